Background: an optimization exercise with open tools, aiming at small area. Do not read the settings as production practice. Where RTL was checked, it was by simulation tests only, not by an equivalence proof against the original. Runs are listed by start time; runs that overlapped did not see each other's results, and the first one shown may already differ from the original design. The series may have gaps, and a smaller design here may also do less where the tests do not look. For run 2, only the layout was checked, not whether the RTL still works. In runs 4 to 9 the design's own scripts or RTL, not TritonCTS, make the clock network. The clock port is modelled as an ideal driver, which makes a skipped or thinned clock tree look cheaper than it is; a real chip needs a root buffer or a tree. Power figures rest on the tool's default switching activity, not on a simulated workload.

## config.mk

```make
export PLATFORM = sky130hd
export DESIGN_NAME = final_top
export DESIGN_NICKNAME = final_top
export VERILOG_FILES = /design/flow/design.v
export SDC_FILE = /design/flow/constraint.sdc
export NUM_CORES = 4
export LEC_CHECK = 0
export CAP_MARGIN = 20
export CORE_MARGIN = 2
export CORE_UTILIZATION = 40
export PLACE_DENSITY = 0.6
export SLEW_MARGIN = 20
```

## design.v

```verilog
module final_top(
    input freqIn,
    input clk,
    input rst,
    input ips_r, ips_L, ips_a,
    input obs_det,
    output RMF,RMB,LMF,LMB, LM_pwm,RM_pwm,  
    output select0,
    output select1,
    output reg select2,
    output reg select3,
    output EO,
    output [3:0]an, 
    output a, b, c, d, e, f, g 
    );
    reg [24:0] red;
    reg [24:0] green;
    reg [24:0] blue;
    reg prevFreq;
    reg [21:0] counter;
    reg [21:0] clkCount;
    reg [24:0] freqCount;
    reg [24:0] freq;
    reg [6:0]sseg_temp;
    reg [1:0] colState;
    reg[20:0] counter_r;
    reg[20:0] counter_L;
    reg[22:0] pulsewidth_r;
    reg[22:0] pulsewidth_L;
    reg RM_pwm_temp;
    reg LM_pwm_temp;
    reg [2:0] motor_temp;
    reg RMF_temp, RMB_temp, LMF_temp, LMB_temp;
    reg [2:0] state_temp;
    reg [2:0] state_cur;
    reg [2:0] pwm_state;
    reg green_state;
    reg red_state;
    reg blue_state;
    assign EO = 0;
    assign select0 = 1;
    assign select1 = 0;
    assign an = 4'b0111;
    always@ (posedge clk)
    begin
        if(rst)
        begin
            counter <= 0;
            prevFreq <= 0;
            freqCount <= 0;
            freq <= 0;
        end
        else
        begin
            prevFreq <= freqIn;
            if(counter == 3_125_000)
            begin
                freq <= freqCount << 5;
                freqCount <= (freqIn == 1 && prevFreq == 0) ? 25'd1 : 25'd0;
                counter <= 0;
            end
            else
            begin
                counter <= counter + 1;
                if(freqIn == 1 && prevFreq == 0)
                    freqCount <= freqCount + 1;
            end
        end
    end
    always@(posedge clk)
    begin
        if(rst)
        begin
            counter_r <= 0;
            RM_pwm_temp <= 0;
        end
        else
        begin
            if(counter_r == 1666667)
                counter_r <= 0;
            else
                counter_r <= counter_r +1;
            if(counter_r < pulsewidth_r)
                RM_pwm_temp <= 1;
            else
                RM_pwm_temp <= 0;
        end
    end
    always@(posedge clk)
    begin
        if(rst)
        begin
            counter_L <= 0;
            LM_pwm_temp <= 0;
        end
        else
        begin
            if(counter_L == 1666667)
                counter_L <= 0;
            else
                counter_L <= counter_L +1;
            if(counter_L < pulsewidth_L)
                LM_pwm_temp <= 1;
            else
                LM_pwm_temp <= 0;
        end
    end
    always@ (posedge clk)
    begin
    if(rst)
    begin
        red <= 0;
        green <= 0;
        blue <= 0;
        clkCount <= 0;
        colState <= 0;
        select2 <= 0;
        select3 <= 0;
        sseg_temp <= 7'b0111111;
        red_state <= 0;
        green_state <= 0;
        blue_state <= 0;
    end
    else
    case(colState)
    0 : begin  
            clkCount <= clkCount + 1;
            if(clkCount == 3_125_000)
            begin 
                red <= freq;
                clkCount <= 0;
                colState <= 1;
                select2 <= 0;
                select3 <= 1;
            end
        end
    1 : begin  
            clkCount <= clkCount + 1;
            if(clkCount == 3_125_000)
            begin
                blue <= freq;
                clkCount <= 0;
                colState <= 2;
                select2 <= 1;
                select3 <= 1;
            end
        end
    2 : begin
            clkCount <= clkCount + 1;
            if(clkCount == 3_125_000)
            begin
                green <= freq;
                clkCount <= 0;
                colState <= 3;
                select2 <= 0;
                select3 <= 0;
            end
        end
    3: begin
         if(blue < green && red > blue && blue > 1000)  
            begin
                sseg_temp   <= 7'b0000010;
                blue_state  <= 0;
                green_state <= 1;
                red_state   <= 0;
            end
         else if(red < green && red < blue && red > 700)  
            begin   
                sseg_temp   <= 7'b0101111;
                blue_state  <= 0;
                green_state <= 0;
                red_state   <= 1;
            end
         else if(green > blue && red > blue && green > 1700)  
            begin
                sseg_temp   <= 7'b0000011;
                blue_state  <= 1;
                green_state <= 0;
                red_state   <= 0;
            end
         else
            begin
                sseg_temp <= 7'b0111111;
            end
            colState <= 0;
            select2 <= 0;
            select3 <= 0;
        end
    endcase
    end
always@(*)
begin
    if(obs_det == 0)
        state_cur = 4'd1;
    else
        state_cur = state_temp;
end
always@(posedge clk)
begin
    if(rst)
    begin
        state_temp <= 0;
        motor_temp <= 0;
        pwm_state <= 0;
    end
    else
    begin
    if(obs_det == 0)
     begin
     end
    else if(red_state == 1)
     begin
          pwm_state <= 4'd6;
     end
    else if(blue_state == 1)
     begin
          pwm_state <= 4'd2;
     end
    else if(green_state == 1)
     begin
          pwm_state <= 4'd0;
     end
    case(state_cur)
        4'd0:  
         begin
           if(ips_L == 0 && ips_r == 0)
                begin
                    motor_temp <= 4'd0;
                    state_temp <= 4'd0;
                end 
          else if(ips_L == 0)
                begin                  
                    motor_temp <= 4'd1;
                    state_temp <= 4'd0;
                end
          else if(ips_r == 0)
                begin                   
                    motor_temp <= 4'd2;
                    state_temp <= 4'd0;
                end
          else
                begin
                    motor_temp <= 4'd0;
                    state_temp <= 4'd0;
                end
        end
        4'd1:  
         begin
            if(ips_a == 0)  
             begin           
                state_temp <= 4'd2;  
             end
            else 
             begin
                motor_temp <= 4'd4;  
                state_temp <= 4'd1;
             end
         end
       4'd2:  
        begin
            if(ips_r == 1)
             begin
                motor_temp <= 4'd2;
                state_temp <= 4'd2; 
             end
            else 
             begin
                state_temp <= 4'd6;                
             end
        end 
        4'd6:  
         begin
         if(ips_L == 0 && ips_r == 0)
                begin
                    motor_temp <= 4'd0;
                    state_temp <= 4'd6;
                end 
          else if(ips_L == 0)
                begin                  
                    motor_temp <= 4'd1;
                    state_temp <= 4'd6;
                end
          else if(ips_r == 0)
                begin                   
                    motor_temp <= 4'd2;
                    state_temp <= 4'd6;
                end
          else if(ips_a == 0)
           begin
                   state_temp <= 4'd2;
           end
          else
                begin
                    motor_temp <= 4'd0;
                    state_temp <= 4'd6;
                end
         end
        default:
                state_temp <= state_cur;
    endcase
    end
end
always@(*)
    begin
        case(pwm_state)
        4'd0:  
         begin
             pulsewidth_L = 1666667;
             pulsewidth_r = 1666667;
         end
        4'd1:  
         begin
            pulsewidth_L = 1333333;
            pulsewidth_r = 1333333;
         end
        4'd2:  
         begin
            pulsewidth_L = 833334;
            pulsewidth_r = 833334;
         end
        4'd3:  
         begin
            pulsewidth_L = 500000;
            pulsewidth_r = 500000;
         end
        4'd4: 
         begin
            pulsewidth_L = 333333;
            pulsewidth_r = 333333;            
         end
         4'd5:  
          begin 
            pulsewidth_L = 416666;
            pulsewidth_r = 416666;
          end
         4'd6:  
          begin
            pulsewidth_L = 0;
            pulsewidth_r = 0;
          end
         4'd7:  
          begin
            pulsewidth_L = 1083333;
            pulsewidth_r = 1083333;
          end
         default:
          begin
            pulsewidth_L = 0;
            pulsewidth_r = 0;
          end
        endcase
    end
    always@(*)
     begin 
        case(motor_temp)
            4'd0:  
                begin
                    RMF_temp  =  1;
                    RMB_temp  =  0;
                    LMF_temp  =  1;
                    LMB_temp  =  0;
                end
            4'd1:  
                begin
                    RMF_temp  =  1;
                    RMB_temp  =  0;
                    LMF_temp  =  0;
                    LMB_temp  =  1;
                end
           4'd2:  
                begin
                    RMF_temp  =  0;
                    RMB_temp  =  1;
                    LMF_temp  =  1;
                    LMB_temp  =  0;
                end
          4'd3:  
                begin
                    RMF_temp  =  0;
                    RMB_temp  =  0;
                    LMF_temp  =  0;
                    LMB_temp  =  0;
                end
          4'd4:  
                begin
                    RMF_temp  =  0;
                    RMB_temp  =  1;
                    LMF_temp  =  0;
                    LMB_temp  =  1;
                end
           default:  
                begin
                    RMF_temp  =  1;
                    RMB_temp  =  0;
                    LMF_temp  =  1;
                    LMB_temp  =  0;
                end
        endcase
     end
    assign {g, f, e, d, c, b, a} = sseg_temp;
    assign RM_pwm = RM_pwm_temp;  
    assign LM_pwm = LM_pwm_temp;  
    assign RMF = RMF_temp;
    assign RMB = RMB_temp;
    assign LMF = LMF_temp;
    assign LMB = LMB_temp;
endmodule
```

## run.sh

```bash
#!/bin/bash
# synth_recipe.tcl (not shown) runs the flow's synth.tcl, then flattens the netlist and writes it again
# the make line also repeats each setting of config.mk as NAME=value (left out here)
make -C /OpenROAD-flow-scripts/flow DESIGN_CONFIG=/design/flow/config.mk WORK_HOME=/design/flow/orfs CLKGATE_MAP_FILE= SYNTH_SCRIPT=/design/flow/synth_recipe.tcl finish
```

## constraint.sdc

```tcl
create_clock -name core_clock -period 10.0 [get_ports {clk}]
set_input_delay 2.0000 -clock core_clock [delete_from_list [all_inputs] [get_ports {clk}]]
set_output_delay 2.0000 -clock core_clock [all_outputs]
set_load 0.01 [all_outputs]
```

==> run_results.csv, run 1 <==
group,metric,value,unit
timing,hold_viol,0,
worst_setup_path,startpoint,"motor_temp[2]",
yosys,syn_area,10900,um^2
final_layout,mostFrequentLayoutCells,"nand2_1, dfxtp_1, nor2_1, a21oi_1, ha_1",
clock_tree,cts_tree,"built",
timing,finalCritPeriodShare,0.385,
final_layout,n_antenna_cell,0,
placed_design,io_buffers,19,
yosys,ys.flop_type,"dfxtp_1",
worst_setup_path,worstReg2RegEnd,"colState[0]",
clock_tree,cts.reportedPaths.clkPinSlew,60,ps
clock_tree,cts_buffer_depth,3,
final_layout,area_delta_synth_final,10.3,%
final_layout,fillers,2702,
grt,grt_max_degree,59,
routing,drt_first_iter_violations,461,
grt,met3_usage,0.0215,
yosys,yosysWarnings,1,
worst_setup_path,r2r-start,"clkCount[15]",
worst_setup_path,path_max_fanout,4,
routing,drt_wl_total,24100,um
outcome,outcome,"no timing/DRC/antenna violations",
clock_tree,post_cts_buffers,0,
routing,firstDrtPassIters,4,
timing,rsz0062_at_grt,"false",
timing,worst_slew_pin_slew,1040,ps
grt,grt_antenna_before_repair,0,
routing,via_count,8744,
die,pin_count,29,
pwr,irDropWorstVdd,0.101,mV
routing,detail_route.wl_per_cell,14.2,um
yosys,synth.avg_cell_area,8.21,um^2
worst_setup_path,end_kind,"primary output",
yosys,synth.distinct_cells,58,
min_path,holdCritStartpoint,"blue[8]",
worst_setup_path,r2r_slack,7060,ps
die,chipHeight,169,um
die,core,26900,um^2
timing,finalSetupTns,0,ps
die,initial_utilization,0.407,
worst_setup_path,critical_path_class,"flip-flop to primary output",
final_layout,final_cell_count_no_fill,1694,
clock_tree,cts_buffers,24,
job,maxCapViolations,0,
placed_design,globalplace.congestion,0.833,
timing,relSlewSlack,0.310,
placed_design,dpl.hpwl,16900,um
routing,postRouteAntennaNets,0,
placed_design,dpl.cell_count,1651,
timing,timing.fmax,260,MHz
timing,holdWs,453,ps
final_layout,final_common_cell,"nand2_1",
grt,grtUsageTotal,0.171,
worst_setup_path,worstPathRequired,8000,ps
final_layout,drive_above_1_share,0.0399,
pwr,p_leak,0.00472,uW
grt,met2_usage,0.278,
clock_tree,cts_resized,0,
clock_tree,insertion_delay,510,ps
clock_tree,cts_root_buf,"clkbuf_16",
clock_tree,htreeDepth,1,
placed_design,pre_cts_ws,5700,ps
clock_tree,clock_sinks,213,
die,die_w,169,um
worst_setup_path,reg2reg_depth,6,
die,rows,60,
clock_tree,ctsHoldBuffers,0,
grt,grt-busiest-layer,"met2",
die,die_area,28700,um^2
timing,setup_slack,6150,ps
yosys,synth_edf_count,0,
grt,overflow,0,
timing,setup_viol,0,
yosys,synthCells,1334,
grt,grt_pass1_wl,40800,um
timing,slew_viol_final,0,
timing,fin_crit,3850,ps
routing,remaining_drc_errors,0,
grt,first_global_vias,8115,
yosys,async_flop_share,0,
grt,met1_usage,0.237,
yosys,ys_seq_area_frac,0.390,
worst_setup_path,crit_path_end,"LMB",
worst_setup_path,crit_arrival,1850,ps
yosys,synth_seq_cells,213,
final_layout,fin_nets,1450,
routing,via_per_inst,5.16,
min_path,min_path_type,"flip-flop to flip-flop",
pwr,powerDensity,148,nW/um^2
timing,skew,9.14,ps
worst_setup_path,critical_path.startpoint_type,"flip-flop",
[cells by family (layout without fill, tap and decap cells)]
family / Yosys count / in the layout / share of synthesized area
AO/OA/AOI/OAI: 221 / 221 / 0.114
XOR/XNOR: 91 / 91 / 0.0728
adder cells (fa/ha/maj): 107 / 107 / 0.122
buffers and inverters: 124 / 136 / 0.0533
flip-flops: 213 / 213 / 0.390
multiplexers: 5 / 5 / 0.00457
other: 2 / 9 / 0.000686
AND/OR/NAND/NOR: 571 / 571 / 0.243
[per-stage QoR]
stage / cell area (um^2) / total power (uW) / utilization
2_1_floorplan: 11000 / 926 / -
3_3_place_gp: 11300 / 941 / 0.421
3_5_place_dp: 11300 / 941 / 0.421
4_1_cts: 12100 / 1810 / 0.449
5_1_grt: 12100 / 1850 / 0.449
6_report: 12100 / 1780 / 0.449
[worst min-delay path by stage]
stage | to | slack, ps | cells after the start
CTS | blue[8] | 460 | 2
detailed placement | blue[8] | 450 | 2
global route | blue[6] | 490 | 2
global placement | blue[7] | 440 | 2
finish | blue[8] | 450 | 2
floorplan | blue[6] | 430 | 2
[per-layer routing]
metal,vias to the layer above,part of all wire
met5,-,0
met1,4034,0.49
met3,44,0.024
met4,0,0.027
li1,4555,-
met2,111,0.45
[power breakdown]
group	internal [uW]	total, uW	switching [uW]	leakage (uW)
Sequential	856	866	9.42	0.00172
Clock	512	862	349	0.000379
Combinational	22.0	56.6	34.6	0.00262
Total	1390	1780	393	0.00472
[worst max-delay path, cell delays in order (launching register included)]
cell and delay [ps]:
dfxtp_1 350, inv_1 80, nor3_1 190, a21oi_1 90, nor2_1 90, clkdlybuf4s50_1 540
[registers in the layout, summed over array words and instances, names as in the netlist, 2 cells and up]
signal / cells
blue: 20
clkCount: 22
colState: 2
counter: 22
counter_L: 21
counter_r: 21
freq: 20
freqCount: 20
green: 20
motor_temp: 3
pulsewidth_r: 6
pwm_state: 2
red: 20
sseg_temp: 3
state_temp: 3
[cell usage after synthesis, types with 3 or more instances]
| library cell | instances | area share |
|---|---|---|
| mux2i_1 | 5 | 0.0046 |
| xor2_1 | 65 | 0.052 |
| ha_1 | 107 | 0.12 |
| a21oi_1 | 139 | 0.064 |
| nand2b_1 | 9 | 0.0051 |
| or3_1 | 12 | 0.0069 |
| nor3_1 | 15 | 0.0069 |
| buf_4 | 15 | 0.010 |
| xnor2_1 | 26 | 0.021 |
| nand2_1 | 230 | 0.079 |
| nand3_1 | 47 | 0.021 |
| and3_1 | 17 | 0.0097 |
| a221o_1 | 4 | 0.0037 |
| nor4_1 | 18 | 0.010 |
| nor2b_1 | 3 | 0.0017 |
| clkbuf_1 | 26 | 0.0089 |
| o21ai_0 | 38 | 0.017 |
| nand4b_1 | 8 | 0.0064 |
| and4_1 | 8 | 0.0064 |
| buf_2 | 7 | 0.0032 |
| a221oi_1 | 4 | 0.0032 |
| dfxtp_1 | 213 | 0.39 |
| nor2_1 | 143 | 0.049 |
| and2_1 | 8 | 0.0046 |
| a21o_1 | 15 | 0.010 |
| nand4_1 | 33 | 0.019 |
| inv_1 | 71 | 0.024 |
| nor4b_1 | 3 | 0.0024 |
| a211oi_1 | 3 | 0.0021 |
| buf_8 | 4 | 0.0055 |
[layout make-up]
| type | count | area [um^2] | area share |
|---|---|---|---|
| clock buffer | 36 | 707 | 0.0585 |
| clock inverter | 7 | 62.6 | 0.00518 |
| inverter | 71 | 267 | 0.0221 |
| multi-input combinational | 1004 | 6140 | 0.508 |
| sequential | 213 | 4260 | 0.353 |
| tap | 341 | 427 | 0.0353 |
| timing repair buffer | 22 | 210 | 0.0174 |
==> inputs of run 2 (changes only) <==
==> design.v (replaced) <==
module final_top #(
    parameter NW = 22, KW = 20, parameter [NW-1:0] TW = 22'h25B6B0,
    parameter NP = 20, KP = 16, parameter [NP-1:0] TP = 20'h8D9B5,
    parameter DW = 20, THB = 32, THR = 22, THG = 54
    ) (
    input freqIn,
    input clk,
    input rst,
    input ips_r, ips_L, ips_a,
    input obs_det,
    output RMF,RMB,LMF,LMB, LM_pwm,RM_pwm,
    output select0,
    output select1,
    output select2,
    output select3,
    output EO,
    output [3:0]an,
    output a, b, c, d, e, f, g
    );
    localparam [NW-1:0] S22 = {NW{1'b1}};
    localparam [NW-1:0] T22 = TW;
    localparam [NW-1:0] P22 = {1'b0, {(NW-1){1'b1}}};
    localparam [NP-1:0] S20 = {NP{1'b1}};
    localparam [NP-1:0] T20 = TP;
    localparam [1:0] PH0 = 2'b00, PH1 = 2'b01, PH2 = 2'b11, PH3 = 2'b10;
    localparam [1:0] CG = 2'b00, CB = 2'b01, CR = 2'b10, CN = 2'b11;
    localparam [1:0] RR = 2'b00, RB = 2'b01, RG = 2'b10;
    assign EO = 0;
    assign select0 = 1;
    assign select1 = 0;
    assign an = 4'b0111;
    reg [NW-1:0] wl;
    wire we = (wl == T22);
    always @(posedge clk)
        wl <= (rst | we) ? S22 : {wl[NW-2:0], wl[NW-1] ^ wl[KW]};
    reg [NW-1:0] cl;
    reg [1:0] ph;
    wire ct = (cl == T22);
    always @(posedge clk)
    begin
        if (rst)
        begin
            cl <= S22;
            ph <= PH0;
        end
        else
        begin
            if (ct)
                cl <= (ph == PH2) ? P22 : S22;
            else
                cl <= {cl[NW-2:0], cl[NW-1] ^ cl[KW]};
            case (ph)
                PH0: if (ct) ph <= PH1;
                PH1: if (ct) ph <= PH2;
                PH2: if (ct) ph <= PH3;
                default: ph <= PH0;
            endcase
        end
    end
    assign select3 = ph[0];
    assign select2 = ph[1] & ph[0];
    reg prevFreq;
    wire rise = freqIn & ~prevFreq;
    reg [DW-1:0] A;
    reg [DW-1:0] C;
    reg [1:0] role;
    reg [1:0] plan;
    wire lt = C < A;
    wire gt = C > A;
    reg [1:0] nrole;
    always @(*)
        case (ph)
            PH0: nrole = ct ? RG : RB;
            PH1: nrole = ct ? RR : RG;
            PH2: nrole = RR;
            default: nrole = RB;
        endcase
    always @(posedge clk)
    begin
        if (rst)
        begin
            prevFreq <= 0;
            A <= 0;
            C <= 0;
            role <= RB;
        end
        else
        begin
            prevFreq <= freqIn;
            if (we)
            begin
                C <= {{(DW-1){1'b0}}, rise};
                role <= nrole;
                if (role == RR || (role == RB && lt))
                    A <= C;
            end
            else
                C <= C + rise;
        end
    end
    always @(posedge clk)
        if (we)
        begin
            if (role == RB)
                plan <= lt ? ((C >= THB) ? CG : CB) : (gt && A >= THR) ? CR : CN;
            else if (role == RG && !(gt && (plan != CB || C >= THG)))
                plan <= CN;
        end
    reg n;
    reg [1:0] col;
    reg [1:0] sp;
    always @(posedge clk)
    begin
        if (rst)
        begin
            n <= 1;
            col <= CN;
            sp <= CG;
        end
        else
        begin
            if (ph == PH3)
            begin
                n <= (plan == CN);
                if (plan != CN)
                    col <= plan;
            end
            if (obs_det && col != CN)
                sp <= col;
        end
    end
    assign g = 1'b0;
    assign b = 1'b1;
    assign e = n;
    assign {f, d, c} = {3{n | col[1]}};
    assign a = n | col[1] | col[0];
    reg [NP-1:0] pl;
    reg h;
    reg pwm;
    wire pt = (pl == T20);
    always @(posedge clk)
    begin
        if (rst)
        begin
            pl <= S20;
            h <= 1;
            pwm <= 0;
        end
        else
        begin
            pl <= pt ? S20 : {pl[NP-2:0], pl[NP-1] ^ pl[KP]};
            if (pt)
                h <= ~h;
            pwm <= sp[1] ? 1'b0 : sp[0] ? h : (h | ~pt);
        end
    end
    assign RM_pwm = pwm;
    assign LM_pwm = pwm;
    localparam [1:0] ST0 = 2'b00, ST1 = 2'b01, ST2 = 2'b10, ST6 = 2'b11;
    reg [1:0] st;
    reg mR, mL;
    wire [1:0] sc = obs_det ? st : ST1;
    always @(posedge clk)
    begin
        if (rst)
        begin
            st <= ST0;
            mR <= 1;
            mL <= 1;
        end
        else
            case (sc)
                ST0:
                begin
                    mR <= ips_r | ~ips_L;
                    mL <= ips_L | ~ips_r;
                end
                ST1:
                    if (ips_a == 0)
                        st <= ST2;
                    else
                    begin
                        mR <= 0;
                        mL <= 0;
                        st <= ST1;
                    end
                ST2:
                    if (ips_r)
                    begin
                        mR <= 0;
                        mL <= 1;
                        st <= ST2;
                    end
                    else
                        st <= ST6;
                default:
                    if (ips_L && ips_r && ips_a == 0)
                        st <= ST2;
                    else
                    begin
                        mR <= ips_r | ~ips_L;
                        mL <= ips_L | ~ips_r;
                        st <= ST6;
                    end
            endcase
    end
    assign RMF = mR;
    assign RMB = ~mR;
    assign LMF = mL;
    assign LMB = ~mL;
endmodule
==> run 2 against run 1 <==
Compared with the run above:
- still clean
- register-to-register slack gained 110 ps
- count of clock-buffer cells in the layout shrank 18
- sequential share of layout area grew 4.8 points
- via count shrank 58%
- power shrank 37%
- final area shrank 49%
- setup slack gained 64 ps
==> run_results.csv, run 2 <==
group,metric,value,unit
worst_setup_path,reg2reg_depth,8,
clock_tree,cts_buffers,17,
routing,drt_first_iter_violations,187,
routing,drt_wl_total,9850,um
timing,timing.fmax,264,MHz
yosys,synthTopCellsByArea,"dfxtp_1, nand2b_1, ha_1",
worst_setup_path,path_max_fanout,4,
outcome,outcome,"no timing/DRC/antenna violations",
worst_setup_path,path_buf_inv,1,
pwr,powerDensity,183,nW/um^2
timing,finalCritPeriodShare,0.379,
yosys,ys_top_cells_by_count,"dfxtp_1, nand2b_1, nor2_1, or3_1, inv_1",
yosys,synth_seq_cells,122,
yosys,ys.flop_type,"dfxtp_1",
die,core,12700,um^2
placed_design,globalplace.congestion,0.791,
timing,holdWs,421,ps
yosys,yosysTopAreaCell,"dfxtp_1",
worst_setup_path,critical_path.cell_chain,"clkdlybuf4s50_1 > nor2b_1 > ha_1 > ha_1 > nand2_1 > nor3_1 > nor2b_1 > nand2_1 > xor2_1 > nor2_1",
die,initial_utilization,0.414,
worst_setup_path,end_kind,"flip-flop",
routing,via_count,3679,
timing,setup_viol,0,
final_layout,mostFrequentLayoutCells,"dfxtp_1, nand2b_1, nor2_1, or3_1, inv_1",
job,maxCapViolations,0,
final_layout,postLayoutCoreUtil,0.482,
placed_design,io_buffers,19,
final_layout,fin_nets,603,
yosys,synth.avg_cell_area,9.57,um^2
yosys,synth.distinct_cells,53,
clock_tree,clock_sinks,122,
grt,grt-busiest-layer,"met2",
clock_tree,htreeDepth,4,
pwr,p_leak,0.00231,uW
worst_setup_path,worstPathRequired,10270,ps
yosys,netlist.area_leader.share,0.456,
worst_setup_path,r2r_slack,7170,ps
grt,met1_usage,0.196,
yosys,yosysWarnings,1,
timing,finalSetupTns,0,ps
die,rows,41,
min_path,min_path_type,"flip-flop to flip-flop",
routing,detail_route.wl_per_cell,13.1,um
worst_setup_path,r2r-start,"C[15]",
placed_design,pre_cts_ws,5810,ps
clock_tree,insertion_delay,410,ps
timing,hold_viol,0,
final_layout,n_antenna_cell,0,
die,pin_count,29,
grt,grt_pass1_wl,16600,um
clock_tree,cts_tree,"built",
clock_tree,cts_buffer_depth,2,
routing,firstDrtPassIters,4,
grt,grt_antenna_before_repair,0,
routing,remaining_drc_errors,0,
worst_setup_path,critical_path_class,"input pin to flip-flop",
worst_setup_path,slowest_delay,460,ps
die,die_w,119,um
timing,rsz0062_at_grt,"false",
worst_setup_path,crit_path_end,"C[16]",
die,die_area,14100,um^2
clock_tree,cts_root_buf,"clkbuf_16",
timing,worst_slew_pin_slew,804,ps
timing,setup_slack,6210,ps
worst_setup_path,crit_cells,10,
routing,postRouteAntennaNets,0,
worst_setup_path,critical_path.startpoint_type,"input pin",
worst_setup_path,startpoint,"freqIn",
final_layout,final_common_cell,"dfxtp_1",
die,chipHeight,119,um
worst_setup_path,crit_family,"simple AND/OR/NAND/NOR gates",
final_layout,area_delta_synth_final,16.4,%
pwr,irDropWorstVdd,0.100,mV
yosys,ys_seq_area_frac,0.467,
grt,met2_usage,0.218,
clock_tree,cts_resized,0,
worst_setup_path,cpMaxStageDelayCell,"clkdlybuf4s50_1",
worst_setup_path,crit_arrival,4060,ps
clock_tree,ctsHoldBuffers,0,
grt,overflow,0,
worst_setup_path,worstReg2RegEnd,"A[18]",
yosys,syn_area,5270,um^2
timing,skew,7.33,ps
placed_design,dpl.hpwl,6580,um
yosys,synthCells,551,
yosys,yosysMostFrequentCell,"dfxtp_1",
grt,met3_usage,0.0436,
timing,relSlewSlack,0.464,
grt,first_global_vias,3537,
yosys,async_flop_share,0,
final_layout,reg.largest.list,"cl x22, wl x22",
clock_tree,post_cts_buffers,0,
grt,grtUsageTotal,0.145,
grt,grt_max_degree,106,
yosys,synth_edf_count,2,
clock_tree,cts.reportedPaths.clkPinSlew,60,ps
routing,via_per_inst,4.88,
final_layout,drive_above_1_share,0.0962,
timing,fin_crit,3790,ps
timing,slew_viol_final,0,
## run 2: changes by cell type after synthesis, sizes merged, moves of 53 or more
cell and delta:
nand2 -215, a21oi -120, nor2 -94, dfxtp -93, ha -80, xor2 -53
## run 2: kinds of logic (layout without fill, tap and decap cells)
| family | after synthesis | after routing | share of synthesized area |
|---|---|---|---|
| AND/OR/NAND/NOR | 254 | 254 | 0.287 |
| flip-flops | 122 | 122 | 0.467 |
| buffers and inverters | 63 | 87 | 0.0565 |
| AO/OA/AOI/OAI | 41 | 41 | 0.0496 |
| adder cells (fa/ha/maj) | 27 | 27 | 0.0641 |
| XOR/XNOR | 21 | 21 | 0.0349 |
| multiplexers | 21 | 21 | 0.0399 |
| other | 2 | 9 | 0.00142 |
## run 2: stage by stage
| step | cell area [um^2] | std cells | total power, uW |
|---|---|---|---|
| CTS | 6140 | 754 | 1140 |
| floorplan | 5300 | 558 | 539 |
| global placement | 5570 | 722 | 550 |
| global route | 6140 | 754 | 1160 |
| finish | 6140 | 754 | 1120 |
| detailed placement | 5570 | 722 | 551 |
## run 2: worst min path at each step
stage	end	depth (start not counted)	startpoint	slack (ps)
6_report	wl[21]	2	wl[20]	420
2_1_floorplan	wl[21]	2	wl[20]	400
5_1_grt	wl[12]	1	wl[11]	450
3_5_place_dp	wl[21]	2	wl[20]	410
4_1_cts	wl[21]	2	wl[20]	430
3_3_place_gp	wl[21]	2	wl[20]	400
## run 2: report_power, final
part | switching, uW | internal (uW)
clock network | 237 | 347
logic | 22.9 | 19.7
registers | 3.95 | 494
## run 2: area by class of cell
class,instances,area (um^2)
fillers,1233,6590
repair buffers,24,223
flip-flops and latches,122,2460
multi-input cells,373,2550
inverters,31,116
clock buffers,18,429
clock inverters,14,136
well taps,172,215
## run 2: worst min-delay path, stage by stage (launching register included)
cell and delay, ps:
dfxtp_1 310, inv_1 40, nand2_1 40
## run 2: layer usage
| layer | share of wire | up-vias |
|---|---|---|
| met4 | 0.0095 | 0 |
| met1 | 0.52 | 1720 |
| met3 | 0.037 | 10 |
| li1 | - | 1890 |
| met2 | 0.44 | 59 |
| met5 | 0 | - |
==> inputs of run 3 (changes only) <==
--- a/design.v
+++ b/design.v
@@ -22,33 +22,37 @@
     localparam [NW-1:0] P22 = {1'b0, {(NW-1){1'b1}}};
     localparam [NP-1:0] S20 = {NP{1'b1}};
     localparam [NP-1:0] T20 = TP;
+    localparam [NW-1:0] POLW = {(NW+1)/2{2'b10}};
+    localparam [NP-1:0] POLP = {(NP+1)/2{2'b10}};
     localparam [1:0] PH0 = 2'b00, PH1 = 2'b01, PH2 = 2'b11, PH3 = 2'b10;
     localparam [1:0] CG = 2'b00, CB = 2'b01, CR = 2'b10, CN = 2'b11;
-    localparam [1:0] RR = 2'b00, RB = 2'b01, RG = 2'b10;
+    localparam [1:0] RR = 2'b00, RB = 2'b01, RG = 2'b10, RF = 2'b11;
     assign EO = 0;
     assign select0 = 1;
     assign select1 = 0;
     assign an = 4'b0111;
-    reg [NW-1:0] wl;
+    reg [NW-1:0] wq;
+    wire [NW-1:0] wl = wq ^ POLW;
     wire we = (wl == T22);
     always @(posedge clk)
-        wl <= (rst | we) ? S22 : {wl[NW-2:0], wl[NW-1] ^ wl[KW]};
-    reg [NW-1:0] cl;
+        wq <= ((rst | we) ? S22 : {wl[NW-2:0], wl[NW-1] ^ wl[KW]}) ^ POLW;
+    reg [NW-1:0] cq;
+    wire [NW-1:0] cl = cq ^ POLW;
     reg [1:0] ph;
     wire ct = (cl == T22);
     always @(posedge clk)
     begin
         if (rst)
         begin
-            cl <= S22;
+            cq <= S22 ^ POLW;
             ph <= PH0;
         end
         else
         begin
             if (ct)
-                cl <= (ph == PH2) ? P22 : S22;
+                cq <= ((ph == PH2) ? P22 : S22) ^ POLW;
             else
-                cl <= {cl[NW-2:0], cl[NW-1] ^ cl[KW]};
+                cq <= {cl[NW-2:0], cl[NW-1] ^ cl[KW]} ^ POLW;
             case (ph)
                 PH0: if (ct) ph <= PH1;
                 PH1: if (ct) ph <= PH2;
@@ -61,12 +65,17 @@
     assign select2 = ph[1] & ph[0];
     reg prevFreq;
     wire rise = freqIn & ~prevFreq;
+    reg pend;
+    wire inc = rise | pend;
     reg [DW-1:0] A;
     reg [DW-1:0] C;
+    reg gtf;
     reg [1:0] role;
     reg [1:0] plan;
-    wire lt = C < A;
-    wire gt = C > A;
+    wire eq = (C == A);
+    wire gt = gtf;
+    wire lt = ~gtf & ~eq;
+    wire [DW:0] Cn = {1'b0, C} + inc;
     reg [1:0] nrole;
     always @(*)
         case (ph)
@@ -76,32 +85,42 @@
             default: nrole = RB;
         endcase
     always @(posedge clk)
+        if (we && (role == RR || (role == RB && lt)))
+            A <= C;
+    always @(posedge clk)
     begin
         if (rst)
         begin
             prevFreq <= 0;
-            A <= 0;
+            pend <= 0;
             C <= 0;
-            role <= RB;
+            gtf <= 0;
+            role <= RF;
         end
         else
         begin
             prevFreq <= freqIn;
+            pend <= we & rise;
             if (we)
             begin
-                C <= {{(DW-1){1'b0}}, rise};
+                C <= 0;
+                gtf <= 0;
                 role <= nrole;
-                if (role == RR || (role == RB && lt))
-                    A <= C;
             end
             else
-                C <= C + rise;
+            begin
+                C <= Cn[DW-1:0];
+                if (inc)
+                    gtf <= ~Cn[DW] & (gtf | eq);
+            end
         end
     end
     always @(posedge clk)
         if (we)
         begin
-            if (role == RB)
+            if (role == RF)
+                plan <= CN;
+            else if (role == RB)
                 plan <= lt ? ((C >= THB) ? CG : CB) : (gt && A >= THR) ? CR : CN;
             else if (role == RG && !(gt && (plan != CB || C >= THG)))
                 plan <= CN;
@@ -134,7 +153,8 @@
     assign e = n;
     assign {f, d, c} = {3{n | col[1]}};
     assign a = n | col[1] | col[0];
-    reg [NP-1:0] pl;
+    reg [NP-1:0] pq;
+    wire [NP-1:0] pl = pq ^ POLP;
     reg h;
     reg pwm;
     wire pt = (pl == T20);
@@ -142,13 +162,13 @@
     begin
         if (rst)
         begin
-            pl <= S20;
+            pq <= S20 ^ POLP;
             h <= 1;
             pwm <= 0;
         end
         else
         begin
-            pl <= pt ? S20 : {pl[NP-2:0], pl[NP-1] ^ pl[KP]};
+            pq <= (pt ? S20 : {pl[NP-2:0], pl[NP-1] ^ pl[KP]}) ^ POLP;
             if (pt)
                 h <= ~h;
             pwm <= sp[1] ? 1'b0 : sp[0] ? h : (h | ~pt);
==> flow/run.sh (new file) <==
#!/bin/bash
# The standard layout (standard.sh, standard synthesis unchanged) with three
# changes to how the layout is made:
#  - clock tree from clkbuf_4 cells only, without dummy loads;
#  - port buffers are buf_1 cells (every input and output still gets its buffer);
#  - constant outputs share the synthesis's tie cells instead of one tie cell each.
# make's full output goes to flow_make.log in this folder; ORFS keeps each step's
# log under orfs/logs/.
set -euo pipefail
bash standard.sh \
  "CTS_ARGS=-sink_clustering_enable -repair_clock_nets -dont_use_dummy_load -buf_list sky130_fd_sc_hd__clkbuf_4" \
  "BUFFER_PORTS_ARGS=-buffer_cell sky130_fd_sc_hd__buf_1" \
  SKIP_REPAIR_TIE_FANOUT=1 \
  finish > flow_make.log 2>&1
==> standard.sh (new file) <==
#!/bin/bash
# synth_recipe.tcl (not shown) runs the flow's synth.tcl, then flattens the netlist and writes it again
# the make line also repeats each setting of config.mk as NAME=value (left out here)
make -C /OpenROAD-flow-scripts/flow DESIGN_CONFIG=/design/flow/config.mk WORK_HOME=/design/flow/orfs CLKGATE_MAP_FILE= SYNTH_SCRIPT=/design/flow/synth_recipe.tcl "${@:-finish}"
removed: run.sh
==> run 3 against run 2 <==
Compared with the run above:
- power is 32% lower
- clock skew is 29 ps higher
- clock power is 63% lower
- final cell count is 20% lower
- register-to-register slack better by 540 ps
- synthesized area is 12% lower
- synthesized cell count is 19% lower
- sequential share of layout area is 15 points higher
- via count is 19% lower
- critical endpoint is now select2
- largest cell class is now registers
- highest routed layer unchanged
==> run_results.csv, run 3 <==
group,metric,value,unit
worst_setup_path,critical_path.startpoint_type,"flip-flop",
final_layout,final_common_cell,"dfxtp_1",
pwr,power,766,uW
final_layout,n_antenna_cell,0,
clock_tree,cts_root_buf,"clkbuf_4",
final_layout,reg.largest.list,"cq x22, wq x22",
grt,grtUsageTotal,0.144,
timing,hold_viol,0,
routing,firstDrtPassIters,4,
final_layout,fillers,1080,
yosys,syn_area,4620,um^2
yosys,synthTopCellsByArea,"dfxtp_1, edfxtp_1, nor2_1",
pwr,p_leak,0.00174,uW
yosys,synth_edf_count,22,
worst_setup_path,crit_arrival,1330,ps
worst_setup_path,startpoint,"ph[0]",
die,die_w,112,um
die,pin_count,29,
clock_tree,post_cts_buffers,0,
routing,remaining_drc_errors,0,
yosys,yosysTopAreaCell,"dfxtp_1",
outcome,outcome,"no timing/DRC/antenna violations",
die,die_area,12400,um^2
routing,via_count,2989,
worst_setup_path,path_max_fanout,7,
clock_tree,htreeDepth,4,
yosys,synth_seq_cells,124,
yosys,async_flop_share,0,
clock_tree,insertion_delay,490,ps
timing,skew,36.5,ps
clock_tree,ctsHoldBuffers,0,
clock_tree,cts_resized,0,
yosys,yosysWarnings,1,
yosys,ys_top_cells_by_count,"dfxtp_1, nor2_1, nand2_1, xnor2_1, edfxtp_1",
timing,setup_slack,6670,ps
timing,slew_viol_final,0,
clock_tree,clock_sinks,124,
grt,overflow,0,
yosys,netlist.area_leader.share,0.442,
placed_design,globalplace.congestion,0.825,
timing,fin_crit,3330,ps
final_layout,fin_nets,475,
timing,finalCritPeriodShare,0.333,
yosys,ys.flop_type,"dfxtp_1",
die,core,11400,um^2
worst_setup_path,critical_path_class,"flip-flop to primary output",
min_path,min_path_type,"flip-flop to flip-flop",
grt,grt_pass1_wl,14100,um
timing,finalSetupTns,0,ps
yosys,ys_seq_area_frac,0.584,
worst_setup_path,worstReg2RegEnd,"C[6]",
timing,rsz0062_at_grt,"false",
timing,relSlewSlack,0.335,
timing,worst_slew_pin_slew,994,ps
grt,grt_antenna_before_repair,0,
yosys,synth.distinct_cells,52,
worst_setup_path,r2r_slack,7710,ps
clock_tree,cts_buffer_depth,2,
final_layout,final_cell_count_no_fill,602,
die,initial_utilization,0.407,
final_layout,mostFrequentLayoutCells,"dfxtp_1, nor2_1, nand2_1, xnor2_1, edfxtp_1",
placed_design,io_buffers,19,
worst_setup_path,end_kind,"primary output",
yosys,yosysMostFrequentCell,"dfxtp_1",
placed_design,pre_cts_ws,6210,ps
clock_tree,cts_tree,"built",
worst_setup_path,r2r-start,"wq[5]",
min_path,min_path_cells,1,
clock_tree,cts_buffers,17,
routing,via_per_inst,4.97,
clock_tree,cts.reportedPaths.clkPinSlew,100,ps
die,rows,39,
die,chipHeight,112,um
timing,setup_viol,0,
job,maxCapViolations,0,
pwr,irDropWorstVdd,0.0989,mV
placed_design,dpl.hpwl,5730,um
min_path,min_to,"pq[8]",
pwr,powerDensity,157,nW/um^2
timing,holdWs,362,ps
routing,detail_route.wl_per_cell,13.5,um
routing,drt_first_iter_violations,99,
grt,grt_max_degree,30,
min_path,holdCritStartpoint,"pq[7]",
worst_setup_path,worstPathRequired,8000,ps
routing,drt_wl_total,8100,um
placed_design,dpl.cell_count,585,
routing,postRouteAntennaNets,0,
grt,first_global_vias,2998,
yosys,synth.avg_cell_area,10.4,um^2
final_layout,drive_above_1_share,0.0719,
worst_setup_path,reg2reg_depth,5,
final_layout,area_delta_synth_final,5.30,%
timing,timing.fmax,300,MHz
yosys,synthCells,446,
## run 3: cell count changes after synthesis, moves of 19 or more
| cell | previous run | this run |
|---|---|---|
| edfxtp_1 | 2 | 22 |
| ha_1 | 27 | 7 |
| mux2i_1 | 21 | 2 |
| nand2_1 | 16 | 44 |
| nand2b_1 | 61 | 5 |
| nor2_1 | 50 | 70 |
| or3_1 | 35 | 1 |
## run 3: kinds of logic after synthesis
logic type,count (synthesis),synth area share
buf+inv,40,0.0465
simple gates,196,0.219
flops,124,0.584
compound gates,34,0.0476
mux,2,0.00433
fa+ha+maj,7,0.0189
xor+xnor,41,0.0777
other cells,2,0.00162
## run 3: how the worst max path moves through the flow
stage	cells past startpoint	endpoint	slack, ps
2_1_floorplan	8	C[14]	6590
3_3_place_gp	9	C[14]	6270
3_5_place_dp	9	C[18]	6210
4_1_cts	2	select2	6610
5_1_grt	2	select2	6560
6_report	2	select2	6670
## run 3: final cells by class
class / count / area, um^2 / share of cell area
Sequential cell: 124 / 2700 / 0.555
Multi-Input combinational cell: 282 / 1720 / 0.353
Tap cell: 143 / 179 / 0.0367
Clock buffer: 17 / 128 / 0.0262
Timing Repair Buffer: 21 / 86.3 / 0.0177
Inverter: 15 / 56.3 / 0.0116
## run 3: critical path, cell delays in order, from the launching register on
cell and delay, ps:
dfxtp_1 470, and2_1 200, buf_1 160
## run 3: metrics by stage
| stage | instance area [um^2] | utilization |
|---|---|---|
| floorplan | 4620 | - |
| global placement | 4740 | 0.417 |
| detailed placement | 4740 | 0.417 |
| CTS | 4870 | 0.428 |
| global route | 4870 | 0.428 |
| finish | 4870 | 0.428 |
## run 3: where the power goes
part / total [uW] / switching, uW / internal (uW) / leakage [uW]
clock: 218 / 140 / 77.6 / 0.0000782
combinational: 32.1 / 21.1 / 11.0 / 0.000664
sequential: 516 / 3.97 / 512 / 0.00100
total: 766 / 165 / 601 / 0.00174
## run 3: metal layers
layer	global-route usage	routed length [um]	share of wire
met3	0.0490	302	0.037
met5	0	0	0
met4	0.0543	108	0.013
met2	0.226	3690	0.46
met1	0.186	4000	0.49
==> inputs of run 4 (changes only) <==
--- a/design.v
+++ b/design.v
@@ -1,6 +1,9 @@
 module final_top #(
-    parameter NW = 22, KW = 20, parameter [NW-1:0] TW = 22'h25B6B0,
-    parameter NP = 20, KP = 16, parameter [NP-1:0] TP = 20'h8D9B5,
+    parameter NW = 22, KW = 20,
+    parameter [NW-1:0] TW = 22'h25B6B0, MW = 22'h2FFFDF,
+    parameter [NW-1:0] SX = 22'h286415, TX = 22'h000400, MX = 22'h3EABFF,
+    parameter NP = 20, KP = 16,
+    parameter [NP-1:0] TP = 20'h8D9B5, MP = 20'hFD7FF,
     parameter DW = 20, THB = 32, THR = 22, THG = 54
     ) (
     input freqIn,
@@ -33,13 +36,13 @@
     assign an = 4'b0111;
     reg [NW-1:0] wq;
     wire [NW-1:0] wl = wq ^ POLW;
-    wire we = (wl == T22);
-    always @(posedge clk)
-        wq <= ((rst | we) ? S22 : {wl[NW-2:0], wl[NW-1] ^ wl[KW]}) ^ POLW;
+    wire we = ((wl & MX) == (TX & MX));
+    always @(posedge clk)
+        wq <= ((rst | we) ? SX : {wl[NW-2:0], wl[NW-1] ^ wl[KW]}) ^ POLW;
     reg [NW-1:0] cq;
     wire [NW-1:0] cl = cq ^ POLW;
     reg [1:0] ph;
-    wire ct = (cl == T22);
+    wire ct = ((cl & MW) == (T22 & MW));
     always @(posedge clk)
     begin
         if (rst)
@@ -157,7 +160,7 @@
     wire [NP-1:0] pl = pq ^ POLP;
     reg h;
     reg pwm;
-    wire pt = (pl == T20);
+    wire pt = ((pl & MP) == (T20 & MP));
     always @(posedge clk)
     begin
         if (rst)
==> flow/run.sh (replaced) <==
#!/bin/bash
# The standard layout (standard.sh, standard synthesis unchanged) with these
# changes to how the layout is made:
#  - after floorplan, flow/downsize.tcl (POST_FLOORPLAN_TCL hook) gives every logic
#    cell the smallest drive of its family; repair_design later fixes slew and load;
#  - clock tree built by flow/manual_cts.tcl (PRE_CTS_TCL hook): the clock port
#    drives 4 clkbuf_16 leaf buffers, each driving the flip-flops of one placement
#    cluster; TritonCTS is skipped;
#  - port buffers are buf_1 cells (every input and output still gets its buffer);
#  - constant outputs share the synthesis's tie cells instead of one tie cell each;
#  - power recovery (downsizing off the critical path) after global routing.
# make's full output goes to flow_make.log in this folder; ORFS keeps each step's
# log under orfs/logs/.
set -euo pipefail
here=$(pwd)
bash standard.sh \
  "POST_FLOORPLAN_TCL=$here/flow/downsize.tcl" \
  "PRE_CTS_TCL=$here/flow/manual_cts.tcl" \
  MCTS_NLEAF=4 MCTS_BUF=sky130_fd_sc_hd__clkbuf_16 \
  "BUFFER_PORTS_ARGS=-buffer_cell sky130_fd_sc_hd__buf_1" \
  SKIP_REPAIR_TIE_FANOUT=1 \
  RECOVER_POWER=100 \
  finish > flow_make.log 2>&1
==> flow/downsize.tcl (new file) <==
# Swap every standard cell to the smallest cell of its family (same function
# name, same pins), e.g. nor4_4 -> nor4_1; repair_design later upsizes or
# buffers where slew or capacitance needs it. Flip-flops keep their cell type.
set db [ord::get_db]
set block [ord::get_db_block]
array set fam {}
foreach lib [$db getLibs] {
  foreach m [$lib getMasters] {
    set nm [$m getName]
    if {[regexp {^(sky130_fd_sc_hd__[a-z0-9]+)_([0-9]+)$} $nm -> base drive]} {
      lappend fam($base) $m
    }
  }
}
set dont_use {}
if {[info exists ::env(DONT_USE_CELLS)]} { set dont_use $::env(DONT_USE_CELLS) }
proc pins_of {m} { lsort [lmap t [$m getMTerms] {$t getName}] }
set nswap 0; set saved 0
foreach inst [$block getInsts] {
  set m [$inst getMaster]
  set nm [$m getName]
  if {![regexp {^(sky130_fd_sc_hd__[a-z0-9]+)_([0-9]+)$} $nm -> base drive]} continue
  if {[string match "*df*" $base] || [string match "*clkbuf*" $base] || [string match "*tap*" $base] || [string match "*conb*" $base]} continue
  set best $m; set ba [expr {[$m getWidth] * [$m getHeight]}]
  foreach c $fam($base) {
    set cn [$c getName]
    set skip 0
    foreach pat $dont_use { if {[string match $pat $cn]} { set skip 1 } }
    if {$skip} continue
    if {[pins_of $c] ne [pins_of $m]} continue
    set ca [expr {[$c getWidth] * [$c getHeight]}]
    if {$ca < $ba} { set best $c; set ba $ca }
  }
  if {$best ne $m} {
    set saved [expr {$saved + [$m getWidth] * [$m getHeight] - $ba}]
    $inst swapMaster $best
    incr nswap
  }
}
puts "downsize: swapped $nswap cells, [expr {$saved / 1e6}] um2"
==> flow/manual_cts.tcl (new file) <==
# Manual clock tree, run as ORFS's PRE_CTS_TCL hook: the clock port drives
# NLEAF leaf buffers, each driving the flip-flops nearest to it (k-means on the
# placed flip-flop positions). TritonCTS is then skipped.
set nleaf [expr {[info exists ::env(MCTS_NLEAF)] ? $::env(MCTS_NLEAF) : 4}]
set bufname [expr {[info exists ::env(MCTS_BUF)] ? $::env(MCTS_BUF) : "sky130_fd_sc_hd__clkbuf_8"}]
set block [ord::get_db_block]
set db [ord::get_db]
set clkport [$block findBTerm clk]
set clknet [$clkport getNet]
set sinks {}
foreach it [$clknet getITerms] { lappend sinks $it }
set n [llength $sinks]
puts "manual_cts: [llength $sinks] sinks, $nleaf leaves of $bufname"
# positions
set xs {}; set ys {}
foreach it $sinks {
  set inst [$it getInst]
  set bb [$inst getBBox]
  lappend xs [expr {([$bb xMin] + [$bb xMax]) / 2.0}]
  lappend ys [expr {([$bb yMin] + [$bb yMax]) / 2.0}]
}
# k-means, initial centres spread along sorted x+y
set idx [lsort -integer -indices -command {apply {{a b} {expr {$a < $b ? -1 : $a > $b ? 1 : 0}}}} [lmap x $xs y $ys {expr {int($x + $y)}}]]
set cx {}; set cy {}
for {set k 0} {$k < $nleaf} {incr k} {
  set j [lindex $idx [expr {int(($k + 0.5) * $n / $nleaf)}]]
  lappend cx [lindex $xs $j]; lappend cy [lindex $ys $j]
}
set cap [expr {int(ceil(double($n) / $nleaf)) + 2}]
for {set iter 0} {$iter < 30} {incr iter} {
  # balanced assignment: greedy by distance with capacity
  set pairs {}
  for {set i 0} {$i < $n} {incr i} {
    for {set k 0} {$k < $nleaf} {incr k} {
      set d [expr {abs([lindex $xs $i] - [lindex $cx $k]) + abs([lindex $ys $i] - [lindex $cy $k])}]
      lappend pairs [list $d $i $k]
    }
  }
  set pairs [lsort -real -index 0 $pairs]
  set asg [lrepeat $n -1]; set cnt [lrepeat $nleaf 0]
  foreach p $pairs {
    lassign $p d i k
    if {[lindex $asg $i] >= 0} continue
    if {[lindex $cnt $k] >= $cap} continue
    lset asg $i $k; lset cnt $k [expr {[lindex $cnt $k] + 1}]
  }
  set sx [lrepeat $nleaf 0.0]; set sy [lrepeat $nleaf 0.0]
  for {set i 0} {$i < $n} {incr i} {
    set k [lindex $asg $i]
    lset sx $k [expr {[lindex $sx $k] + [lindex $xs $i]}]
    lset sy $k [expr {[lindex $sy $k] + [lindex $ys $i]}]
  }
  for {set k 0} {$k < $nleaf} {incr k} {
    if {[lindex $cnt $k] > 0} {
      lset cx $k [expr {[lindex $sx $k] / [lindex $cnt $k]}]
      lset cy $k [expr {[lindex $sy $k] / [lindex $cnt $k]}]
    }
  }
}
set master [$db findMaster $bufname]
for {set k 0} {$k < $nleaf} {incr k} {
  set inst [odb::dbInst_create $block $master "mcts_leaf_$k"]
  $inst setLocation [expr {int([lindex $cx $k])}] [expr {int([lindex $cy $k])}]
  $inst setPlacementStatus PLACED
  set net [odb::dbNet_create $block "mcts_clknet_$k"]
  $net setSigType CLOCK
  [$inst findITerm A] connect $clknet
  [$inst findITerm X] connect $net
  set leaves($k) $net
}
for {set i 0} {$i < $n} {incr i} {
  set it [lindex $sinks $i]
  $it disconnect
  $it connect $leaves([lindex $asg $i])
}
$clknet setSigType CLOCK
puts "manual_cts: cluster sizes $cnt"
rename clock_tree_synthesis orig_clock_tree_synthesis
proc clock_tree_synthesis {args} {
  puts "manual_cts: TritonCTS skipped"
  set_propagated_clock [all_clocks]
}
==> run 4 against run 3 <==
Compared with the run above:
- still clean on timing, DRC and antenna
- critical path depth increased by 3
- utilization down 0.84 points
- synthesized area shrank 1.3%
- combinational power grew 5%
- flip-flop and latch count unchanged
- worst hold slack better by 15 ps
- maximum frequency is 21% lower
- clock skew is 25 ps lower
- final cell count shrank 3.3%
- final area decreased by 2.8%
- sequential power is 1% higher
- critical path type is now input pin to flip-flop
- largest cell class unchanged
- largest power group unchanged
- highest routed layer unchanged
==> run_results.csv, run 4 <==
group,metric,value,unit
placed_design,placed_area,4650,um^2
routing,drt_wl_total,7670,um
final_layout,drive_above_1_share,0.0137,
yosys,ys.flop_type,"dfxtp_1",
yosys,yosysMostFrequentCell,"dfxtp_1",
final_layout,mostFrequentLayoutCells,"dfxtp_1, nor2_1, nand2_1, xor2_1, edfxtp_1",
final_layout,final_common_cell,"dfxtp_1",
worst_setup_path,path_max_fanout,25,
yosys,ys_seq_area_frac,0.592,
routing,via_per_inst,4.88,
clock_tree,ctsHoldBuffers,0,
worst_setup_path,crit_arrival,4230,ps
yosys,netlist.area_leader.share,0.447,
worst_setup_path,critical_path.startpoint_type,"input pin",
timing,slew_viol_final,0,
routing,detail_route.wl_per_cell,13.2,um
routing,drt_first_iter_violations,120,
routing,firstDrtPassIters,4,
die,die_w,111,um
grt,overflow,0,
die,die_area,12300,um^2
final_layout,fin_area,4730,um^2
yosys,async_flop_share,0,
placed_design,dpl.hpwl,5470,um
die,core,11300,um^2
die,chipHeight,111,um
clock_tree,cts.reportedPaths.clkPinSlew,110,ps
yosys,synthCells,438,
timing,timing.fmax,238,MHz
grt,first_global_vias,2821,
routing,via_count,2839,
outcome,outcome,"no timing/DRC/antenna violations",
worst_setup_path,end_kind,"flip-flop",
final_layout,area_delta_synth_final,3.73,%
final_layout,reg.largest.list,"cq x22, wq x22",
clock_tree,insertion_delay,170,ps
worst_setup_path,worstPathRequired,10030,ps
timing,fin_crit,4200,ps
yosys,synth_seq_cells,124,
timing,setup_viol,0,
yosys,ys_top_cells_by_count,"dfxtp_1, nor2_1, nand2_1, xor2_1, edfxtp_1",
yosys,synth.avg_cell_area,10.4,um^2
die,pin_count,29,
job,maxCapViolations,0,
yosys,synth.distinct_cells,51,
placed_design,globalplace.congestion,0.790,
clock_tree,post_cts_buffers,0,
clock_tree,cts_resized,0,
pwr,irDropWorstVdd,0.121,mV
yosys,yosysWarnings,1,
timing,skew,12.0,ps
worst_setup_path,critical_path_class,"input pin to flip-flop",
pwr,powerDensity,159,nW/um^2
grt,grt_max_degree,34,
yosys,synthTopCellsByArea,"dfxtp_1, edfxtp_1, nor2_1",
pwr,p_leak,0.00168,uW
timing,finalSetupTns,0,ps
routing,postRouteAntennaNets,0,
yosys,yosysTopAreaCell,"dfxtp_1",
min_path,min_path_type,"flip-flop to flip-flop",
yosys,synth_edf_count,22,
routing,remaining_drc_errors,0,
die,initial_utilization,0.405,
timing,rsz0062_at_grt,"false",
timing,hold_viol,0,
grt,grt_antenna_before_repair,0,
grt,grt_pass1_wl,13500,um
die,rows,39,
placed_design,io_buffers,19,
final_layout,fin_nets,454,
timing,relSlewSlack,0.288,
timing,finalCritPeriodShare,0.420,
final_layout,n_antenna_cell,0,
grt,grtUsageTotal,0.127,
yosys,syn_area,4560,um^2
timing,worst_slew_pin_slew,1070,ps
## run 4: changes by cell type after synthesis, sizes merged, moves of 3 or more
cell   before  now
a21oi       7   12
nand2      44   49
nand4      16   13
nor2       70   65
nor3       10    7
nor4       13    9
o21ai      10    6
xnor2      24   18
xor2       17   24
## run 4: critical path, cell delays in order
cell,delay [ps]
buf_1,80
clkbuf_1,760
inv_1,510
nand2_1,760
nor2_1,110
## run 4: area by class of cell
type                    count  area, um^2
inverters                  13        48.8
plain buffers               4         100
fillers                  1078        6540
repair buffers             21        78.8
flip-flops and latches    124        2700
multi-input cells         277        1620
well taps                 143         179
## run 4: logic make-up (layout without fill, tap and decap cells)
| kind of cell | after synthesis | after routing | share of synthesized area |
|---|---|---|---|
| AO/OA/AOI/OAI | 35 | 35 | 0.0502 |
| multiplexers | 1 | 1 | 0.00219 |
| other | 2 | 2 | 0.00165 |
| buffers and inverters | 37 | 38 | 0.0458 |
| AND/OR/NAND/NOR | 191 | 191 | 0.211 |
| XOR/XNOR | 42 | 42 | 0.0806 |
| flip-flops | 124 | 124 | 0.592 |
| adder cells (fa/ha/maj) | 6 | 6 | 0.0165 |
## run 4: path summary, 6_finish.rpt
kind	start	end	slack, ps	cells after the start
worst max-delay path	rst	C[15]	5800	5
worst min-delay path	pq[11]	pq[12]	380	1
worst max register to register	wq[0]	A[14]	7130	5
worst min register to register	pq[11]	pq[12]	380	1
## run 4: metrics by stage
| stage | instances | total power [uW] | hold slack (ps) | worst slack, ps | utilization |
|---|---|---|---|---|---|
| floorplan | 438 | 562 | 343 | 6600 | - |
| global placement | 578 | 568 | 349 | 6260 | 0.412 |
| detailed placement | 578 | 568 | 357 | 6200 | 0.412 |
| CTS | 582 | 761 | 379 | 6390 | 0.421 |
| global route | 582 | 784 | 389 | 5400 | 0.420 |
| finish | 582 | 751 | 378 | 5800 | 0.420 |
## run 4: power breakdown
| part | switching, uW | leakage [uW] | total, uW | internal [uW] |
|---|---|---|---|---|
| combinational | 21.7 | 0.000630 | 33.7 | 12.0 |
| clock | 120 | 0.0000493 | 195 | 74.5 |
| sequential | 6.10 | 0.000999 | 523 | 517 |
| total | 148 | 0.00168 | 751 | 603 |
## run 4: per-layer routing
metal | vias up | global-route usage | routed length [um]
met3 | 6 | 0.00984 | 159
met5 | - | 0 | 0
met2 | 24 | 0.222 | 3580
met4 | 0 | 0.00750 | 65
li1 | 1463 | - | -
met1 | 1346 | 0.180 | 3870
==> inputs of run 5 (changes only) <==
==> flow/run.sh (replaced) <==
#!/bin/bash
# The standard layout (standard.sh) with these changes to how the layout is made:
#  - synthesis: the standard synthesis runs unchanged; then flow/resyn.sh re-maps its
#    combinational logic for area with ABC (flip-flops keep their instances, names
#    and cell types) and the layout continues from that netlist;
#  - after floorplan (POST_FLOORPLAN_TCL hook): flow/downsize.tcl gives every logic
#    cell the smallest drive of its family (repair_design later fixes slew and load),
#    and flow/tiemerge.tcl leaves a single tie cell for all constants;
#  - clock tree built by flow/manual_cts.tcl (PRE_CTS_TCL hook): the clock port drives
#    4 clkbuf_16 leaf buffers, each driving the flip-flops of one placement cluster;
#    TritonCTS is skipped;
#  - port buffers are buf_1 cells (every input and output still gets its buffer);
#  - power recovery (downsizing off the critical path) after global routing.
# Logs in this folder: flow_synth.log and flow_make.log (make), resyn_yosys.log
# (yosys); ORFS keeps each step's log under orfs/logs/.
set -euo pipefail
here=$(pwd)
export FLOW_FLOW_DIR=$here/flow
R=$here/orfs/results/sky130hd/final_top/base
LIB=$FLOW_HOME/platforms/sky130hd/lib/sky130_fd_sc_hd__tt_025C_1v80.lib
KNOBS=(
  "POST_FLOORPLAN_TCL=$here/flow/post_floorplan.tcl"
  "PRE_CTS_TCL=$here/flow/manual_cts.tcl"
  MCTS_NLEAF=4 MCTS_BUF=sky130_fd_sc_hd__clkbuf_16
  "BUFFER_PORTS_ARGS=-buffer_cell sky130_fd_sc_hd__buf_1"
  SKIP_REPAIR_TIE_FANOUT=1
  RECOVER_POWER=100
)
bash standard.sh "${KNOBS[@]}" synth > flow_synth.log 2>&1
cp "$R/1_2_yosys.v" "$R/1_2_yosys.std.v"
bash flow/resyn.sh "$R/1_2_yosys.std.v" "$R/1_2_yosys.v" "$LIB" flow/dont_use.txt flow/resyn.abc resyn_yosys.log
bash standard.sh "${KNOBS[@]}" finish > flow_make.log 2>&1
==> flow/dont_use.txt (new file) <==
sky130_fd_sc_hd__probe_p_8 sky130_fd_sc_hd__probec_p_8 sky130_fd_sc_hd__lpflow_bleeder_1 sky130_fd_sc_hd__lpflow_clkbufkapwr_1 sky130_fd_sc_hd__lpflow_clkbufkapwr_16 sky130_fd_sc_hd__lpflow_clkbufkapwr_2 sky130_fd_sc_hd__lpflow_clkbufkapwr_4 sky130_fd_sc_hd__lpflow_clkbufkapwr_8 sky130_fd_sc_hd__lpflow_clkinvkapwr_1 sky130_fd_sc_hd__lpflow_clkinvkapwr_16 sky130_fd_sc_hd__lpflow_clkinvkapwr_2 sky130_fd_sc_hd__lpflow_clkinvkapwr_4 sky130_fd_sc_hd__lpflow_clkinvkapwr_8 sky130_fd_sc_hd__lpflow_decapkapwr_12 sky130_fd_sc_hd__lpflow_decapkapwr_3 sky130_fd_sc_hd__lpflow_decapkapwr_4 sky130_fd_sc_hd__lpflow_decapkapwr_6 sky130_fd_sc_hd__lpflow_decapkapwr_8 sky130_fd_sc_hd__lpflow_inputiso0n_1 sky130_fd_sc_hd__lpflow_inputiso0p_1 sky130_fd_sc_hd__lpflow_inputiso1n_1 sky130_fd_sc_hd__lpflow_inputiso1p_1 sky130_fd_sc_hd__lpflow_inputisolatch_1 sky130_fd_sc_hd__lpflow_isobufsrc_1 sky130_fd_sc_hd__lpflow_isobufsrc_16 sky130_fd_sc_hd__lpflow_isobufsrc_2 sky130_fd_sc_hd__lpflow_isobufsrc_4 sky130_fd_sc_hd__lpflow_isobufsrc_8 sky130_fd_sc_hd__lpflow_isobufsrckapwr_16 sky130_fd_sc_hd__lpflow_lsbuf_lh_hl_isowell_tap_1 sky130_fd_sc_hd__lpflow_lsbuf_lh_hl_isowell_tap_2 sky130_fd_sc_hd__lpflow_lsbuf_lh_hl_isowell_tap_4 sky130_fd_sc_hd__lpflow_lsbuf_lh_isowell_4 sky130_fd_sc_hd__lpflow_lsbuf_lh_isowell_tap_1 sky130_fd_sc_hd__lpflow_lsbuf_lh_isowell_tap_2 sky130_fd_sc_hd__lpflow_lsbuf_lh_isowell_tap_4 sky130_fd_sc_hd__fill_1 sky130_fd_sc_hd__fill_2 sky130_fd_sc_hd__fill_4 sky130_fd_sc_hd__fill_8
==> flow/post_floorplan.tcl (new file) <==
# POST_FLOORPLAN_TCL hook: smallest drive for every logic cell, then one tie cell.
source $::env(FLOW_FLOW_DIR)/downsize.tcl
source $::env(FLOW_FLOW_DIR)/tiemerge.tcl
==> flow/resyn.abc (new file) <==
strash
dch
amap
&get -n
&st
&dch
&nf -a
&put
strash
dc2
dch
map -a
mfs2
topo
strash
dch
amap
==> flow/resyn.sh (new file) <==
#!/bin/bash
# Re-maps the combinational logic of the standard synthesis netlist for area with
# ABC (flow/resyn.abc). Flip-flops and tie cells stay as they are (same instances,
# names and cell types); every other cell is read as its liberty function.
# usage: resyn.sh IN.v OUT.v LIBERTY DONT_USE_LIST ABC_SCRIPT LOG
set -euo pipefail
in=$1; out=$2; lib=$3; du=$(cat "$4"); abcs=$5; log=$6
dargs=""; for c in $du; do dargs="$dargs -dont_use $c"; done
yosys=${YOSYS_EXE:-$FLOW_HOME/../tools/install/yosys/bin/yosys}
cat > "${out%.v}.ys" <<EOS
read_liberty -ignore_miss_func $lib
blackbox sky130_fd_sc_hd__*df* sky130_fd_sc_hd__conb_1
read_verilog $in
hierarchy -top final_top
flatten
opt_clean -purge
abc -liberty $lib -script $abcs $dargs
opt_clean -purge
hilomap -singleton -hicell sky130_fd_sc_hd__conb_1 HI -locell sky130_fd_sc_hd__conb_1 LO
splitnets
insbuf -buf sky130_fd_sc_hd__buf_4 A X
opt_clean -purge
rename -enumerate
stat -liberty $lib
write_verilog -noattr -noexpr -nohex -nodec $out
EOS
"$yosys" -l "$log" "${out%.v}.ys" > /dev/null
==> flow/tiemerge.tcl (new file) <==
# One tie cell for all constants: loads of every other conb_1 output move to the
# first conb_1's HI or LO net; tie cells left without loads are removed.
set block [ord::get_db_block]
set keep ""
set keepnet(HI) ""; set keepnet(LO) ""
set ties {}
foreach inst [$block getInsts] {
  if {[[$inst getMaster] getName] eq "sky130_fd_sc_hd__conb_1"} { lappend ties $inst }
}
proc loads_of {net drv} {
  set l {}
  foreach it [$net getITerms] { if {$it ne $drv} { lappend l $it } }
  return $l
}
set moved 0; set removed 0
foreach inst $ties {
  foreach p {HI LO} {
    set it [$inst findITerm $p]
    set net [$it getNet]
    if {$net eq "NULL" || $net eq ""} continue
    set nl [llength [loads_of $net $it]]
    set nb [llength [$net getBTerms]]
    if {$nl == 0 && $nb == 0} { $it disconnect; odb::dbNet_destroy $net; continue }
    if {$keepnet($p) eq ""} {
      if {$keep eq ""} { set keep $inst }
      if {$inst eq $keep} { set keepnet($p) $net; continue }
    }
    if {$keepnet($p) eq ""} {
      # the kept cell has no net on this output yet: give it this one
      $it disconnect
      [$keep findITerm $p] connect $net
      set keepnet($p) $net
      continue
    }
    foreach l [loads_of $net $it] { $l disconnect; $l connect $keepnet($p); incr moved }
    foreach bt [$net getBTerms] { $bt disconnect; $bt connect $keepnet($p); incr moved }
    $it disconnect
    odb::dbNet_destroy $net
  }
}
foreach inst $ties {
  if {$inst eq $keep} continue
  set used 0
  foreach p {HI LO} { set n [[$inst findITerm $p] getNet]; if {$n ne "NULL" && $n ne ""} { set used 1 } }
  if {!$used} { odb::dbInst_destroy $inst; incr removed }
}
puts "tiemerge: [llength $ties] tie cells, moved $moved loads, removed $removed cells"
==> run 5 against run 4 <==
Compared with the run above:
- critical endpoint is now gtf
- register-to-register slack got worse by 800 ps
- utilization rose by 2.0 points
- highest routed layer unchanged
- maximum frequency down 22%
- setup slack got worse by 1200 ps
- still clean on timing, DRC and antenna
- final cell count up 1.4%
- power is 1.5% lower
- flip-flop and latch count stayed put
- clock power is essentially flat
==> run_results.csv, run 5 <==
group,metric,value,unit
worst_setup_path,cp_common_cell,"nor2_1",
placed_design,dpl.cell_count,586,
final_layout,postLayoutCoreUtil,0.440,
die,die_area,11500,um^2
yosys,synthCells,439,
worst_setup_path,slowest_delay,230,ps
timing,holdWs,375,ps
yosys,synth.avg_cell_area,9.71,um^2
yosys,syn_area,4260,um^2
final_layout,area_delta_synth_final,6.54,%
die,chipHeight,107,um
timing,worst_slew_pin_slew,1100,ps
grt,grt_antenna_before_repair,0,
final_layout,fillers,1016,
pwr,powerDensity,163,nW/um^2
grt,first_global_vias,2799,
clock_tree,cts_resized,0,
outcome,outcome,"no timing/DRC/antenna violations",
timing,setup_viol,0,
grt,grt_pass1_wl,13300,um
routing,detail_route.wl_per_cell,13.2,um
timing,rsz0062_at_grt,"false",
grt,overflow,0,
routing,wl_met2,3420,um
routing,drt_first_iter_violations,199,
worst_setup_path,critical_path_class,"input pin to flip-flop",
final_layout,drive_above_1_share,0.0110,
pwr,power,740,uW
routing,drt_wl_total,7760,um
final_layout,final_common_cell,"dfxtp_1",
placed_design,dpl.hpwl,5610,um
min_path,min_path_type,"flip-flop to flip-flop",
timing,relSlewSlack,0.269,
routing,remaining_drc_errors,0,
clock_tree,cts.reportedPaths.clkPinSlew,110,ps
pwr,p_leak,0.00156,uW
routing,via_count,2948,
worst_setup_path,critical_path.startpoint_type,"input pin",
final_layout,mostFrequentLayoutCells,"dfxtp_1, nor2_1, nand2_1, clkinv_1, edfxtp_1",
worst_setup_path,crit_arrival,5440,ps
job,maxCapViolations,0,
final_layout,regArea,2700,um^2
placed_design,io_buffers,19,
final_layout,reg.largest.list,"cq x22, wq x22",
clock_tree,insertion_delay,170,ps
final_layout,final_cell_count_no_fill,590,
grt,grtUsageTotal,0.139,
pwr,irDropWorstVdd,0.122,mV
routing,top_layer_used,"met4",
routing,via_per_inst,5.00,
routing,wl_met3,256,um
final_layout,n_antenna_cell,0,
die,rows,37,
routing,wl_met1,3960,um
worst_setup_path,end_kind,"flip-flop",
grt,grt_max_degree,34,
clock_tree,ctsHoldBuffers,0,
timing,timing.fmax,186,MHz
timing,skew,12.2,ps
timing,finalCritPeriodShare,0.538,
die,die_w,107,um
worst_setup_path,worstPathRequired,10060,ps
die,core,10300,um^2
timing,hold_viol,0,
worst_setup_path,path_max_fanout,4,
final_layout,multi_input_area,1350,um^2
die,initial_utilization,0.413,
timing,fin_crit,5380,ps
die,pin_count,29,
placed_design,globalplace.congestion,0.855,
worst_setup_path,cpMaxStageDelayCell,"nor2_1",
timing,slew_viol_final,0,
final_layout,fin_nets,464,
routing,postRouteAntennaNets,0,
yosys,yosysWarnings,1,
timing,finalSetupTns,0,ps
routing,firstDrtPassIters,4,
clock_tree,post_cts_buffers,0,
## run 5: final timing paths
kind / from / end / slack (ps) / depth (start not counted)
min reg2reg: wq[16] / wq[17] / 370 / 1
max: freqIn / gtf / 4620 / 25
min: wq[16] / wq[17] / 370 / 1
max reg2reg: prevFreq / gtf / 6330 / 23
## run 5: area by class of cell
class | instances | share of cell area
flip-flops and latches | 124 | 0.595
plain buffers | 4 | 0.0220
well taps | 136 | 0.0375
repair buffers | 22 | 0.0182
multi-input cells | 267 | 0.297
inverters | 37 | 0.0306
## run 5: worst max-delay path, delay by kind of cell
kind	cells	cell delay, ps
AO/OA/AOI/OAI	2	260
buffers and inverters	3	260
AND/OR/NAND/NOR	20	2890
## run 5: per-layer routing
metal  vias up  GRT usage
met1      1361      0.205
met4         0     0.0204
met5         -          0
li1       1527          -
met2        51      0.231
met3         9    0.00605
## run 5: where the power goes
part / leakage (uW) / switching [uW] / total, uW / internal, uW
clock: 0.0000493 / 120 / 194 / 74.5
combinational: 0.000492 / 17.6 / 25.4 / 7.77
sequential: 0.00102 / 4.92 / 520 / 515
## run 5: through the flow
step / cell area [um^2] / setup slack, ps
after global placement: 4450 / 4570
after detailed placement: 4450 / 4440
final: 4540 / 4620
after CTS: 4550 / 4620
after global routing: 4540 / 4000
after floorplan: 4260 / 5150
==> inputs of run 6 (changes only) <==
--- a/flow/run.sh
+++ b/flow/run.sh
@@ -2,7 +2,8 @@
 # The standard layout (standard.sh) with these changes to how the layout is made:
 #  - synthesis: the standard synthesis runs unchanged; then flow/resyn.sh re-maps its
 #    combinational logic for area with ABC (flip-flops keep their instances, names
-#    and cell types) and the layout continues from that netlist;
+#    and cell types), keeps the smallest candidate that yosys proves equivalent to
+#    the standard netlist, and the layout continues from that netlist;
 #  - after floorplan (POST_FLOORPLAN_TCL hook): flow/downsize.tcl gives every logic
 #    cell the smallest drive of its family (repair_design later fixes slew and load),
 #    and flow/tiemerge.tcl leaves a single tie cell for all constants;
@@ -11,8 +12,8 @@
 #    TritonCTS is skipped;
 #  - port buffers are buf_1 cells (every input and output still gets its buffer);
 #  - power recovery (downsizing off the critical path) after global routing.
-# Logs in this folder: flow_synth.log and flow_make.log (make), resyn_yosys.log
-# (yosys); ORFS keeps each step's log under orfs/logs/.
+# Logs in this folder: flow_synth.log and flow_make.log (make), resyn.log (summary),
+# resyn_yosys_*.log and resyn_equiv_*.log (yosys); ORFS keeps each step's log under orfs/logs/.
 set -euo pipefail
 here=$(pwd)
 export FLOW_FLOW_DIR=$here/flow
@@ -28,5 +29,5 @@
 )
 bash standard.sh "${KNOBS[@]}" synth > flow_synth.log 2>&1
 cp "$R/1_2_yosys.v" "$R/1_2_yosys.std.v"
-bash flow/resyn.sh "$R/1_2_yosys.std.v" "$R/1_2_yosys.v" "$LIB" flow/dont_use.txt flow/resyn.abc resyn_yosys.log
+bash flow/resyn.sh "$R/1_2_yosys.std.v" "$R/1_2_yosys.v" "$LIB" flow/dont_use.txt "$here/flow" "$here" > resyn.log 2>&1
 bash standard.sh "${KNOBS[@]}" finish > flow_make.log 2>&1
==> flow/abc1.abc (new file) <==
strash
&get -n
&deepsyn -T 5
&put
dch
amap
==> flow/abc2.abc (new file) <==
strash
dch
amap
&get -n
&st
&dch
&nf -a
&put
strash
dc2
dch
map -a
mfs2
topo
strash
dch
amap
==> flow/abc3.abc (new file) <==
strash
&get -n
&dch -f
&put
amap
==> flow/resyn.sh (replaced) <==
#!/bin/bash
# Re-maps the combinational logic of the standard synthesis netlist for area with
# ABC. Flip-flops and tie cells stay as they are (same instances, names and cell
# types); every other cell is read as its liberty function. Each ABC script in
# flow/abc*.abc gives a candidate; a candidate counts only if yosys proves it
# equivalent to the standard netlist (flip-flops paired by name). The smallest
# proven candidate replaces the netlist; with none, the standard netlist stays.
# usage: resyn.sh IN.v OUT.v LIBERTY DONT_USE_LIST FLOWDIR LOGDIR
set -uo pipefail
in=$1; out=$2; lib=$3; du=$(cat "$4"); fdir=$5; ldir=$6
dargs=""; for c in $du; do dargs="$dargs -dont_use $c"; done
yosys=${YOSYS_EXE:-$FLOW_HOME/../tools/install/yosys/bin/yosys}
tmp=$(dirname "$out")/resyn; mkdir -p "$tmp"
best=""; besta=""
for s in "$fdir"/abc*.abc; do
  n=$(basename "$s" .abc)
  cat > "$tmp/$n.ys" <<EOS
read_liberty -ignore_miss_func $lib
blackbox sky130_fd_sc_hd__*df* sky130_fd_sc_hd__conb_1
read_verilog $in
hierarchy -top final_top
flatten
opt_clean -purge
abc -liberty $lib -script $s $dargs
opt_clean -purge
hilomap -singleton -hicell sky130_fd_sc_hd__conb_1 HI -locell sky130_fd_sc_hd__conb_1 LO
splitnets
insbuf -buf sky130_fd_sc_hd__buf_4 A X
opt_clean -purge
rename -enumerate
tee -o $tmp/$n.stat stat -liberty $lib
write_verilog -noattr -noexpr -nohex -nodec $tmp/$n.v
EOS
  timeout 600 "$yosys" -l "$ldir/resyn_yosys_$n.log" "$tmp/$n.ys" > /dev/null 2>&1 || { echo "$n: synthesis failed"; continue; }
  cat > "$tmp/$n.eq.ys" <<EOS
read_liberty -ignore_miss_func $lib
read_verilog $in
rename final_top gold
read_verilog $tmp/$n.v
rename final_top gate
hierarchy -check
flatten gold gate
opt_clean
rename -hide gold/w:_*
rename -hide gate/w:_*
equiv_make gold gate equiv
hierarchy -top equiv
equiv_simple
equiv_induct
equiv_status -assert
EOS
  if ! timeout 900 "$yosys" -l "$ldir/resyn_equiv_$n.log" "$tmp/$n.eq.ys" > /dev/null 2>&1; then
    echo "$n: not proven equivalent, skipped"; continue
  fi
  a=$(sed -n "s/.*Chip area for module '.final_top': *\([0-9.]*\).*/\1/p" "$tmp/$n.stat" | tail -1)
  echo "$n: proven, area $a"
  if [[ -n "$a" ]] && { [[ -z "$besta" ]] || awk -v x="$a" -v y="$besta" 'BEGIN{exit !(x<y)}'; }; then
    best=$n; besta=$a
  fi
done
if [[ -n "$best" ]]; then
  echo "using $best (area $besta)"
  cp "$tmp/$best.v" "$out"
else
  echo "no proven candidate; keeping the standard netlist"
  cp "$in" "$out"
fi
removed: flow/resyn.abc
==> run 6 against run 5 <==
Compared with the run above:
- now fails the layout checks on capacitance limit, slew limit
- first-iteration DRC count decreased by 20%
- combinational power fell by 6%
- synthesized area shrank 0.94%
- setup slack improved by 110 ps
- maximum frequency is 2.1% higher
- worst hold slack improved by 0.50 ps
- largest power group unchanged
- synthesized cell count fell by 2.1%
- flip-flop and latch count unchanged
- sequential share of layout area increased by 0.65 points
==> run_results.csv, run 6 <==
group,metric,value,unit
grt,grt_antenna_before_repair,0,
outcome,violations,"capacitance limit, slew limit",
clock_tree,post_cts_buffers,0,
outcome,outcome,"failed layout checks",
clock_tree,insertion_delay,170,ps
grt,grtUsageTotal,0.137,
timing,setup_viol,0,
grt,grt_pass1_wl,13100,um
timing,setup_slack,4740,ps
final_layout,fin_area,4490,um^2
timing,fin_crit,5260,ps
timing,relSlewSlack,-0.293,
yosys,yosysWarnings,1,
timing,rsz0062_at_grt,"false",
clock_tree,cts_resized,0,
die,initial_utilization,0.411,
routing,drt_wl_total,7720,um
routing,postRouteAntennaNets,0,
job,maxCapViolations,1,
routing,remaining_drc_errors,0,
pwr,powerDensity,165,nW/um^2
yosys,synth.avg_cell_area,9.82,um^2
final_layout,n_antenna_cell,0,
pwr,power,740,uW
timing,hold_viol,0,
final_layout,drive_above_1_share,0.00901,
routing,drt_first_iter_violations,159,
routing,via_count,2972,
die,die_w,107,um
worst_setup_path,worstPathRequired,10070,ps
yosys,synthCells,430,
routing,wl_met1,3850,um
worst_setup_path,crit_arrival,5330,ps
worst_setup_path,worstReg2RegEnd,"gtf",
timing,slew_viol_final,21,
placed_design,pre_cts_ws,4570,ps
final_layout,fin_nets,454,
worst_setup_path,end_kind,"flip-flop",
grt,grt_max_degree,34,
timing,skew,7.73,ps
grt,first_global_vias,2706,
final_layout,area_delta_synth_final,6.40,%
final_layout,mostFrequentLayoutCells,"dfxtp_1, nor2_1, nand2_1, clkinv_1, o21ai_0",
timing,finalSetupTns,0,ps
placed_design,dpl.hpwl,5540,um
min_path,min_path_cells,1,
timing,worst_slew_pin_slew,1940,ps
placed_design,io_buffers,19,
die,core,10300,um^2
yosys,syn_area,4220,um^2
routing,via_per_inst,5.12,
worst_setup_path,critical_path.startpoint_type,"input pin",
die,rows,37,
min_path,min_to,"cq[6]",
final_layout,reg.largest.list,"cq x22, wq x22",
worst_setup_path,r2r_slack,6370,ps
min_path,min_path_type,"flip-flop to flip-flop",
min_path,holdCritStartpoint,"cq[5]",
routing,wl_met3,230,um
die,chipHeight,107,um
routing,top_layer_used,"met4",
worst_setup_path,path_max_fanout,4,
worst_setup_path,r2r-start,"C[0]",
pwr,p_leak,0.00155,uW
final_layout,final_common_cell,"dfxtp_1",
worst_setup_path,critical_path_class,"input pin to flip-flop",
routing,detail_route.wl_per_cell,13.3,um
worst_setup_path,reg2reg_depth,23,
die,die_area,11400,um^2
grt,overflow,0,
clock_tree,cts.reportedPaths.clkPinSlew,110,ps
timing,timing.fmax,190,MHz
clock_tree,ctsHoldBuffers,0,
pwr,irDropWorstVdd,0.114,mV
placed_design,globalplace.congestion,0.865,
timing,finalCritPeriodShare,0.526,
placed_design,placed_area,4410,um^2
routing,firstDrtPassIters,4,
routing,wl_met2,3540,um
die,pin_count,29,
-- run 6: worst max-delay path, cell delays in order --
cell and delay, ps:
buf_1 80, clkinv_1 90, nor2_1 110, nor2_1 70, nor2_1 150, nand2_1 110
nor2_1 190, nand2_1 130, clkinv_1 90, nand2_1 60, nor2_1 210, nand2_1 110
nor2_1 200, nand2_1 100, nor2_1 200, nand2_1 100, nor2_1 190, nand2_1 100
nor2_1 200, nand2_1 100, nor2_1 200, nand2_1 100, nor2_1 180, a21oi_1 120
nand2_1 100, a21oi_1 40
-- run 6: how the worst max path moves through the flow --
stage | to | startpoint | slack [ps] | cells past startpoint
CTS | gtf | freqIn | 4740 | 26
finish | gtf | freqIn | 4740 | 26
global route | gtf | freqIn | 3980 | 26
floorplan | gtf | freqIn | 5180 | 25
global placement | gtf | freqIn | 4680 | 26
detailed placement | gtf | freqIn | 4570 | 26
-- run 6: final cells by class --
type | instances | area, um^2
plain buffers | 4 | 100
fillers | 1028 | 5780
inverters | 38 | 143
multi-input cells | 257 | 1300
flip-flops and latches | 124 | 2700
well taps | 136 | 170
repair buffers | 21 | 78.8
-- run 6: report_power, final --
| group | internal (uW) | switching [uW] |
|---|---|---|
| registers | 515 | 4.79 |
| clock network | 74.6 | 122 |
| logic | 7.35 | 16.5 |
-- run 6: through the flow --
stage	hold WS, ps	util	std cells
floorplan	343	-	430
global placement	346	0.429	576
detailed placement	350	0.429	576
CTS	376	0.438	580
global route	384	0.437	580
finish	375	0.437	580
-- run 6: per-layer routing --
| metal | vias up | GRT usage |
|---|---|---|
| li1 | 1499 | - |
| met2 | 44 | 0.222 |
| met3 | 8 | 0.0116 |
| met4 | 0 | 0.0158 |
| met1 | 1421 | 0.207 |
| met5 | - | 0 |
==> inputs of run 7 (changes only) <==
==> flow/abc_a0.abc (new file) <==
strash
dch
amap
&get -n
&st
&dch
&nf -a
&put
strash
dc2
dch
map -a
mfs2
topo
strash
dch
amap
==> flow/abc_d0.abc (new file) <==
strash
&get -n
&deepsyn -T 5 -S 0
&put
dch
amap
mfs2
strash
dch
amap
==> flow/abc_d1.abc (new file) <==
strash
&get -n
&deepsyn -T 5 -S 1
&put
dch
amap
mfs2
strash
dch
amap
==> flow/abc_d2.abc (new file) <==
strash
&get -n
&deepsyn -T 5 -S 2
&put
dch
amap
mfs2
strash
dch
amap
==> flow/abc_d3.abc (new file) <==
strash
&get -n
&deepsyn -T 5 -S 3
&put
dch
amap
mfs2
strash
dch
amap
==> flow/abc_d4.abc (new file) <==
strash
&get -n
&deepsyn -T 5 -S 4
&put
dch
amap
mfs2
strash
dch
amap
==> flow/abc_d5.abc (new file) <==
strash
&get -n
&deepsyn -T 5 -S 5
&put
dch
amap
mfs2
strash
dch
amap
==> flow/abc_e0.abc (new file) <==
strash
&get -n
&deepsyn -T 5
&put
dch
amap
removed: flow/abc1.abc
removed: flow/abc2.abc
removed: flow/abc3.abc
==> run 7 against run 6 <==
Compared with the run above:
- the run now finishes clean
- sequential power about the same
- synthesized area fell by 0.33%
- register-to-register slack got worse by 80 ps
- maximum frequency fell by 2.2%
- first-iteration DRC count decreased by 14%
- worst hold slack improved by 0.82 ps
- final area is 0.22% lower
- clock power is 2% lower
- critical endpoint unchanged
- largest power group unchanged
==> run_results.csv, run 7 <==
group,metric,value,unit
outcome,outcome,"no timing/DRC/antenna violations",
worst_setup_path,reg2reg_depth,22,
grt,grt_pass1_wl,12700,um
routing,firstDrtPassIters,4,
job,maxCapViolations,0,
final_layout,postLayoutCoreUtil,0.436,
timing,relSlewSlack,0.264,
timing,slew_viol_final,0,
routing,remaining_drc_errors,0,
routing,via_per_inst,5.01,
routing,detail_route.wl_per_cell,13.0,um
routing,drt_wl_total,7510,um
timing,finalCritPeriodShare,0.538,
placed_design,pre_cts_ws,4430,ps
pwr,power_frac_clock,0.260,
routing,drt_first_iter_violations,137,
final_layout,n_antenna_cell,0,
timing,finalSetupTns,0,ps
die,pin_count,29,
final_layout,mostFrequentLayoutCells,"dfxtp_1, nor2_1, nand2_1, clkinv_1",
routing,postRouteAntennaNets,0,
worst_setup_path,critical_path_class,"input pin to flip-flop",
min_path,min_path_type,"flip-flop to flip-flop",
pwr,swShare,0.190,
die,core,10300,um^2
worst_setup_path,crit_path_end,"gtf",
timing,worst_slew_pin_slew,1100,ps
worst_setup_path,worstReg2RegEnd,"gtf",
yosys,yosysWarnings,1,
final_layout,final_common_cell,"dfxtp_1",
worst_setup_path,worstPathRequired,10080,ps
worst_setup_path,path_max_fanout,4,
timing,skew,16.2,ps
worst_setup_path,r2r-start,"C[0]",
placed_design,globalplace.congestion,0.819,
grt,overflow,0,
final_layout,fin_nets,451,
clock_tree,cts_resized,0,
grt,grt_max_degree,34,
clock_tree,post_cts_buffers,0,
yosys,syn_area,4210,um^2
pwr,p_int,598,uW
timing,hold_viol,0,
worst_setup_path,critical_path.startpoint_type,"input pin",
pwr,irDropWorstVdd,0.0956,mV
worst_setup_path,startpoint,"freqIn",
yosys,synthCells,426,
grt,first_global_vias,2739,
clock_tree,ctsHoldBuffers,0,
worst_setup_path,crit_arrival,5460,ps
final_layout,area_delta_synth_final,6.51,%
routing,via_count,2889,
clock_tree,cts.reportedPaths.clkPinSlew,110,ps
final_layout,drive_above_1_share,0.00907,
yosys,synth.avg_cell_area,9.88,um^2
timing,setup_viol,0,
worst_setup_path,end_kind,"flip-flop",
grt,grt_antenna_before_repair,0,
pwr,p_leak,0.00152,uW
worst_setup_path,r2r_slack,6290,ps
final_layout,fillers,1014,
die,chipHeight,107,um
pwr,p_sw,140,uW
final_layout,reg.largest.list,"cq x22, wq x22",
clock_tree,insertion_delay,170,ps
timing,rsz0062_at_grt,"false",
die,initial_utilization,0.410,
min_path,min_path_cells,1,
pwr,combPwrFrac,0.035,
placed_design,io_buffers,19,
grt,grtUsageTotal,0.133,
timing,fin_crit,5380,ps
die,die_w,107,um
placed_design,dpl.hpwl,5410,um
timing,setup_slack,4620,ps
pwr,power_frac_seq,0.705,
timing,timing.fmax,186,MHz
die,die_area,11400,um^2
die,rows,37,
pwr,powerDensity,165,nW/um^2
-- run 7: how the worst min path moves through the flow --
stage               slack (ps)    from      to
floorplan                  340   cq[5]   cq[6]
global placement           340  wq[10]  wq[11]
detailed placement         350   cq[5]   cq[6]
CTS                        380   cq[5]   cq[6]
global route               390  wq[10]  wq[11]
finish                     380   cq[5]   cq[6]
-- run 7: cell type report --
| cell class | instances | area, um^2 | share of cell area |
|---|---|---|---|
| Timing Repair Buffer | 22 | 82.6 | 0.0184 |
| Tap cell | 136 | 170 | 0.0379 |
| Buffer | 4 | 100 | 0.0223 |
| Sequential cell | 124 | 2700 | 0.603 |
| Inverter | 33 | 124 | 0.0276 |
| Multi-Input combinational cell | 258 | 1310 | 0.291 |
-- run 7: critical path, stage by stage --
cell and delay (ps):
buf_1 70, clkinv_1 70, nor2_1 170, nor2_1 70, nor2_1 150, nand2_1 110, nor2_1 180, nand2_1 130
clkinv_1 70, nand3_1 120, nor2_1 210, nand2_1 100, nor2_1 210, nand2_1 110, nor2_1 210, nand2_1 110
nor2_1 230, nand2_1 110, nor2_1 190, nand2_1 100, nor2_1 190, nand2_1 100, nor2_1 180, a21oi_1 130
o311a_1 140
-- run 7: power groups by stage --
stage	Clock (uW)	Combinational, uW	Sequential [uW]
detailed placement	0	26.4	532
global placement	0	25.9	532
floorplan	0	19.1	531
CTS	199	26.4	521
global route	213	29.6	522
finish	192	25.9	521
-- run 7: per-stage QoR --
step	instances	total power, uW	area [um^2]	hold slack, ps
floorplan	426	550	4210	343
global placement	573	558	4400	345
detailed placement	573	558	4400	349
CTS	577	746	4500	378
global route	577	764	4480	390
finish	577	738	4480	376
-- run 7: routing by layer --
layer | global-route usage | up-vias | routed length, um
met4 | 0.0297 | 0 | 180
met1 | 0.185 | 1334 | 3710
met5 | 0 | - | 0
met3 | 0.00912 | 13 | 236
met2 | 0.227 | 44 | 3380
li1 | - | 1498 | -
==> inputs of run 8 (changes only) <==
--- a/flow/run.sh
+++ b/flow/run.sh
@@ -10,8 +10,7 @@
 #  - clock tree built by flow/manual_cts.tcl (PRE_CTS_TCL hook): the clock port drives
 #    4 clkbuf_16 leaf buffers, each driving the flip-flops of one placement cluster;
 #    TritonCTS is skipped;
-#  - port buffers are buf_1 cells (every input and output still gets its buffer);
-#  - power recovery (downsizing off the critical path) after global routing.
+#  - port buffers are buf_1 cells (every input and output still gets its buffer).
 # Logs in this folder: flow_synth.log and flow_make.log (make), resyn.log (summary),
 # resyn_yosys_*.log and resyn_equiv_*.log (yosys); ORFS keeps each step's log under orfs/logs/.
 set -euo pipefail
@@ -25,7 +24,6 @@
   MCTS_NLEAF=4 MCTS_BUF=sky130_fd_sc_hd__clkbuf_16
   "BUFFER_PORTS_ARGS=-buffer_cell sky130_fd_sc_hd__buf_1"
   SKIP_REPAIR_TIE_FANOUT=1
-  RECOVER_POWER=100
 )
 bash standard.sh "${KNOBS[@]}" synth > flow_synth.log 2>&1
 cp "$R/1_2_yosys.v" "$R/1_2_yosys.std.v"
==> run 8 against run 7 <==
Compared with the run above:
- routed wire length shrank 0.21%
- clock power is essentially flat
- via count about the same
- power barely moved
- first-iteration DRC count is 5.8% higher
- final area up 0.36%
- utilization up 0.16 points
- maximum frequency about the same
- final cell count unchanged
- critical path type unchanged
==> run_results.csv, run 8 <==
group,metric,value,unit
outcome,outcome,"no timing/DRC/antenna violations",
pwr,power_frac_clock,0.260,
clock_tree,post_cts_buffers,0,
routing,postRouteAntennaNets,0,
grt,grt_antenna_before_repair,0,
pwr,p_sw,140,uW
grt,overflow,0,
timing,finalSetupTns,0,ps
grt,grt_pass1_wl,12700,um
grt,grtUsageTotal,0.133,
final_layout,n_antenna_cell,0,
min_path,min_to,"cq[6]",
timing,finalCritPeriodShare,0.538,
clock_tree,ctsHoldBuffers,0,
min_path,holdCritStartpoint,"cq[5]",
worst_setup_path,critical_path.startpoint_type,"input pin",
timing,hold_viol,0,
placed_design,globalplace.congestion,0.819,
timing,rsz0062_at_grt,"false",
placed_design,dpl.hpwl,5410,um
die,die_area,11400,um^2
worst_setup_path,crit_arrival,5460,ps
timing,relSlewSlack,0.496,
routing,drt_first_iter_violations,145,
worst_setup_path,critical_path_class,"input pin to flip-flop",
yosys,synthCells,426,
die,chipHeight,107,um
die,pin_count,29,
die,die_w,107,um
final_layout,drive_above_1_share,0.0181,
routing,via_per_inst,5.01,
min_path,min_path_type,"flip-flop to flip-flop",
worst_setup_path,r2r_slack,6290,ps
pwr,powerDensity,164,nW/um^2
grt,first_global_vias,2739,
pwr,combPwrFrac,0.035,
worst_setup_path,reg2reg_depth,22,
clock_tree,cts.reportedPaths.clkPinSlew,110,ps
yosys,yosysWarnings,1,
timing,timing.fmax,186,MHz
routing,detail_route.wl_per_cell,13.0,um
clock_tree,cts_resized,0,
grt,grt_max_degree,34,
worst_setup_path,end_kind,"flip-flop",
pwr,swShare,0.190,
timing,slew_viol_final,0,
yosys,syn_area,4210,um^2
final_layout,final_common_cell,"dfxtp_1",
die,core,10300,um^2
clock_tree,insertion_delay,170,ps
worst_setup_path,r2r-start,"C[0]",
pwr,p_leak,0.00153,uW
placed_design,io_buffers,19,
pwr,p_int,598,uW
placed_design,placed_area,4400,um^2
worst_setup_path,worstReg2RegEnd,"gtf",
final_layout,fin_nets,451,
die,rows,37,
routing,drt_wl_total,7490,um
final_layout,mostFrequentLayoutCells,"dfxtp_1, nor2_1, nand2_1, clkinv_1",
worst_setup_path,path_max_fanout,4,
routing,via_count,2891,
final_layout,reg.largest.list,"cq x22, wq x22",
final_layout,area_delta_synth_final,6.89,%
routing,firstDrtPassIters,4,
timing,fin_crit,5380,ps
pwr,power_frac_seq,0.705,
final_layout,fin_area,4500,um^2
job,maxCapViolations,0,
worst_setup_path,worstPathRequired,10080,ps
die,initial_utilization,0.410,
timing,worst_slew_pin_slew,756,ps
yosys,synth.avg_cell_area,9.88,um^2
min_path,min_path_cells,1,
timing,skew,16.0,ps
pwr,irDropWorstVdd,0.0955,mV
routing,remaining_drc_errors,0,
timing,setup_viol,0,
## run 8: worst max-delay path by stage
| stage | from | end | cells past startpoint |
|---|---|---|---|
| after global routing | freqIn | gtf | 25 |
| after CTS | freqIn | gtf | 25 |
| after detailed placement | freqIn | gtf | 25 |
| final | freqIn | gtf | 25 |
| after floorplan | freqIn | gtf | 24 |
| after global placement | freqIn | gtf | 25 |
## run 8: power by group through the flow
stage          registers (uW)  logic (uW)  clock network, uW
6_report                  521        26.2                192
5_1_grt                   522        30.0                213
4_1_cts                   521        26.4                199
3_5_place_dp              532        26.4                  0
3_3_place_gp              532        25.9                  0
2_1_floorplan             531        19.1                  0
## run 8: worst max-delay path, stage by stage
cell and delay [ps]:
buf_1 70, clkinv_1 70, nor2_1 170, nor2_1 70, nor2_1 150, nand2_1 110
nor2_1 180, nand2_1 130, clkinv_1 70, nand3_1 120, nor2_1 210, nand2_1 100
nor2_1 210, nand2_1 110, nor2_1 210, nand2_1 110, nor2_1 230, nand2_1 110
nor2_1 190, nand2_1 100, nor2_1 190, nand2_1 100, nor2_1 180, a21oi_1 130
o311a_1 130
## run 8: final cells by class
| cell class | count | area, um^2 |
|---|---|---|
| well taps | 136 | 170 |
| flip-flops and latches | 124 | 2700 |
| plain buffers | 4 | 100 |
| inverters | 33 | 124 |
| repair buffers | 22 | 93.8 |
| fillers | 1013 | 5780 |
| multi-input cells | 258 | 1310 |
## run 8: per-stage QoR
step / hold slack [ps] / std cells / setup WS, ps / power [uW] / utilization
4_1_cts: 378 / 577 / 4600 / 746 / 0.438
3_5_place_dp: 349 / 573 / 4430 / 558 / 0.428
2_1_floorplan: 343 / 426 / 5090 / 550 / -
3_3_place_gp: 345 / 573 / 4560 / 558 / 0.428
5_1_grt: 390 / 577 / 3890 / 765 / 0.438
6_report: 376 / 577 / 4620 / 739 / 0.438
## run 8: layer usage
| layer | track usage | vias up | routed length [um] |
|---|---|---|---|
| li1 | - | 1500 | - |
| met3 | 0.00912 | 13 | 222 |
| met1 | 0.185 | 1335 | 3720 |
| met2 | 0.227 | 43 | 3360 |
| met4 | 0.0297 | 0 | 180 |
| met5 | 0 | - | 0 |
==> inputs of run 9 (changes only) <==
--- a/flow/run.sh
+++ b/flow/run.sh
@@ -10,7 +10,10 @@
 #  - clock tree built by flow/manual_cts.tcl (PRE_CTS_TCL hook): the clock port drives
 #    4 clkbuf_16 leaf buffers, each driving the flip-flops of one placement cluster;
 #    TritonCTS is skipped;
-#  - port buffers are buf_1 cells (every input and output still gets its buffer).
+#  - port buffers are buf_1 cells (every input and output still gets its buffer);
+#  - power recovery (downsizing off the critical path) after global routing, then
+#    flow/post_global_route.tcl (POST_GLOBAL_ROUTE_TCL hook) repairs slew and
+#    capacitance again.
 # Logs in this folder: flow_synth.log and flow_make.log (make), resyn.log (summary),
 # resyn_yosys_*.log and resyn_equiv_*.log (yosys); ORFS keeps each step's log under orfs/logs/.
 set -euo pipefail
@@ -24,6 +27,8 @@
   MCTS_NLEAF=4 MCTS_BUF=sky130_fd_sc_hd__clkbuf_16
   "BUFFER_PORTS_ARGS=-buffer_cell sky130_fd_sc_hd__buf_1"
   SKIP_REPAIR_TIE_FANOUT=1
+  RECOVER_POWER=100
+  "POST_GLOBAL_ROUTE_TCL=$here/flow/post_global_route.tcl"
 )
 bash standard.sh "${KNOBS[@]}" synth > flow_synth.log 2>&1
 cp "$R/1_2_yosys.v" "$R/1_2_yosys.std.v"
==> flow/post_global_route.tcl (new file) <==
# POST_GLOBAL_ROUTE_TCL hook: power recovery may have downsized a driver below what
# its load needs; repair slew and capacitance once more, as after placement.
global_route -start_incremental
repair_design -slew_margin $::env(SLEW_MARGIN) -cap_margin $::env(CAP_MARGIN)
detailed_placement
global_route -end_incremental
estimate_parasitics -global_routing
==> run 9 against run 8 <==
Compared with the run above:
- still clean
- clock skew barely moved
- worst hold slack barely moved
- final cell count did not move
- routed wire length rose by 0.23%
- synthesized area did not move
- flip-flop and latch count did not move
- register-to-register slack barely moved
- setup slack got worse by 0.54 ps
- sequential power barely moved
- critical endpoint unchanged
- largest cell class unchanged
==> run_results.csv, run 9 <==
group,metric,value,unit
final_layout,area_delta_synth_final,6.54,%
worst_setup_path,crit_arrival,5460,ps
yosys,yosysWarnings,1,
timing,hold_viol,0,
grt,met2_usage,0.227,
worst_setup_path,reg2reg_depth,22,
final_layout,n_antenna_cell,0,
grt,grtUsageTotal,0.133,
grt,grt_antenna_before_repair,0,
timing,skew,16.2,ps
placed_design,placed_area,4400,um^2
routing,remaining_drc_errors,0,
routing,drt_first_iter_violations,139,
timing,timing.fmax,186,MHz
timing,holdWs,376,ps
pwr,irDropWorstVdd,0.0956,mV
routing,detail_route.wl_per_cell,13.0,um
routing,drt_wl_total,7510,um
final_layout,fin_area,4490,um^2
yosys,syn_area,4210,um^2
outcome,outcome,"no timing/DRC/antenna violations",
placed_design,pre_cts_ws,4430,ps
timing,setup_viol,0,
final_layout,mostFrequentLayoutCells,"dfxtp_1, nor2_1, nand2_1, clkinv_1",
placed_design,dpl.hpwl,5410,um
min_path,min_path_cells,1,
worst_setup_path,path_max_fanout,4,
yosys,synthCells,426,
grt,met1_usage,0.185,
pwr,powerDensity,165,nW/um^2
clock_tree,cts_resized,0,
routing,firstDrtPassIters,4,
final_layout,fin_nets,451,
grt,grt-busiest-layer,"met2",
timing,finalCritPeriodShare,0.538,
die,chipHeight,107,um
timing,worst_slew_pin_slew,1030,ps
die,rows,37,
die,die_area,11400,um^2
worst_setup_path,critical_path_class,"input pin to flip-flop",
worst_setup_path,critical_path.startpoint_type,"input pin",
worst_setup_path,end_kind,"flip-flop",
clock_tree,post_cts_buffers,0,
die,pin_count,29,
routing,via_per_inst,5.01,
routing,via_count,2888,
final_layout,final_common_cell,"dfxtp_1",
clock_tree,insertion_delay,170,ps
grt,first_global_vias,2739,
timing,relSlewSlack,0.313,
placed_design,io_buffers,19,
grt,met3_usage,0.00912,
worst_setup_path,worstPathRequired,10080,ps
yosys,synth.avg_cell_area,9.88,um^2
grt,grt_pass1_wl,12700,um
timing,finalSetupTns,0,ps
grt,overflow,0,
pwr,p_leak,0.00153,uW
routing,postRouteAntennaNets,0,
min_path,min_path_type,"flip-flop to flip-flop",
grt,grt_max_degree,34,
timing,setup_slack,4620,ps
final_layout,reg.largest.list,"cq x22, wq x22",
placed_design,globalplace.congestion,0.819,
clock_tree,ctsHoldBuffers,0,
die,initial_utilization,0.410,
final_layout,drive_above_1_share,0.0113,
job,maxCapViolations,0,
timing,fin_crit,5380,ps
die,die_w,107,um
die,core,10300,um^2
timing,slew_viol_final,0,
clock_tree,cts.reportedPaths.clkPinSlew,110,ps
[run 9: worst paths after layout]
check,slack [ps],to,start
setup / recovery,4620,gtf,freqIn
hold reg to reg,380,cq[6],cq[5]
setup reg to reg,6290,gtf,C[0]
hold / removal,380,cq[6],cq[5]
[run 9: stage by stage]
step / util / power (uW) / std cells
2_1_floorplan: - / 550 / 426
3_3_place_gp: 0.428 / 558 / 573
3_5_place_dp: 0.428 / 558 / 573
4_1_cts: 0.438 / 746 / 577
6_report: 0.436 / 738 / 577
[run 9: cell type report]
type	count	area (um^2)
timing repair buffer	22	83.8
sequential	124	2700
inverter	33	124
fill	1015	5790
buffer	4	100
tap	136	170
multi-input combinational	258	1310
[run 9: where the power goes]
| group | switching, uW | internal [uW] |
|---|---|---|
| Clock | 117 | 74.4 |
| Combinational | 17.8 | 8.05 |
| Sequential | 5.10 | 516 |
[run 9: critical path, stage by stage]
cell and delay, ps:
buf_1 70, clkinv_1 70, nor2_1 170, nor2_1 70, nor2_1 150, nand2_1 110, nor2_1 180, nand2_1 130
clkinv_1 70, nand3_1 120, nor2_1 210, nand2_1 100, nor2_1 210, nand2_1 110, nor2_1 210, nand2_1 110
nor2_1 230, nand2_1 110, nor2_1 190, nand2_1 100, nor2_1 190, nand2_1 100, nor2_1 180, a21oi_1 130
o311a_1 140
[run 9: routing by layer]
layer	vias to the layer above	share of wire
met5	-	0
met4	0	0.024
met3	13	0.031
met2	44	0.45
met1	1333	0.49
li1	1498	-

[port drivers added, routing unchanged]
In the flow no input, the clock included, has a driving cell. The finished layouts below were timed again as built, in two steps. Step 1 sets driving cells, clkbuf_16 on the clock port and buf_2 on the other inputs (assumed; they add their load-dependent delay and slew). Step 2, shift: input delay + t, output delay - t, t = (earliest + latest rising clock arrival at the registers) / 2. This alone moves slack from input paths to output paths. Slacks: no drivers / after step 1 / after step 2; pairs: no drivers / after step 1.
run	t, ns	slack for setup (ns)	hold WS [ns]	worst register clock-pin slew, ns	pins driven straight from the clock port
run 1	0.558	6.151 / 6.103 / 5.661	0.453 / 0.453 / 0.453	0.06 / 0.06	1
run 2	0.449	6.215 / 6.231 / 5.782	0.421 / 0.421 / 0.421	0.06 / 0.06	1
run 3	0.510	6.670 / 6.636 / 6.194	0.362 / 0.362 / 0.362	0.11 / 0.11	1
run 4	0.245	5.803 / 5.858 / 5.613	0.378 / 0.378 / 0.378	0.11 / 0.11	4
run 5	0.245	4.624 / 4.678 / 4.433	0.375 / 0.375 / 0.375	0.11 / 0.11	4
run 6	0.251	4.736 / 4.794 / 4.543	0.375 / 0.375 / 0.375	0.11 / 0.11	4
run 7	0.246	4.619 / 4.676 / 4.430	0.376 / 0.376 / 0.376	0.11 / 0.11	4
run 8	0.246	4.620 / 4.677 / 4.430	0.376 / 0.376 / 0.376	0.11 / 0.11	4
run 9	0.246	4.619 / 4.676 / 4.430	0.376 / 0.376 / 0.376	0.11 / 0.11	4
For run 1, which loses most, drivers alone change the setup slack by -0.048 ns; drivers and shift together by -0.490 ns.
